Background: an optimization exercise with open tools, aiming at small area. Do not read the settings as production practice. RTL that was checked went through simulation tests only; none was proved equivalent to the original. Runs are listed by start time; runs that overlapped did not see each other's results, and the first one shown may already differ from the original design. Not every run is shown, and edits may drop behaviour that the tests do not exercise. No functional check of the RTL was part of run 2. Power and IR drop assume default switching activity. The flow treats the clock pin as an ideal source, which a real chip does not have.

### design/flow/design.v
`timescale 1ns / 1ps
module NegEdgeBuffer32(
    input clk,
    input rst,
    input [31:0] In,
    output reg [31:0] Out
    );
	always @(posedge clk) begin
		if (rst) Out <= 0;
		else Out <= In;
	end
endmodule
`timescale 1ns / 1ps
module NegEdgeBuffer1(
    input clk,
    input rst,
    input In,
    output reg Out
    );
	always @(posedge clk) begin
		if (rst) Out <= 0;
		else Out <= In;
	end
endmodule
`timescale 1ns / 1ps
module NegEdgeBuffer2(
    input clk,
    input rst,
    input [1:0] In,
    output reg [1:0] Out
    );
	always @(posedge clk) begin
		if (rst) Out <= 0;
		else Out <= In;
	end
endmodule
`timescale 1ns / 1ps
module NegEdgeBuffer5(
    input clk,
    input rst,
    input [4:0] In,
    output reg [4:0] Out
    );
	always @(posedge clk) begin
		if (rst) Out <= 0;
		else Out <= In;
	end
endmodule
`timescale 1ns / 1ps
module MUX4(
    input [1:0] select,
    input [BITS-1:0] in1,
    input [BITS-1:0] in2,
    input [BITS-1:0] in3,
    input [BITS-1:0] in4,
    output wire [BITS-1:0] out
    );
	 parameter BITS = 32;
	 assign out = (select == 0) ? in1 :  
					  (select == 1) ? in2 :  
					  (select == 2) ? in3 :  
					  in4;
endmodule
`timescale 1ns / 1ps
module MUX2(
    input select,
    input [BITS-1:0] in1,
    input [BITS-1:0] in2,
    output wire [BITS-1:0] out
    );
	 parameter BITS = 32;
	 assign out = (select == 0) ? in1 :  
					  in2;  
endmodule
`timescale 1ns / 1ps
module Adder(
    input [31:0] A,
    input [31:0] B,
    output [31:0] C
    );
	 assign C = A+B;
endmodule
`timescale 1ns / 1ps
module BarrelShifter32(
    input [4:0] SH,
    input LR,
    input [31:0] Input,
    output wire [31:0] Output
    );
	assign Output = LR ? (Input << SH) : (Input >> SH);
endmodule
`timescale 1ns / 1ps
module ALU(
    input [4:0] Select,
    input [BITS-1:0] A,
    input [BITS-1:0] B,
    output wire [BITS-1:0] Out,
	 output wire statV,
    output wire Cout,
	 output reg shift,  
	 output reg LR
    );
	 parameter BITS = 32;
	 reg Cout_;
	 reg [BITS-1:0] Out_;
	 reg statV_;
	 assign Out = Out_;
	 assign Cout= Cout_;
	 assign statV=statV_;
	 always @(*) begin
		shift=0;
		LR=0;
		{Cout_, Out_} = 0;
		statV_ = 0;
		case(Select)
			5'b00000: 	{Cout_, Out_} = {1'b0, A};		 
			5'b00010: 	{Cout_, Out_} = A+B;			 
			5'b00101: 	{Cout_, Out_} = A+{1'b0,~B}+1;	 
			5'b00111: 	{Cout_, Out_} = A+{1'b0,~B}+1;	 
			5'b01000: 	{Cout_, Out_} = {1'b0, A&B};	 
			5'b01010: 	{Cout_, Out_} = {1'b0, A|B};	 
			5'b01100: 	{Cout_, Out_} = {1'b0, A^B};	 
			5'b01110: 	{Cout_, Out_} = {1'b0, ~A};		 
			5'b10100:	begin shift=1; LR=1; end			 
			5'b11000:	begin shift=1; LR=0; end			 
			default: ;
		endcase
		if(Select == 5'b00010)
			statV_ = (A[BITS-1] == B[BITS-1]) && (Out_[BITS-1] != A[BITS-1]);
		else if(Select == 5'b00101 || Select == 5'b00111)
			statV_ = (A[BITS-1] != B[BITS-1]) && (Out_[BITS-1] != A[BITS-1]);
	 end
endmodule
`timescale 1ns / 1ps
module FunctionUnit(
    input [BITS-1:0] A,
    input [BITS-1:0] B,
    input [4:0] FS,  
	 input [4:0] SH,  
    output wire statC,
    output wire statN,
    output wire statV,
    output wire statZ,
	 output wire [BITS-1:0] Out
    );
	parameter BITS = 32;
	assign statZ = (Out == 0);
	assign statN = Out[BITS-1];  
	wire [BITS-1:0] aluOut, ShiftOut;
	wire LR, shift;
	defparam alu1.BITS = BITS;
	ALU alu1(FS, A, B, aluOut, statV, statC, shift, LR);
	BarrelShifter32 bs1(SH, LR, A, ShiftOut);
	MUX2 muxF(shift, aluOut, ShiftOut, Out);
endmodule
`timescale 1ns / 1ps
module RegisterFile_32Bit(
	 input clk,
	 input rst,
    input Write,
    input [4:0] AddrA,
    input [4:0] AddrB,
    input [4:0] DestAddr,
    input [BITS-1:0] DestData,
    output wire [BITS-1:0] DataA,
    output wire [BITS-1:0] DataB
    );
	 parameter BITS = 32;
	 reg [BITS-1:0] Registers [31:0];
	 integer i;
	 assign DataA = (Write && DestAddr == AddrA) ? DestData : Registers[AddrA];
	 assign DataB = (Write && DestAddr == AddrB) ? DestData : Registers[AddrB];
	 always @(posedge clk) begin
		if(rst) begin
			for(i=0;i<32;i=i+1) Registers[i] <= 0;
		end else if(Write) begin
			Registers[DestAddr] <= DestData;
		end
	 end
endmodule
`timescale 1ns / 1ps
module InstructionDecoder(
    input [31:0] InputIR,
    output reg RW,	 
    output reg [1:0] MD,  
    output reg [1:0] BS,  
    output reg PS, 
    output reg MW,  
    output reg [4:0] FS,  
    output reg MA,  
    output reg MB,  
    output reg CS); 
	 wire [6:0] Select;
	 assign Select = InputIR[31:25];
	 always @(*) begin
		RW=0;
		MD=0;
		BS=0;
		PS=0;
		MW=0;
		FS=0;
		MA=0;
		MB=0;
		CS=0;
		case(InputIR[31:25])
			7'b0000000: begin		 
							RW=0;
							BS=0;
							MW=0;
						end
			7'b0000010: begin		 
							RW=1;
							MD=0;
							BS=0;
							MW=0;
							FS=2;
							MB=0;
							MA=0;
						end
			7'b0000101: begin		 
							RW=1;
							MD=0;
							BS=0;
							MW=0;
							FS=5;
							MB=0;
							MA=0;
						end
			7'b1100101: begin		 
							RW=1;
							MD=2;
							BS=0;
							MW=0;
							FS=5;
							MB=0;
							MA=0;
						end
			7'b0010000: begin		 
							RW=1;
							MD=0;
							BS=0;
							MW=0;
							FS=8;
							MB=0;
							MA=0;
						end
			7'b0001010: begin		 
							RW=1;
							MD=0;
							BS=0;
							MW=0;
							FS=10;
							MB=0;
							MA=0;
						end
			7'b0001100: begin		 
							RW=1;
							MD=0;
							BS=0;
							MW=0;
							FS=12;
							MB=0;
							MA=0;
						end
			7'b0000001: begin		 
							RW=0;
							MD=0;
							BS=0;
							MW=1;
							MB=0;
							MA=0;
						end
			7'b0100001: begin		 
							RW=1;
							MD=1;
							BS=0;
							MW=0;
							MA=0;
						end
			7'b0100010: begin		 
							RW=1;
							MD=0;
							BS=0;
							MW=0;
							FS=2;
							MB=1;
							MA=0;
							CS=1;
						end
			7'b0100101: begin		 
							RW=1;
							MD=0;
							BS=0;
							MW=0;
							FS=5;
							MB=1;
							MA=0;
							CS=1;
						end
			7'b0101110: begin		 
							RW=1;
							MD=0;
							BS=0;
							MW=0;
							FS=14;
							MB=0;
							MA=0;
						end
			7'b0101000: begin		 
							RW=1;
							MD=0;
							BS=0;
							MW=0;
							FS=8;
							MB=1;
							MA=0;
							CS=0;
						end
			7'b0101010: begin		 
							RW=1;
							MD=0;
							BS=0;
							MW=0;
							FS=10;
							MB=1;
							MA=0;
							CS=0;
						end
			7'b0101100: begin		 
							RW=1;
							MD=0;
							BS=0;
							MW=0;
							FS=12;
							MB=1;
							MA=0;
							CS=0;
						end
			7'b1100010: begin		 
							RW=1;
							MD=0;
							BS=0;
							MW=0;
							FS=2;
							MB=1;
							MA=0;
							CS=0;
						end
			7'b1000101: begin		 
							RW=1;
							MD=0;
							BS=0;
							MW=0;
							FS=5;
							MB=1;
							MA=0;
							CS=0;
						end
			7'b1000000: begin		 
							RW=1;
							MD=0;
							BS=0;
							MW=0;
							FS=0;
							MA=0;
						end
			7'b0110000: begin		 
							RW=1;
							MD=0;
							BS=0;
							MW=0;
							FS=20;
							MA=0;
						end
			7'b0110001: begin		 
							RW=1;
							MD=0;
							BS=0;
							MW=0;
							FS=24;
							MA=0;
						end
			7'b1100001: begin		 
							RW=0;
							BS=2;
							MW=0;
							FS=0;
						end
			7'b0100000: begin		 
							RW=0;
							BS=1;
							PS=0;
							MW=0;
							FS=0;
							MB=1;
							MA=0;
							CS=1;
						end
			7'b1100000: begin		 
							RW=0;
							BS=1;
							PS=1;
							MW=0;
							FS=0;
							MB=1;
							MA=0;
							CS=1;
						end
			7'b0000111: begin		 
							RW=0;
							BS=3;
							MW=0;
							MB=1;
							CS=1;
						end
			7'b1100000: begin		 
							RW=1;
							MD=0;
							BS=3;
							MW=0;
							FS=7;
							MB=1;
							MA=1;
							CS=1;
						end
		endcase
	 end
endmodule
`timescale 1ns / 1ps
module RISC(
	input clk,
	input rst,
	output [31:0] imem_addr,
	input  [31:0] imem_rdata,
	output        dmem_we,
	output [31:0] dmem_addr,
	output [31:0] dmem_wdata,
	input  [31:0] dmem_rdata
	);
	wire [31:0] PC;
	wire [1:0] PCSelect;
	wire [31:0] PC_IF, IR;
	wire [31:0] IR_DOF, PC_DOF, DecBusA, DecBusB, RAA, MBd, MbConstIM;
	wire [4:0] RegA, RegB, RegD;
	wire RW, PS, MW, MA, MB, CS;
	wire [1:0] BS, MD;
	wire [4:0] FS, SH;
	wire [31:0] PC_EX, RAA_EX, MBd_EX, BrA;
	wire [4:0] FS_EX, SH_EX, DA_EX;
	wire [1:0] MD_EX, BS_EX;
	wire RW_EX, MW_EX, PS_EX, Z, C, N, V;
	wire [31:0] MemDataOut, FuncOut;
	wire CompBA_EX, CompAA_EX, HA, HB;
	wire [31:0] MDOut2;
	wire [31:0] FO_WB, MEM_WB;
	wire [4:0] DA_WB;
	wire [1:0] MD_WB;
	wire RW_WB, NV_WB;
	wire [31:0] MDOut;
	assign PCSelect = {{BS_EX[1]}, {BS_EX[0] & (BS_EX[1] | (PS_EX^Z))}};
	MUX4 mC(PCSelect, PC_IF+32'd1, BrA, RAA_EX, BrA, PC);  
	 NegEdgeBuffer32 pcif(clk, rst, PC, PC_IF);
	 assign imem_addr = PC_IF;
	 assign IR = imem_rdata;
	 NegEdgeBuffer32 pcdof(clk, rst, PC_IF+32'd1, PC_DOF);
	 NegEdgeBuffer32 irdof(clk, rst, IR, IR_DOF);
	 assign RegA = IR_DOF[19:15];
	 assign RegB = IR_DOF[14:10];
	 assign RegD = IR_DOF[24:20];
	 assign SH = IR_DOF[4:0];
	 assign MbConstIM = CS ? {{17{IR_DOF[14]}}, IR_DOF[14:0]} : {17'b0, IR_DOF[14:0]};
	 InstructionDecoder id1(IR_DOF, RW, MD, BS, PS, MW, FS, MA, MB, CS);
	 RegisterFile_32Bit RegFile(clk, rst, RW_WB, RegA, RegB, DA_WB, MDOut, DecBusA, DecBusB);
	 MUX4 mA({{HA},{MA}}, DecBusA, PC_DOF, MDOut2, 32'd0, RAA);  
	 MUX4 mB({{HB},{MB}}, DecBusB, MbConstIM, MDOut2, 32'd0, MBd);  
	 assign CompAA_EX = (RegA == DA_EX);
	 assign CompBA_EX = (RegB == DA_EX);
	 assign HA = CompAA_EX && ~MA && RW_EX;
	 assign HB = CompBA_EX && ~MB && RW_EX;
	 MUX4 mD2(MD_EX, FuncOut, MemDataOut, {{31'b0000000000000000000000000000000},{N^V}}, 32'd0, MDOut2);  
	 NegEdgeBuffer32 pcex(clk, rst, PC_DOF, PC_EX);
	 NegEdgeBuffer1  rwex(clk, rst, RW, RW_EX);
	 NegEdgeBuffer5  daex(clk, rst, RegD, DA_EX);
	 NegEdgeBuffer2  mdex(clk, rst, MD, MD_EX);
	 NegEdgeBuffer2  bsex(clk, rst, BS, BS_EX);
	 NegEdgeBuffer1  psex(clk, rst, PS, PS_EX);
	 NegEdgeBuffer1  mwex(clk, rst, MW, MW_EX);
	 NegEdgeBuffer5  fsex(clk, rst, FS, FS_EX);
	 NegEdgeBuffer5  shex(clk, rst, SH, SH_EX);
	 NegEdgeBuffer32 busaex(clk, rst, RAA, RAA_EX);
	 NegEdgeBuffer32 busbex(clk, rst, MBd, MBd_EX);
	 assign dmem_we = MW_EX;
	 assign dmem_addr = RAA_EX;
	 assign dmem_wdata = MBd_EX;
	 assign MemDataOut = dmem_rdata;
	 FunctionUnit fu1(RAA_EX, MBd_EX, FS_EX, SH_EX, C, N, V, Z, FuncOut);
	 Adder add1(PC_EX, MBd_EX, BrA);
	 NegEdgeBuffer1  rwWB(clk, rst, RW_EX, RW_WB);
	 NegEdgeBuffer5  daWB(clk, rst, DA_EX, DA_WB);  
	 NegEdgeBuffer1  NVWB(clk, rst, (N^V), NV_WB);
	 NegEdgeBuffer32 FOWB(clk, rst, FuncOut, FO_WB);
	 NegEdgeBuffer32 memWB(clk, rst, MemDataOut, MEM_WB);
	 NegEdgeBuffer2  mdwb(clk, rst, MD_EX, MD_WB);
	 MUX4 mD(MD_WB, FO_WB, MEM_WB, {{31'b0000000000000000000000000000000},{NV_WB}}, 32'd0, MDOut);  
endmodule
### design/flow/config.mk
export PLATFORM = sky130hd
export DESIGN_NAME = RISC
export DESIGN_NICKNAME = RISC
export VERILOG_FILES = /design/flow/design.v
export SDC_FILE = /design/flow/constraint.sdc
export NUM_CORES = 4
export LEC_CHECK = 0
export CAP_MARGIN = 20
export CORE_MARGIN = 2
export CORE_UTILIZATION = 45
export PLACE_DENSITY = 0.6
export SLEW_MARGIN = 20
### design/flow/run.sh
#!/bin/bash
# synth_recipe.tcl (not shown) runs the flow's synth.tcl, then flattens the netlist and writes it again
# the make line also repeats each setting of config.mk as NAME=value (left out here)
make -C /OpenROAD-flow-scripts/flow DESIGN_CONFIG=/design/flow/config.mk WORK_HOME=/design/flow/orfs CLKGATE_MAP_FILE= SYNTH_SCRIPT=/design/flow/synth_recipe.tcl finish
### design/flow/constraint.sdc
create_clock -name core_clock -period 7.5 [get_ports {clk}]
set_input_delay 1.5000 -clock core_clock [delete_from_list [all_inputs] [get_ports {clk}]]
set_output_delay 1.5000 -clock core_clock [all_outputs]
set_load 0.01 [all_outputs]
==> run_results.csv, run 1 <==
group,metric,value,unit
placed_design,gp_congestion,1.04,
sta,layout_min_cycle_time,7.13,ns
yosys,yosysTopAreaCell,"edfxtp_1",
yosys,syn_nets,6547,
sta,period_share,0.951,
yosys,synth_top_family_by_area,"multiplexers",
yosys,ys.flop_type,"edfxtp_1",
route,drt_iter0_drc,8148,
yosys,ys_top_cells_by_count,"nor2_1 (1,402), edfxtp_1 (1,024), mux4_2 (683)",
clock_tree,h-tree-depth,4,
global_routing,grt_antenna_before_repair,9,
final_layout,fillers,14550,
final_layout,drive_gt1_frac,0.214,
setup_path,critPathSlowestCell,"a211oi_1",
sta,hold_viol,0,
floorplanning,initial_utilization,0.453,
yosys,synth_cell_type_count,100,
yosys,synth.most_common_cell,"nor2_1",
yosys,async_flop_share,0,
yosys,syn_avg_cell_area,11.9,um^2
final_layout,fin_nets,6421,
setup_path,cp_cell_sequence,"buf_4, inv_1, ha_1, or4_1, nand2b_1, a211oi_1, nor3_1, o211ai_1, o2111ai_1, o22ai_1, nor4b_2, nand4_1, nor4_4, mux2i_2, buf_4, nand2_4, mux2_4",
placed_design,placed_cell_area,79500,um^2
clock_tree,clk_pin_slew,0.06,ns
sta,max_freq,140,MHz
setup_path,r2r_start,"busaex.Out[14]",
min_path,min_from,"pcdof.Out[25]",
global_routing,grt_pass1_wl,448000,um
setup_path,reg2reg_slack,0.37,ns
final_layout,finalInstanceArea,84400,um^2
yosys,ys_ff_latch,1311,
floorplanning,die_area,172000,um^2
min_path,holdPathEnd,"pcex.Out[25]",
sta,tightest_slew,1.24,ns
clock_tree,cts_buffers,150,
floorplanning,die_h,414,um
global_routing,gr-usage-all-layers,0.372,
sta,skew,0.0277,ns
yosys,synth_xor_area_frac,0.0101,
yosys,synthesis.area,75800,um^2
yosys,post_synth_mux_area_share,0.234,
global_routing,grt-ovfl-total,0,
yosys,synth_compound_area_frac,0.0801,
final_layout,ff_latch_area,36500,um^2
placed_design,portBuffers,162,
route,antenna_left,0,
setup_path,r2r_cells,17,
min_path,worstHoldPathCells,1,
route,drcViolationCount,0,
yosys,synthAdderAreaFrac,0.0233,
status,status,"timing/DRC/antenna clean",
floorplanning,die_w,414,um
min_path,worstHoldPathType,"register to register",
clock_tree,clk_latency,0.84,ns
global_routing,grt_pass1_vias,57259,
setup_path,startpoint_type,"register",
setup_path,cp_data_required_time,8.21,ns
job,cap_violations,0,
setup_path,cp_max_fo,17,
sta,rsz0062_at_grt,"no",
clock_tree,cts_root_buffer,"clkbuf_16",
power,power_density,229,nW/um^2
clock_tree,cts.sinks,1311,
yosys,synth_warnings,7,
setup_path,cp_num_buf_inv,3,
yosys,synth_top_area_frac,0.406,
setup_path,reg2reg_to,"pcif.Out[21]",
power,p_leak,28.3,nW
setup_path,worst_path_most_repeated_cell,"buf_4",
route,dr_total_vias,58395,
placed_design,place_hpwl,208000,um
setup_path,worstSetupEndpointType,"register",
clock_tree,clock_path_buffers,3,
clock_tree,cts_resized,0,
sta,setup_violations,0,
setup_path,path_delay_family,"simple AND/OR/NAND/NOR gates",
sta,drv_slew,0,
setup_path,critPathKind,"register to register",
clock_tree,cts_setup_buffers,0,
route,routed_wl,323000,um
clock_tree,ctsHoldBuffers,0,
sta,slew_headroom,0.169,
power,ir_drop,285,uV
yosys,synth_cells,6342,
yosys,yosysSeqAreaShare,0.482,
final_layout,multi_input_area,36500,um^2
yosys,yosys.area_share.simple,0.131,
final_layout,area_growth_syn_to_layout,11.5,%
sta,fin_setup_tns,0,ns
setup_path,cpPeakStageDelay,0.80,ns
floorplanning,io_pins,163,
clock_tree,cts_tree,"done",
yosys,synth_area_leaders,"edfxtp_1 (41%), mux4_2 (20%), dfxtp_1 (7.6%)",
floorplanning,row_count,150,
floorplanning,core,167000,um^2
setup_path,crit_arrival,7.85,ns
yosys,synth_edf_count,1024,
global_routing,grt_max_degree,133,
route,via_per_inst,6.83,
route,first_pass_iters,6,
route,wl_per_cell,37.7,um
## registers in the layout, summed over array words and instances, names as in the netlist, 2 cells and up
signal and count:
RegFile.Registers 1024, FOWB.Out 32, busaex.Out 32, busbex.Out 32
irdof.Out 32, memWB.Out 32, pcdof.Out 32, pcex.Out 32
pcif.Out 32, daWB.Out 5, daex.Out 5, fsex.Out 5
shex.Out 5, bsex.Out 2, mdex.Out 2, mdwb.Out 2
## layout make-up
cell class	count	share of cell area
Inverter	123	0.00547
Clock buffer	190	0.0471
Timing Repair Buffer	357	0.0388
Sequential cell	1311	0.433
Tap cell	2204	0.0327
Antenna cell	9	0.000267
Multi-Input combinational cell	4273	0.432
Clock inverter	83	0.0107
## power by group
part / internal (mW) / total [mW] / switching, mW / leakage [nW]
logic: 1.26 / 3.52 / 2.25 / 13.0
clock network: 4.27 / 7.46 / 3.20 / 2.37
registers: 8.09 / 8.39 / 0.297 / 12.9
total: 13.6 / 19.4 / 5.75 / 28.3
## layout by cell type (no fill, tap or decap), types with 29 or more instances in the layout
master,n
nor2_1,1398
edfxtp_1,1024
mux4_2,683
dfxtp_1,271
a21oi_1,250
nand2_1,192
buf_4,179
nor2b_1,167
clkdlybuf4s50_1,161
clkbuf_16,152
mux2i_1,138
ha_1,136
inv_1,119
a211oi_1,113
o21ai_0,103
nor3_1,83
mux2_2,76
nand3_1,66
nand2_2,64
xor2_1,51
or2_2,48
o211ai_1,47
nand2b_1,36
xnor2_1,35
clkbuf_1,35
a31oi_1,33
o22ai_1,32
a221oi_1,32
nand4_1,29
## worst reg2reg max path, cell delays in order, from the launching register on
cell and delay, ns:
dfxtp_1 0.30, buf_4 0.29, inv_1 0.29, ha_1 0.58
or4_1 0.62, nand2b_1 0.18, a211oi_1 0.80, nor3_1 0.26
o211ai_1 0.27, o2111ai_1 0.14, o22ai_1 0.69, nor4b_2 0.78
nand4_1 0.27, nor4_4 0.55, mux2i_2 0.26, buf_4 0.20
nand2_4 0.19, mux2_4 0.37
## per-stage QoR
stage / power, mW / setup WS [ns] / hold WS, ns / std cells / utilization
final: 19.4 / 0.367 / 0.434 / 8550 / 0.505
after global routing: 19.8 / 0.428 / 0.452 / 8545 / 0.505
after CTS: 19.3 / 0.680 / 0.432 / 8540 / 0.505
after detailed placement: 11.9 / 0.677 / 0.423 / 8267 / 0.475
after global placement: 11.9 / 0.667 / 0.416 / 8267 / 0.475
after floorplan: 10.5 / 2.58 / 0.414 / 6342 / -
## worst max-delay path by stage
stage | from | to | slack (ns) | cells after the start
3_3_place_gp | busaex.Out[14] | pcif.Out[23] | 0.67 | 17
4_1_cts | busaex.Out[14] | pcif.Out[21] | 0.68 | 17
3_5_place_dp | busaex.Out[14] | pcif.Out[21] | 0.68 | 17
2_1_floorplan | busaex.Out[0] | pcif.Out[21] | 2.58 | 19
5_1_grt | busaex.Out[11] | pcif.Out[21] | 0.43 | 16
6_report | busaex.Out[14] | pcif.Out[21] | 0.37 | 17
## per-layer routing
metal  share of wire  routed length, um  GRT usage  vias up
met5         0.00012                 38          0        -
met4           0.082              26300      0.256        6
met3            0.11              34500     0.0822     1061
met2            0.47             151000      0.593     4050
met1            0.34             111000      0.451    29665
li1                -                  -          -    23613
## kinds of logic (layout without fill, tap and decap cells)
| kind of cell | Yosys count | after routing |
|---|---|---|
| buffers and inverters | 758 | 753 |
| XOR/XNOR | 87 | 87 |
| AND/OR/NAND/NOR | 2255 | 2255 |
| other | 0 | 9 |
| flip-flops | 1311 | 1311 |
| multiplexers | 902 | 902 |
| adder cells (fa/ha/maj) | 139 | 139 |
| AO/OA/AOI/OAI | 890 | 890 |
==> run 2, diff against run 1 <==
==> design/flow/design.v (replaced) <==
`timescale 1ns / 1ps
module RF_AOI222(input a0, input b0, input a1, input b1, input a2, input b2, output y);
	assign y = ~((a0 & b0) | (a1 & b1) | (a2 & b2));
endmodule
module RF_AOI22(input a0, input b0, input a1, input b1, output y);
	assign y = ~((a0 & b0) | (a1 & b1));
endmodule
module RF_Nand11(input [10:0] x, output y);
	assign y = ~&x;
endmodule
module RF_ReadBit(input [31:0] q, input [31:0] sel, output y);
	wire [10:0] t;
	genvar i;
	generate for (i = 0; i < 10; i = i + 1) begin : g
		RF_AOI222 u(q[3*i], sel[3*i], q[3*i+1], sel[3*i+1], q[3*i+2], sel[3*i+2], t[i]);
	end endgenerate
	RF_AOI22 u10(q[30], sel[30], q[31], sel[31], t[10]);
	RF_Nand11 n(t, y);
endmodule
module RegisterFile_32Bit(
	input         clk,
	input         rst,
	input         Write,
	input  [4:0]  AddrA,
	input  [4:0]  AddrB,
	input  [4:0]  DestAddr,
	input  [31:0] DestData,
	output [31:0] DataA,
	output [31:0] DataB
	);
	wire [31:0] wsel = 32'd1 << DestAddr;
	wire [31:0] asel = 32'd1 << AddrA;
	wire [31:0] bsel = 32'd1 << AddrB;
	wire [31:0] wdata = DestData & {32{~rst}};
	genvar g, j;
	generate
		for (g = 0; g < 32; g = g + 1) begin : r
			wire wen = rst | (Write & wsel[g]);
			reg [31:0] q;
			always @(posedge clk)
				if (wen) q <= wdata;
		end
		for (j = 0; j < 32; j = j + 1) begin : c
			wire [31:0] col;
			for (g = 0; g < 32; g = g + 1) begin : e
				assign col[g] = r[g].q[j];
			end
			RF_ReadBit ra(col, asel, DataA[j]);
			RF_ReadBit rb(col, bsel, DataB[j]);
		end
	endgenerate
endmodule
`timescale 1ns / 1ps
module RISC(
	input clk,
	input rst,
	output [31:0] imem_addr,
	input  [31:0] imem_rdata,
	output        dmem_we,
	output [31:0] dmem_addr,
	output [31:0] dmem_wdata,
	input  [31:0] dmem_rdata
	);
	localparam [6:0] OP_ADD = 7'b0000010, OP_SUB = 7'b0000101, OP_SLT = 7'b1100101,
	                 OP_AND = 7'b0010000, OP_OR  = 7'b0001010, OP_XOR = 7'b0001100,
	                 OP_ST  = 7'b0000001, OP_LD  = 7'b0100001, OP_ADI = 7'b0100010,
	                 OP_SBI = 7'b0100101, OP_NOT = 7'b0101110, OP_ANI = 7'b0101000,
	                 OP_ORI = 7'b0101010, OP_XRI = 7'b0101100, OP_AIU = 7'b1100010,
	                 OP_SIU = 7'b1000101, OP_MOV = 7'b1000000, OP_LSL = 7'b0110000,
	                 OP_LSR = 7'b0110001, OP_JMR = 7'b1100001, OP_BZ  = 7'b0100000,
	                 OP_BNZ = 7'b1100000, OP_JMP = 7'b0000111;
	reg  [31:0] PC_IF;
	wire [31:0] PC_inc = PC_IF + 32'd1;
	wire [6:0]  op_IF = imem_rdata[31:25];
	wire        br_IF = (op_IF == OP_BZ) | (op_IF == OP_BNZ) | (op_IF == OP_JMP);
	wire [31:0] target_IF = PC_inc + {{17{imem_rdata[14]}}, imem_rdata[14:0]};
	wire [31:0] X_IF = br_IF ? target_IF : {target_IF[31:20], imem_rdata[24:20], imem_rdata[14:0]};
	assign imem_addr = PC_IF;
	reg [6:0]  op_DOF, op_EX;
	reg [4:0]  SA_DOF, SA_EX;
	reg [31:0] X_DOF, X_EX;
	wire [4:0]  SA = SA_EX;
	wire [4:0]  DA = X_EX[19:15];
	wire [4:0]  SB = X_EX[14:10];
	wire [14:0] K  = X_EX[14:0];
	wire [4:0]  SH = X_EX[4:0];
	reg rw, isld, isslt, mb, cs, sub, arith, shl, shr;
	reg [3:0] ltt;         
	reg isbz, isbnz, isjmp, isjmr, mw;
	always @(*) begin
		rw = 1'b0; isld = 1'b0; isslt = 1'b0; mb = 1'b0; cs = 1'b0; sub = 1'b0;
		arith = 1'b0; shl = 1'b0; shr = 1'b0; ltt = 4'b1100;
		isbz = 1'b0; isbnz = 1'b0; isjmp = 1'b0; isjmr = 1'b0; mw = 1'b0;
		case (op_EX)
			OP_ADD: begin rw = 1; arith = 1; end
			OP_SUB: begin rw = 1; arith = 1; sub = 1; end
			OP_SLT: begin rw = 1; isslt = 1; sub = 1; end
			OP_AND: begin rw = 1; ltt = 4'b1000; end
			OP_OR:  begin rw = 1; ltt = 4'b1110; end
			OP_XOR: begin rw = 1; ltt = 4'b0110; end
			OP_ST:  begin mw = 1; end
			OP_LD:  begin rw = 1; isld = 1; end
			OP_ADI: begin rw = 1; arith = 1; mb = 1; cs = 1; end
			OP_SBI: begin rw = 1; arith = 1; sub = 1; mb = 1; cs = 1; end
			OP_NOT: begin rw = 1; ltt = 4'b0011; end
			OP_ANI: begin rw = 1; ltt = 4'b1000; mb = 1; end
			OP_ORI: begin rw = 1; ltt = 4'b1110; mb = 1; end
			OP_XRI: begin rw = 1; ltt = 4'b0110; mb = 1; end
			OP_AIU: begin rw = 1; arith = 1; mb = 1; end
			OP_SIU: begin rw = 1; arith = 1; sub = 1; mb = 1; end
			OP_MOV: begin rw = 1; ltt = 4'b1100; end
			OP_LSL: begin rw = 1; shl = 1; end
			OP_LSR: begin rw = 1; shr = 1; end
			OP_JMR: begin isjmr = 1; end
			OP_BZ:  begin isbz = 1; end
			OP_BNZ: begin isbnz = 1; end
			OP_JMP: begin isjmp = 1; end
			default: ;
		endcase
	end
	wire [31:0] A, B;
	wire [31:0] result;
	RegisterFile_32Bit RegFile(clk, rst, rw, SA, SB, DA, result, A, B);
	wire [31:0] bop = mb ? {{17{cs & K[14]}}, K} : B;
	wire [31:0] bx  = sub ? ~bop : bop;
	wire [31:0] sum = A + bx + {31'd0, sub};
	wire lt = (A[31] ^ B[31]) ? A[31] : sum[31];    
	reg [31:0] lout;
	integer i;
	always @(*)
		for (i = 0; i < 32; i = i + 1)
			lout[i] = ltt[{A[i], bop[i]}];
	reg [31:0] ain, srt, sout;
	always @(*) begin
		for (i = 0; i < 32; i = i + 1) ain[i] = shl ? A[31-i] : A[i];
		srt = ain >> SH;
		for (i = 0; i < 32; i = i + 1) sout[i] = shl ? srt[31-i] : srt[i];
	end
	assign result = isld  ? dmem_rdata :
	                isslt ? {31'd0, lt} :
	                (shl | shr) ? sout :
	                arith ? sum : lout;
	wire Z = (A == 32'd0);
	wire taken = isjmp | (isbz & Z) | (isbnz & ~Z);
	assign dmem_we    = mw;
	assign dmem_addr  = A;
	assign dmem_wdata = B;
	always @(posedge clk) begin
		if (rst) begin
			PC_IF <= 32'd0;
			op_DOF[4] <= 1'b1; op_DOF[1] <= 1'b1;
			op_EX[4]  <= 1'b1; op_EX[1]  <= 1'b1;
		end else begin
			PC_IF <= isjmr ? A : taken ? X_EX : PC_inc;
			op_DOF[4] <= op_IF[4];  op_DOF[1] <= op_IF[1];
			op_EX[4]  <= op_DOF[4]; op_EX[1]  <= op_DOF[1];
		end
		{op_DOF[6:5], op_DOF[3:2], op_DOF[0]} <= {op_IF[6:5], op_IF[3:2], op_IF[0]};
		{op_EX[6:5],  op_EX[3:2],  op_EX[0]}  <= {op_DOF[6:5], op_DOF[3:2], op_DOF[0]};
		SA_DOF <= imem_rdata[19:15];
		SA_EX  <= SA_DOF;
		X_DOF  <= X_IF;
		X_EX   <= X_DOF;
	end
endmodule
--- a/design/flow/config.mk
+++ b/design/flow/config.mk
@@ -11,2 +11,3 @@
 export PLACE_DENSITY = 0.6
 export SLEW_MARGIN = 20
+export SYNTH_HIERARCHICAL = 1
==> run 2 against run 1 <==
Against the previous run: largest cell class unchanged; critical endpoint is now RegFile.r[22].q[30]; clock skew rose by 0.078 ns; routed wire length fell by 32%; highest routed layer unchanged; setup slack got worse by 0.12 ns; synthesized cell count fell by 42%.
==> run_results.csv, run 2 <==
group,metric,value,unit
status,status,"timing/DRC/antenna clean",
clock_tree,cts_resized,0,
power,p_sw,4.91,mW
final_layout,mostFrequentLayoutCell,"edfxtp_1",
clock_tree,clk_latency,0.80,ns
power,p_int,12.0,mW
sta,setup_violations,0,
sta,tightest_slew,1.16,ns
yosys,synth_warnings,8,
power,power_frac_clock,0.349,
route,antenna_left,0,
setup_path,cp_max_fo,32,
floorplanning,die_h,345,um
yosys,yosysSeqAreaShare,0.632,
global_routing,grt_pass1_wl,303000,um
floorplanning,io_pins,163,
setup_path,cp_data_required_time,8.00,ns
placed_design,gp_congestion,0.988,
yosys,synth_cells,3660,
route,drt_iter0_drc,10229,
power,p_sw_frac,0.291,
global_routing,gr-usage-all-layers,0.355,
clock_tree,cts_setup_buffers,0,
setup_path,startpoint_type,"register",
yosys,yosysTopAreaCell,"edfxtp_1",
sta,fin_hold_ws,0.326,ns
clock_tree,cts_buffers,115,
setup_path,crit_arrival,7.76,ns
yosys,synth.most_common_cell,"edfxtp_1",
global_routing,grt_max_degree,61,
clock_tree,cts_root_buffer,"clkbuf_16",
yosys,syn_avg_cell_area,14.3,um^2
setup_path,cpPeakStageDelay,0.61,ns
yosys,ys.flop_type,"edfxtp_1",
clock_tree,clk_pin_slew,0.06,ns
power,ir_drop,223,uV
route,first_pass_iters,15,
global_routing,grt-ovfl-total,0,
floorplanning,core,116000,um^2
sta,period_share,0.968,
route,routed_wl,219000,um
setup_path,cp_cell_sequence,"nand3b_1, nor2_4, a222oi_1, nand4_1, or3_1, o221a_1, a2111oi_4, buf_4, mux2i_1, fa_1, o21ai_1, a31oi_1, o21ai_1, a221o_1, a41oi_1, buf_4, o21ai_1, o41ai_1, o21ai_0, xnor2_1, a21oi_1, nor2b_2, buf_4",
setup_path,critPathSlowestCell,"or3_1",
global_routing,grt_antenna_before_repair,20,
power,total_power,16.9,mW
final_layout,largest_reg_flops,1024,
route,via_per_inst,7.48,
floorplanning,initial_utilization,0.453,
final_layout,mostFrequentLayoutCells,"edfxtp_1 (1,024), a222oi_1 (640), buf_4 (253)",
sta,layout_min_cycle_time,7.26,ns
clock_tree,cts.sinks,1144,
sta,skew,0.106,ns
yosys,async_flop_share,0,
power,combPwrFrac,0.173,
floorplanning,die_area,119000,um^2
power,power_density,272,nW/um^2
clock_tree,clock_path_buffers,3,
route,dr_total_vias,42846,
yosys,syn_nets,3798,
setup_path,worstSetupEndpointType,"register",
power,p_leak,22.1,nW
sta,slew_headroom,0.216,
sta,hold_viol,0,
yosys,synth_edf_count,1024,
placed_design,place_hpwl,150000,um
power,power_frac_seq,0.478,
sta,drv_slew,0,
clock_tree,h-tree-depth,3,
final_layout,area_growth_syn_to_layout,18.6,%
yosys,synth_cell_type_count,92,
clock_tree,ctsHoldBuffers,0,
global_routing,grt_pass1_vias,40019,
min_path,worstHoldPathType,"register to register",
clock_tree,cts_tree,"done",
sta,rsz0062_at_grt,"no",
floorplanning,die_w,345,um
job,cap_violations,0,
yosys,synth_area_leaders,"edfxtp_1 (59%), a222oi_1 (12%), dfxtp_1 (4.6%)",
route,wl_per_cell,38.3,um
placed_design,portBuffers,162,
floorplanning,row_count,125,
yosys,synth_top_area_frac,0.586,
final_layout,regMostFlops,"RegFile.r.q",
sta,max_freq,138,MHz
yosys,ys_ff_latch,1144,
yosys,synthesis.area,52500,um^2
yosys,ys_top_cells_by_count,"edfxtp_1 (1,024), a222oi_1 (640), nor2_1 (224)",
route,drcViolationCount,0,
sta,fin_setup_tns,0,ns
setup_path,critPathKind,"register to register",
final_layout,drive_gt1_frac,0.168,
final_layout,fin_nets,4236,
==> run 2: changes by cell type after synthesis, sizes merged, moves of 134 or more <==
cell,before,now
nand2,257,123
a222oi,1,640
clkbuf,490,73
mux4,683,29
dfxtp,287,120
nor2,1405,224
==> run 2: area by class of cell <==
type / count / area (um^2)
Timing Repair Buffer: 423 / 3690
Tap cell: 1524 / 1910
Antenna cell: 9 / 22.5
Clock inverter: 73 / 848
Clock buffer: 140 / 2980
Multi-Input combinational cell: 2382 / 19500
Inverter: 32 / 120
Fill cell: 9546 / 53700
Sequential cell: 1144 / 33200
==> run 2: modules after synthesis, one instance, submodules excluded, a selection <==
module	flops+latches	cells	cell area [um^2]	copies in the design
RF_AOI22	0	1	12.5	64
RF_AOI222	0	1	10.0	640
RF_Nand11	0	4	23.8	64
RISC	120	1487	11900	1
RegisterFile_32Bit	1024	1213	31800	1
==> run 2: through the flow <==
stage / setup WS, ns / instances / cell area (um^2) / util
2_1_floorplan: 0.469 / 3660 / 52500 / -
3_3_place_gp: 0.640 / 5505 / 58400 / 0.504
3_5_place_dp: 0.551 / 5505 / 58400 / 0.504
4_1_cts: 0.543 / 5718 / 62200 / 0.537
5_1_grt: 0.0928 / 5720 / 62200 / 0.537
6_report: 0.243 / 5727 / 62200 / 0.537
==> run 2: metal layers <==
metal / wire length, um / global-route usage / vias up
met5: 89 / 0.00200 / -
met4: 16800 / 0.234 / 14
met3: 30100 / 0.0958 / 675
met2: 93900 / 0.519 / 3729
met1: 78200 / 0.465 / 21212
li1: - / - / 17216
==> run 2: cells by family (layout without fill, tap and decap cells) <==
family                   Yosys count  in the layout  share of synthesized area
XOR/XNOR                         118            118                     0.0197
AND/OR/NAND/NOR                  832            832                     0.0820
flip-flops                      1144           1144                      0.632
AO/OA/AOI/OAI                   1163           1163                      0.194
adder cells (fa/ha/maj)           72             72                     0.0175
multiplexers                     197            197                     0.0447
buffers and inverters            134            668                     0.0104
other                              0              9                          0
==> run 2: worst paths after layout <==
check / from / endpoint / slack, ns / cells after the start
max: X_EX[13] / RegFile.r[22].q[30] / 0.24 / 23
min: X_DOF[26] / X_EX[26] / 0.33 / 0
max reg2reg: X_EX[13] / RegFile.r[22].q[30] / 0.24 / 23
min reg2reg: X_DOF[26] / X_EX[26] / 0.33 / 0
==> run 2: power groups by stage <==
stage | Clock (mW) | Combinational, mW | Sequential [mW]
2_1_floorplan | 0 | 1.43 | 8.09
3_3_place_gp | 0 | 2.81 | 8.17
3_5_place_dp | 0 | 2.81 | 8.19
4_1_cts | 5.92 | 2.82 | 8.06
5_1_grt | 6.16 | 3.00 | 8.13
6_report | 5.90 | 2.93 | 8.08
==> run 2: worst max-delay path, delay by kind of cell, from the launching register on <==
| kind | cells | cell delay [ns] |
|---|---|---|
| flops | 1 | 0.53 |
| xor+xnor | 1 | 0.16 |
| buf+inv | 3 | 0.79 |
| fa+ha+maj | 1 | 0.23 |
| compound gates | 12 | 3.28 |
| mux | 1 | 0.23 |
| simple gates | 5 | 1.79 |
==> run 3, diff against run 2 <==
==> design/flow/design.v (replaced) <==
`timescale 1ns / 1ps
module G_MUX2I(input s, input a, input b, output y);    
	assign y = ~(s ? b : a);
endmodule
module G_NOR2(input a, input b, output y);
	assign y = ~(a | b);
endmodule
module G_NAND2(input a, input b, output y);
	assign y = ~(a & b);
endmodule
module G_NAND3(input a, input b, input c, output y);
	assign y = ~(a & b & c);
endmodule
module G_XNOR2(input a, input b, output y);
	assign y = ~(a ^ b);
endmodule
module G_XOR2(input a, input b, output y);
	assign y = a ^ b;
endmodule
module G_HA(input a, input b, output s, output c);
	assign s = a ^ b;
	assign c = a & b;
endmodule
module G_AOI22(input a0, input b0, input a1, input b1, output y);
	assign y = ~((a0 & b0) | (a1 & b1));
endmodule
module G_AOI222(input a0, input b0, input a1, input b1, input a2, input b2, output y);
	assign y = ~((a0 & b0) | (a1 & b1) | (a2 & b2));
endmodule
module G_AO22(input a0, input b0, input a1, input b1, output y);
	assign y = (a0 & b0) | (a1 & b1);
endmodule
module G_AO21(input a0, input a1, input b, output y);
	assign y = (a0 & a1) | b;
endmodule
`timescale 1ns / 1ps
module Adder(
	input  [30:0] g,
	input  [30:0] p,
	input         cin,
	output [31:0] c
	);
	reg [30:0] G, P;
	integer i, d;
	always @(*) begin
		G = g; P = p;
		G[0] = g[0] | (p[0] & cin);
		for (d = 1; d < 31; d = d * 2)
			for (i = 2*d-1; i < 31; i = i + 2*d) begin
				G[i] = G[i] | (P[i] & G[i-d]);
				P[i] = P[i] & P[i-d];
			end
		for (d = 8; d >= 1; d = d / 2)
			for (i = 3*d-1; i < 31; i = i + 2*d) begin
				G[i] = G[i] | (P[i] & G[i-d]);
				P[i] = P[i] & P[i-d];
			end
	end
	assign c = {G, cin};
endmodule
`timescale 1ns / 1ps
module BarrelShifter32(
	input  [4:0]  SH,
	input         rev,
	input  [31:0] A,
	output [31:0] Out
	);
	wire [31:0] n0, l0, n1, l2, n3;
	wire ns1, ns3;
	assign ns1 = ~SH[1];
	assign ns3 = ~SH[3];
	genvar i;
	generate
		for (i = 0; i < 32; i = i + 1) begin : lv
			G_MUX2I ui(rev, A[i], A[31-i], n0[i]);
			if (i + 1 < 32) begin : a
				G_MUX2I m(SH[0], n0[i], n0[i+1], l0[i]);
			end else begin : b
				G_NOR2 m(SH[0], n0[i], l0[i]);
			end
			if (i + 2 < 32) begin : c
				G_MUX2I m(SH[1], l0[i], l0[i+2], n1[i]);
			end else begin : d
				G_NAND2 m(ns1, l0[i], n1[i]);
			end
			if (i + 4 < 32) begin : e
				G_MUX2I m(SH[2], n1[i], n1[i+4], l2[i]);
			end else begin : f
				G_NOR2 m(SH[2], n1[i], l2[i]);
			end
			if (i + 8 < 32) begin : g
				G_MUX2I m(SH[3], l2[i], l2[i+8], n3[i]);
			end else begin : h
				G_NAND2 m(ns3, l2[i], n3[i]);
			end
			if (i + 16 < 32) begin : k
				G_MUX2I m(SH[4], n3[i], n3[i+16], Out[i]);
			end else begin : l
				G_NOR2 m(SH[4], n3[i], Out[i]);
			end
		end
	endgenerate
endmodule
`timescale 1ns / 1ps
module FunctionUnit(
	input  [31:0] A,
	input  [31:0] B,
	input  [31:0] Kx,         
	input  [31:0] MemIn,
	input  [4:0]  SH,
	input  useb, mb, inv, arith,
	input  selx, selg, selld, selshr, selshl, selslt,
	output [31:0] Out,
	output        lt
	);
	wire [31:0] bop, bx, p, g, nt, s, sr, ra, rb, rc;
	wire [31:0] c;
	genvar i;
	generate
		for (i = 0; i < 32; i = i + 1) begin : b
			G_AO22  ub(useb, B[i], mb, Kx[i], bop[i]);
			G_XOR2  ux(bop[i], inv, bx[i]);
			G_HA    uh(A[i], bx[i], p[i], g[i]);
			G_NAND2 un(c[i], arith, nt[i]);
			G_XNOR2 us(p[i], nt[i], s[i]);
			G_AOI222 ua(selx, s[i], selg, g[i], selld, MemIn[i], ra[i]);
			if (i == 0) begin : z
				G_AOI222 ub2(selshr, sr[i], selshl, sr[31-i], selslt, lt, rb[i]);
				G_NAND2 uo(ra[i], rb[i], Out[i]);
			end else begin : nz
				G_NAND2  ub2(selshr, sr[i], rb[i]);
				G_NAND2  uc2(selshl, sr[31-i], rc[i]);
				G_NAND3  uo(ra[i], rb[i], rc[i], Out[i]);
			end
		end
	endgenerate
	Adder cn(g[30:0], p[30:0], inv, c);
	assign lt = (A[31] ^ B[31]) ? A[31] : (p[31] ^ c[31]);
	BarrelShifter32 sh(SH, selshl, A, sr);
endmodule
`timescale 1ns / 1ps
module RF_AOI222(input a0, input b0, input a1, input b1, input a2, input b2, output y);
	assign y = ~((a0 & b0) | (a1 & b1) | (a2 & b2));
endmodule
module RF_NAND2(input a, input b, output y);
	assign y = ~(a & b);
endmodule
module RF_Nand12(input [11:0] x, output y);
	assign y = ~&x;
endmodule
module RF_ReadBit(input [31:0] q, input [31:0] sel, output y);
	wire [11:0] t;
	genvar i;
	generate for (i = 0; i < 10; i = i + 1) begin : g
		RF_AOI222 u(q[3*i], sel[3*i], q[3*i+1], sel[3*i+1], q[3*i+2], sel[3*i+2], t[i]);
	end endgenerate
	RF_NAND2 u10(q[30], sel[30], t[10]);
	RF_NAND2 u11(q[31], sel[31], t[11]);
	RF_Nand12 n(t, y);
endmodule
module RegisterFile_32Bit(
	input         clk,
	input         rst,
	input         Write,
	input  [4:0]  AddrA,
	input  [4:0]  AddrB,
	input  [4:0]  DestAddr,
	input  [31:0] DestData,
	output [31:0] DataA,
	output [31:0] DataB
	);
	wire [31:0] wsel = 32'd1 << DestAddr;
	wire [31:0] asel = 32'd1 << AddrA;
	wire [31:0] bsel = 32'd1 << AddrB;
	genvar g, j;
	generate
		for (g = 0; g < 32; g = g + 1) begin : r
			wire wen = rst | (Write & wsel[g]);
			reg [31:0] q;
			always @(posedge clk)
				if (wen) q <= DestData;
		end
		for (j = 0; j < 32; j = j + 1) begin : c
			wire [31:0] col;
			for (g = 0; g < 32; g = g + 1) begin : e
				assign col[g] = r[g].q[j];
			end
			RF_ReadBit ra(col, asel, DataA[j]);
			RF_ReadBit rb(col, bsel, DataB[j]);
		end
	endgenerate
endmodule
`timescale 1ns / 1ps
module RISC(
	input clk,
	input rst,
	output [31:0] imem_addr,
	input  [31:0] imem_rdata,
	output        dmem_we,
	output [31:0] dmem_addr,
	output [31:0] dmem_wdata,
	input  [31:0] dmem_rdata
	);
	localparam [6:0] OP_ADD = 7'b0000010, OP_SUB = 7'b0000101, OP_SLT = 7'b1100101,
	                 OP_AND = 7'b0010000, OP_OR  = 7'b0001010, OP_XOR = 7'b0001100,
	                 OP_ST  = 7'b0000001, OP_LD  = 7'b0100001, OP_ADI = 7'b0100010,
	                 OP_SBI = 7'b0100101, OP_NOT = 7'b0101110, OP_ANI = 7'b0101000,
	                 OP_ORI = 7'b0101010, OP_XRI = 7'b0101100, OP_AIU = 7'b1100010,
	                 OP_SIU = 7'b1000101, OP_MOV = 7'b1000000, OP_LSL = 7'b0110000,
	                 OP_LSR = 7'b0110001, OP_JMR = 7'b1100001, OP_BZ  = 7'b0100000,
	                 OP_BNZ = 7'b1100000, OP_JMP = 7'b0000111;
	reg  [31:0] PC_IF;
	wire [31:0] PC_inc = PC_IF + 32'd1;
	wire [6:0]  op_IF = imem_rdata[31:25];
	wire        br_IF = (op_IF == OP_BZ) | (op_IF == OP_BNZ) | (op_IF == OP_JMP);
	assign imem_addr = PC_IF;
	wire [8:0] lo_c;
	wire [7:0] lo;
	assign lo_c[0] = 1'b0;
	genvar gi;
	generate for (gi = 0; gi < 8; gi = gi + 1) begin : tlo
		assign lo[gi] = PC_inc[gi] ^ imem_rdata[gi] ^ lo_c[gi];
		assign lo_c[gi+1] = (PC_inc[gi] & imem_rdata[gi]) | (lo_c[gi] & (PC_inc[gi] ^ imem_rdata[gi]));
	end endgenerate
	wire [39:0] X_IF;
	assign X_IF[39:20] = PC_inc[31:12];
	assign X_IF[19:15] = br_IF ? {PC_inc[11:8], lo_c[8]} : imem_rdata[24:20];
	assign X_IF[14:8]  = imem_rdata[14:8];
	assign X_IF[7:0]   = br_IF ? lo : imem_rdata[7:0];
	reg [6:0]  op_DOF, op_EX;
	reg [4:0]  SA_DOF, SA_EX;
	reg [39:0] X_DOF;
	reg [31:0] X_EX;
	wire br_DOF = (op_DOF == OP_BZ) | (op_DOF == OP_BNZ) | (op_DOF == OP_JMP);
	wire [7:0] hi_c;
	wire [6:0] hi;
	assign hi_c[0] = X_DOF[15];
	generate for (gi = 0; gi < 7; gi = gi + 1) begin : thi
		assign hi[gi] = X_DOF[16+gi] ^ X_DOF[8+gi] ^ hi_c[gi];
		assign hi_c[gi+1] = (X_DOF[16+gi] & X_DOF[8+gi]) | (hi_c[gi] & (X_DOF[16+gi] ^ X_DOF[8+gi]));
	end endgenerate
	wire [16:0] pcu = X_DOF[39:23];
	wire        ks  = X_DOF[14];
	wire [16:0] e   = pcu ^ {17{ks}};
	reg  [16:0] run;
	integer ri;
	always @(*) begin
		run[0] = hi_c[7] ^ ks;
		for (ri = 1; ri < 17; ri = ri + 1) run[ri] = run[ri-1] & e[ri-1];
	end
	wire [16:0] up = pcu ^ run;
	wire [31:0] T_DOF = {up, hi, X_DOF[7:0]};
	wire [31:0] X_DOF_EX = br_DOF ? T_DOF : {T_DOF[31:20], X_DOF[19:0]};
	wire [4:0]  SA = SA_EX;
	wire [4:0]  DA = X_EX[19:15];
	wire [4:0]  SB = X_EX[14:10];
	wire [14:0] K  = X_EX[14:0];
	wire [4:0]  SH = X_EX[4:0];
	reg rw, useb, mb, cs, inv, arith, selx, selg, selld, selshr, selshl, selslt;
	reg isbz, isbnz, isjmp, isjmr, mw;
	always @(*) begin
		rw = 1'b0; useb = 1'b0; mb = 1'b0; cs = 1'b0; inv = 1'b0; arith = 1'b0;
		selx = 1'b0; selg = 1'b0; selld = 1'b0; selshr = 1'b0; selshl = 1'b0; selslt = 1'b0;
		isbz = 1'b0; isbnz = 1'b0; isjmp = 1'b0; isjmr = 1'b0; mw = 1'b0;
		case (op_EX)
			OP_ADD: begin rw = 1; useb = 1; arith = 1; selx = 1; end
			OP_SUB: begin rw = 1; useb = 1; arith = 1; inv = 1; selx = 1; end
			OP_SLT: begin rw = 1; useb = 1; inv = 1; selslt = 1; end
			OP_AND: begin rw = 1; useb = 1; selg = 1; end
			OP_OR:  begin rw = 1; useb = 1; selx = 1; selg = 1; end
			OP_XOR: begin rw = 1; useb = 1; selx = 1; end
			OP_ST:  begin mw = 1; end
			OP_LD:  begin rw = 1; selld = 1; end
			OP_ADI: begin rw = 1; mb = 1; cs = 1; arith = 1; selx = 1; end
			OP_SBI: begin rw = 1; mb = 1; cs = 1; arith = 1; inv = 1; selx = 1; end
			OP_NOT: begin rw = 1; inv = 1; selx = 1; end
			OP_ANI: begin rw = 1; mb = 1; selg = 1; end
			OP_ORI: begin rw = 1; mb = 1; selx = 1; selg = 1; end
			OP_XRI: begin rw = 1; mb = 1; selx = 1; end
			OP_AIU: begin rw = 1; mb = 1; arith = 1; selx = 1; end
			OP_SIU: begin rw = 1; mb = 1; arith = 1; inv = 1; selx = 1; end
			OP_MOV: begin rw = 1; selx = 1; end
			OP_LSL: begin rw = 1; selshl = 1; end
			OP_LSR: begin rw = 1; selshr = 1; end
			OP_JMR: begin isjmr = 1; end
			OP_BZ:  begin isbz = 1; end
			OP_BNZ: begin isbnz = 1; end
			OP_JMP: begin isjmp = 1; end
			default: ;
		endcase
	end
	wire [31:0] A, B;
	wire [31:0] result;
	wire lt;
	RegisterFile_32Bit RegFile(clk, rst, rw, SA, SB, DA, result, A, B);
	wire [31:0] Kx = {{17{cs & K[14]}}, K};
	FunctionUnit fu(A, B, Kx, dmem_rdata, SH, useb, mb, inv, arith,
	                selx & ~rst, selg & ~rst, selld & ~rst, selshr & ~rst, selshl & ~rst, selslt & ~rst,
	                result, lt);
	wire Z = (A == 32'd0);
	wire taken = isjmp | (isbz & Z) | (isbnz & ~Z);
	assign dmem_we    = mw;
	assign dmem_addr  = A;
	assign dmem_wdata = B;
	always @(posedge clk) begin
		if (rst) begin
			PC_IF <= 32'd0;
			op_DOF[4] <= 1'b1; op_DOF[1] <= 1'b1;
			op_EX[4]  <= 1'b1; op_EX[1]  <= 1'b1;
		end else begin
			PC_IF <= isjmr ? A : taken ? X_EX : PC_inc;
			op_DOF[4] <= op_IF[4];  op_DOF[1] <= op_IF[1];
			op_EX[4]  <= op_DOF[4]; op_EX[1]  <= op_DOF[1];
		end
		{op_DOF[6:5], op_DOF[3:2], op_DOF[0]} <= {op_IF[6:5], op_IF[3:2], op_IF[0]};
		{op_EX[6:5],  op_EX[3:2],  op_EX[0]}  <= {op_DOF[6:5], op_DOF[3:2], op_DOF[0]};
		SA_DOF <= imem_rdata[19:15];
		SA_EX  <= SA_DOF;
		X_DOF  <= X_IF;
		X_EX   <= X_DOF_EX;
	end
endmodule
--- a/design/flow/config.mk
+++ b/design/flow/config.mk
@@ -9,4 +9,5 @@
 export CORE_MARGIN = 2
 export CORE_UTILIZATION = 45
+export CTS_BUF_LIST = sky130_fd_sc_hd__clkbuf_4 sky130_fd_sc_hd__clkbuf_8
 export PLACE_DENSITY = 0.6
 export SLEW_MARGIN = 20
==> run 3 against run 2 <==
Against the previous run: count of clock-buffer cells in the layout is 114 higher; flip-flop and latch count rose by 8; maximum frequency is 2.8% higher; via count fell by 6.7%; die area down 4.3%; design area fell by 4.4%; sequential share of layout area rose by 2.7 points; hold slack lost 0.012 ns; sequential power fell by 8.8%; clock skew is 0.038 ns lower; register-to-register slack better by 0.20 ns; total power is 14% lower.
==> run_results.csv, run 3 <==
group,metric,value,unit
route,routed_wl,201000,um
job,cap_violations,0,
route,drt_iter0_drc,9964,
global_routing,grt_antenna_before_repair,7,
final_layout,regMostFlops,"RegFile.r.q",
yosys,synth.most_common_cell,"edfxtp_1",
placed_design,portBuffers,162,
yosys,synth_top_area_frac,0.613,
placed_design,placed_cell_area,55600,um^2
setup_path,worstSetupEndpointType,"register",
min_path,worstHoldPathCells,0,
sta,slew_headroom,0.233,
yosys,ys.flop_type,"edfxtp_1",
clock_tree,cts_resized,0,
clock_tree,clk_pin_slew,0.07,ns
floorplanning,core,111000,um^2
yosys,synth_cell_type_count,78,
setup_path,r2r_cells,13,
sta,max_freq,142,MHz
final_layout,fillers,9110,
clock_tree,clock_path_buffers,3,
sta,hold_viol,0,
floorplanning,die_h,338,um
yosys,syn_avg_cell_area,14.9,um^2
yosys,synthesis.area,50200,um^2
route,first_pass_iters,15,
clock_tree,ctsHoldBuffers,0,
sta,fin_hold_ws,0.314,ns
power,ir_drop,149,uV
global_routing,gr-usage-all-layers,0.345,
final_layout,largest_reg_flops,1024,
yosys,synth_warnings,9,
global_routing,grt_pass1_wl,279000,um
power,power_density,243,nW/um^2
final_layout,finalInstanceArea,59500,um^2
route,via_per_inst,7.26,
yosys,syn_nets,3482,
setup_path,startpoint_type,"register",
sta,tightest_slew,1.15,ns
sta,period_share,0.941,
min_path,worstHoldPathType,"register to register",
yosys,synth_cells,3368,
route,dr_total_vias,39972,
sta,skew,0.0681,ns
floorplanning,die_area,114000,um^2
route,drcViolationCount,0,
setup_path,crit_arrival,7.82,ns
clock_tree,cts_root_buffer,"clkbuf_8",
sta,rsz0062_at_grt,"no",
floorplanning,die_w,338,um
clock_tree,cts.sinks,1152,
clock_tree,h-tree-depth,4,
clock_tree,cts_setup_buffers,0,
clock_tree,clk_latency,0.92,ns
yosys,yosysTopAreaCell,"edfxtp_1",
final_layout,reg_top3,"RegFile.r.q (1024), X_DOF (40)",
global_routing,grt_pass1_vias,37671,
clock_tree,cts_tree,"done",
yosys,synth_edf_count,1024,
final_layout,drive_gt1_frac,0.164,
final_layout,fin_util,0.538,
final_layout,area_growth_syn_to_layout,18.5,%
yosys,yosysSeqAreaShare,0.664,
yosys,synth_area_leaders,"edfxtp_1 (61%), a222oi_1 (13%), dfxtp_1 (5.1%)",
setup_path,cp_max_fo,22,
yosys,ys_top_cells_by_count,"edfxtp_1 (1,024), a222oi_1 (673), nand2_1 (308)",
clock_tree,cts_buffers,184,
status,status,"timing/DRC/antenna clean",
global_routing,grt_max_degree,72,
setup_path,cp_data_required_time,8.26,ns
placed_design,gp_congestion,1.03,
sta,fin_setup_tns,0,ns
yosys,ys_ff_latch,1152,
floorplanning,initial_utilization,0.454,
global_routing,grt-ovfl-total,0,
sta,layout_min_cycle_time,7.06,ns
yosys,async_flop_share,0,
route,antenna_left,0,
floorplanning,io_pins,163,
setup_path,critPathKind,"register to register",
power,p_leak,21.0,nW
placed_design,place_hpwl,131000,um
final_layout,fin_nets,3975,
route,wl_per_cell,36.5,um
floorplanning,row_count,122,
final_layout,mostFrequentLayoutCells,"edfxtp_1 (1,024), a222oi_1 (673), nand2_1 (308)",
sta,drv_slew,0,
sta,setup_violations,0,
final_layout,mostFrequentLayoutCell,"edfxtp_1",
[run 3: cell types whose count changed in the layout (fill, tap and decap cells not counted), sizes merged, moves of 30 or more]
cell,before,now
nor2b,47,6
a22oi,69,0
buf,262,190
o21ai,104,41
ha,70,34
a222oi,640,673
nand2,123,311
a22o,3,33
nor2,224,123
nand3,95,57
a21oi,148,29
clkbuf,140,254
nand4,140,213
[run 3: worst max-delay path, stage by stage, from the launching register on]
cell	delay (ns)
dfxtp_1	0.35
nand2b_1	0.81
nor2_4	0.33
buf_4	0.32
a222oi_1	0.28
nand4_1	0.44
or3_1	0.80
nor4_2	0.99
nand4_1	0.39
o2111ai_1	0.62
buf_4	0.22
nand3_2	0.52
and4_1	0.49
a311o_1	0.32
[run 3: stage by stage]
step                      total power, mW  setup slack, ns  instances
after floorplan                      8.09            0.434       3368
after global placement               8.88            0.399       5159
after detailed placement             8.88            0.716       5162
after CTS                            14.5            0.633       5499
after global routing                 14.9            0.277       5502
final                                14.5            0.441       5509
[run 3: power breakdown]
part	leakage (nW)	internal, mW	switching [mW]
Sequential	11.6	7.22	0.155
Clock	2.02	3.01	2.63
Combinational	7.37	0.441	1.01
[run 3: path summary, 6_finish.rpt]
path	start	to	slack [ns]
worst max-delay path	SA_EX[3]	PC_IF[18]	0.44
worst min-delay path	X_DOF[5]	X_EX[5]	0.31
worst max register to register	SA_EX[3]	PC_IF[18]	0.44
worst min register to register	X_DOF[5]	X_EX[5]	0.31
[run 3: final cells by class]
class	instances	area [um^2]	area share
multi-input combinational	2145	17300	0.290
timing repair buffer	351	3100	0.0521
tap	1488	1860	0.0313
sequential	1152	33300	0.560
clock inverter	83	691	0.0116
inverter	27	101	0.00170
clock buffer	254	3130	0.0525
antenna	9	22.5	0.000379
[run 3: layer usage]
metal	part of all wire	up-vias	track usage	routed length [um]
li1	-	16242	-	-
met1	0.37	19860	0.464	74300
met2	0.42	3349	0.496	84800
met3	0.15	519	0.105	29300
met4	0.063	2	0.197	12700
met5	0.000085	-	0	17
[run 3: Yosys stat by module (local to each module, per instance), excerpt]
module	copies in the design	cell area (um^2)
G_HA	32	12.5
G_XNOR2	32	8.76
G_AO22	32	8.76
RegisterFile_32Bit	1	31600
RF_AOI222	640	10.0
RF_Nand12	64	25.0
G_NAND3	31	5.00
G_NOR2	21	3.75
Adder	1	608
G_AOI222	33	10.0
G_MUX2I	161	10.0
RF_NAND2	128	3.75
G_XOR2	32	8.76
[run 3: cells by family after synthesis]
logic type,count (synthesis),share of synthesized area
muxes,180,0.0363
and+or+nand+nor,898,0.0918
adders and majority gates,49,0.0143
xor gates and xnor gates,119,0.0208
DFF,1152,0.664
buffers and inverters,71,0.00601
AOI/OAI and AO/OA,899,0.167
==> run 4, diff against run 3 <==
==> design/flow/flow/run.sh (new file) <==
#!/bin/bash
set -o pipefail
cp standard.sh standard_sh.txt
export BUFFER_PORTS_ARGS="-buffer_cell sky130_fd_sc_hd__buf_1"
export CTS_ARGS="-sink_clustering_enable -repair_clock_nets -dont_use_dummy_load -buf_list {sky130_fd_sc_hd__clkbuf_8 sky130_fd_sc_hd__clkbuf_16} -sink_clustering_size 30 -sink_clustering_max_diameter 120"
bash standard.sh finish > standard.log 2>&1
==> design/flow/standard.sh (new file) <==
#!/bin/bash
# synth_recipe.tcl (not shown) runs the flow's synth.tcl, then flattens the netlist and writes it again
# the make line also repeats each setting of config.mk as NAME=value (left out here)
make -C /OpenROAD-flow-scripts/flow DESIGN_CONFIG=/design/flow/config.mk WORK_HOME=/design/flow/orfs CLKGATE_MAP_FILE= SYNTH_SCRIPT=/design/flow/synth_recipe.tcl "${@:-finish}"
--- a/design/flow/config.mk
+++ b/design/flow/config.mk
@@ -9,5 +9,4 @@
 export CORE_MARGIN = 2
 export CORE_UTILIZATION = 45
-export CTS_BUF_LIST = sky130_fd_sc_hd__clkbuf_4 sky130_fd_sc_hd__clkbuf_8
 export PLACE_DENSITY = 0.6
 export SLEW_MARGIN = 20
removed: design/flow/run.sh
==> run 4 against run 3 <==
Against the previous run: total power decreased by 19%; setup slack got worse by 0.0013 ns; combinational power decreased by 7%; flip-flop and latch count unchanged; design area decreased by 5.6%; first-iteration DRC count decreased by 3.2%; count of clock-buffer cells in the layout decreased by 208; sequential power about the same; highest routed layer unchanged; hold slack got worse by 0.039 ns.
==> run_results.csv, run 4 <==
group,metric,value,unit
final_layout,fin_nets,3864,
floorplanning,die_h,338,um
global_routing,grt_pass1_vias,36813,
yosys,syn_nets,3482,
global_routing,grt_max_degree,72,
global_routing,grtUsageMet3,0.101,
clock_tree,clk_latency,0.73,ns
floorplanning,row_count,122,
final_layout,largest_reg_flops,1024,
final_layout,mostFrequentLayoutCells,"edfxtp_1 (1,024), a222oi_1 (673), nand2_1 (308)",
placed_design,place_hpwl,132000,um
power,power_density,209,nW/um^2
floorplanning,die_area,114000,um^2
sta,setup_slack,0.440,ns
global_routing,busiest_layer,"met2",
yosys,synth_area_leaders,"edfxtp_1 (61%), a222oi_1 (13%), dfxtp_1 (5.1%)",
final_layout,drive_gt1_frac,0.115,
global_routing,grt_use_met2,0.502,
setup_path,crit_path_start,"X_EX[11]",
setup_path,cp_cell_sequence,"or3b_1, nor2_4, a222oi_1, nand4_1, or3_1, a22o_1, xor2_1, ha_1, a21oi_1, o21ai_0, a221oi_2, o41ai_4, a21oi_1, inv_2, a21o_1, nand2_1, xnor2_1, a222oi_1, nand3_1, buf_4",
clock_tree,clk_pin_slew,0.12,ns
clock_tree,cts.sinks,1152,
floorplanning,die_w,338,um
global_routing,grt_pass1_wl,280000,um
final_layout,area_growth_syn_to_layout,11.9,%
route,drt_iter0_drc,9650,
final_layout,regMostFlops,"RegFile.r.q",
power,power_frac_clock,0.258,
setup_path,cp_max_fo,32,
route,dr_total_vias,39175,
clock_tree,cts_setup_buffers,0,
power,p_int,8.66,mW
yosys,ys_top_cells_by_count,"edfxtp_1 (1,024), a222oi_1 (673), nand2_1 (308)",
global_routing,grt-ovfl-total,0,
sta,slew_headroom,0.197,
yosys,synth_cell_type_count,78,
power,p_sw,3.07,mW
global_routing,grt_antenna_before_repair,13,
yosys,yosysSeqAreaShare,0.664,
setup_path,crit_arrival,7.47,ns
yosys,synth_top_area_frac,0.613,
job,cap_violations,0,
floorplanning,io_pins,163,
power,p_leak,19.3,nW
global_routing,use_met1,0.474,
clock_tree,cts_tree,"done",
sta,setup_violations,0,
setup_path,r2r_start,"X_EX[11]",
min_path,worstHoldPathType,"register to register",
clock_tree,cts_resized,0,
yosys,synth.most_common_cell,"edfxtp_1",
sta,fin_setup_tns,0,ns
floorplanning,core,111000,um^2
sta,period_share,0.941,
yosys,synth_cells,3368,
final_layout,mostFrequentLayoutCell,"edfxtp_1",
floorplanning,initial_utilization,0.454,
route,via_per_inst,7.47,
clock_tree,clock_path_buffers,3,
yosys,ys_ff_latch,1152,
yosys,syn_avg_cell_area,14.9,um^2
sta,drv_slew,0,
power,power_frac_seq,0.627,
clock_tree,cts_root_buffer,"clkbuf_16",
power,combPwrFrac,0.115,
final_layout,reg_top3,"RegFile.r.q (1024), X_DOF (40)",
setup_path,cpPeakStageDelay,0.96,ns
power,ir_drop,214,uV
yosys,async_flop_share,0,
clock_tree,ctsHoldBuffers,0,
sta,layout_min_cycle_time,7.06,ns
min_path,min_from,"X_DOF[5]",
placed_design,portBuffers,162,
setup_path,critPathKind,"register to register",
route,first_pass_iters,13,
sta,skew,0.136,ns
setup_path,worstSetupEndpointType,"register",
route,routed_wl,202000,um
sta,hold_viol,0,
setup_path,critPathSlowestCell,"nor2_4",
sta,max_freq,142,MHz
clock_tree,h-tree-depth,2,
status,status,"timing/DRC/antenna clean",
power,p_sw_frac,0.262,
yosys,ys.flop_type,"edfxtp_1",
sta,tightest_slew,1.20,ns
power,total_power,11.7,mW
yosys,synthesis.area,50200,um^2
setup_path,cp_data_required_time,7.91,ns
global_routing,gr-usage-all-layers,0.346,
placed_design,gp_congestion,1.03,
placed_design,preCtsSetupSlack,0.788,ns
sta,rsz0062_at_grt,"no",
yosys,yosysTopAreaCell,"edfxtp_1",
sta,fin_hold_ws,0.274,ns
yosys,synth_edf_count,1024,
route,drcViolationCount,0,
route,antenna_left,0,
yosys,synth_warnings,9,
setup_path,startpoint_type,"register",
route,wl_per_cell,38.6,um
clock_tree,cts_buffers,46,
## run 4: cell counts after synthesis
Identical to the previous run, type by type.
## run 4: final cells by class
type / instances / area (um^2)
Fill cell: 9351 / 54500
Sequential cell: 1152 / 33300
Multi-Input combinational cell: 2145 / 17300
Timing Repair Buffer: 378 / 2440
Tap cell: 1488 / 1860
Clock buffer: 46 / 1150
Inverter: 27 / 101
Antenna cell: 5 / 12.5
## run 4: critical path: cells and delay by family (launching register included)
| kind | cells | cell delay [ns] |
|---|---|---|
| AOI/OAI and AO/OA | 9 | 2.66 |
| and+or+nand+nor | 6 | 2.56 |
| DFF | 1 | 0.52 |
| buffers and inverters | 2 | 0.38 |
| adders and majority gates | 1 | 0.35 |
| xor gates and xnor gates | 2 | 0.30 |
## run 4: worst paths after layout
check	depth (start not counted)	end	slack (ns)
worst max-delay path	20	RegFile.r[26].q[21]	0.44
worst min-delay path	0	X_EX[5]	0.27
worst max register to register	20	RegFile.r[26].q[21]	0.44
worst min register to register	0	X_EX[5]	0.27
## run 4: power by group through the flow
| stage | Combinational (mW) | Sequential (mW) | Clock [mW] |
|---|---|---|---|
| floorplan | 0.617 | 7.47 | 0 |
| global placement | 1.28 | 7.48 | 0 |
| detailed placement | 1.28 | 7.49 | 0 |
| CTS | 1.29 | 7.35 | 3.03 |
| global route | 1.37 | 7.38 | 3.23 |
| finish | 1.35 | 7.35 | 3.02 |
## run 4: cell families after synthesis
group                    share of synthesized area
AO/OA/AOI/OAI                                0.167
AND/OR/NAND/NOR                             0.0918
XOR/XNOR                                    0.0208
adder cells (fa/ha/maj)                     0.0143
multiplexers                                0.0363
flip-flops                                   0.664
buffers and inverters                      0.00601
## run 4: modules after synthesis, one instance, submodules excluded, a selection
module | flops+latches | cell area (um^2) | copies in the design | cells inside
Adder | 0 | 608 | 1 | 98
G_AO22 | 0 | 8.76 | 32 | 1
G_XNOR2 | 0 | 8.76 | 32 | 1
G_MUX2I | 0 | 10.0 | 161 | 1
BarrelShifter32 | 0 | 7.51 | 1 | 2
RF_AOI222 | 0 | 10.0 | 640 | 1
G_NAND2 | 0 | 3.75 | 105 | 1
G_XOR2 | 0 | 8.76 | 32 | 1
FunctionUnit | 0 | 23.8 | 1 | 3
G_NOR2 | 0 | 3.75 | 21 | 1
G_AOI222 | 0 | 10.0 | 33 | 1
RegisterFile_32Bit | 1024 | 31600 | 1 | 1170
RF_NAND2 | 0 | 3.75 | 128 | 1
RISC | 128 | 5690 | 1 | 592
G_HA | 0 | 12.5 | 32 | 1
RF_Nand12 | 0 | 25.0 | 64 | 4
## run 4: per-layer routing
metal  wire (um)  part of all wire
met1       75200              0.37
met3       29700              0.15
met4       12400             0.061
met5          46           0.00023
met2       85100              0.42
## run 4: through the flow
| step | cell area (um^2) | cells | util |
|---|---|---|---|
| 6_report | 56200 | 5241 | 0.508 |
| 5_1_grt | 56200 | 5236 | 0.507 |
| 4_1_cts | 56100 | 5236 | 0.507 |
| 3_5_place_dp | 55000 | 5190 | 0.497 |
| 3_3_place_gp | 55000 | 5189 | 0.497 |
| 2_1_floorplan | 50200 | 3368 | - |
==> run 5, diff against run 4 <==
==> design/flow/flow/run.sh (replaced) <==
#!/bin/bash
set -o pipefail
cp standard.sh standard_sh.txt
export BUFFER_PORTS_ARGS="-buffer_cell sky130_fd_sc_hd__buf_1"
export CTS_ARGS="-sink_clustering_enable -repair_clock_nets -dont_use_dummy_load -buf_list {sky130_fd_sc_hd__clkbuf_8 sky130_fd_sc_hd__clkbuf_16} -sink_clustering_size 20 -sink_clustering_max_diameter 100"
bash standard.sh finish > standard.log 2>&1
==> run 5 against run 4 <==
Against the previous run: final cell count is 0.48% higher; flip-flop and latch count stayed put; critical path depth stayed put; core utilization is 0.54 points higher; hold slack better by 0.021 ns; largest power group unchanged.
==> run_results.csv, run 5 <==
group,metric,value,unit
yosys,synthesis.area,50200,um^2
clock_tree,cts_buffers,70,
floorplanning,core,111000,um^2
yosys,synth_top_area_frac,0.613,
final_layout,fillers,9293,
power,combPwrFrac,0.109,
setup_path,worstSetupEndpointType,"register",
global_routing,grt_pass1_wl,281000,um
clock_tree,clock_path_buffers,3,
yosys,syn_nets,3482,
route,routed_wl,203000,um
clock_tree,cts_root_buffer,"clkbuf_16",
placed_design,portBuffers,162,
clock_tree,cts_resized,0,
sta,skew,0.107,ns
power,power_frac_clock,0.298,
yosys,synth_warnings,9,
route,drcViolationCount,0,
clock_tree,cts_tree,"done",
clock_tree,h-tree-depth,3,
final_layout,drive_gt1_frac,0.121,
global_routing,gr-usage-all-layers,0.348,
status,status,"timing/DRC/antenna clean",
route,top_layer,"met5",
power,power_frac_seq,0.593,
floorplanning,io_pins,163,
placed_design,placed_cell_area,55000,um^2
sta,slew_headroom,0.173,
yosys,ys_top_cells_by_count,"edfxtp_1 (1,024), a222oi_1 (673), nand2_1 (308)",
floorplanning,die_h,338,um
sta,fin_setup_tns,0,ns
setup_path,critPathKind,"register to register",
setup_path,crit_arrival,7.47,ns
clock_tree,cts_setup_buffers,0,
sta,hold_viol,0,
power,p_sw_frac,0.256,
final_layout,mostFrequentLayoutCells,"edfxtp_1 (1,024), a222oi_1 (673), nand2_1 (308)",
global_routing,grt_pass1_vias,37099,
clock_tree,ctsHoldBuffers,0,
sta,tightest_slew,1.24,ns
floorplanning,row_count,122,
route,antenna_left,0,
sta,rsz0062_at_grt,"no",
setup_path,startpoint_type,"register",
route,wl_met2,85300,um
setup_path,crit_path_start,"X_EX[11]",
final_layout,largest_reg_flops,1024,
route,via_per_inst,7.47,
final_layout,fin_nets,3888,
placed_design,place_hpwl,132000,um
yosys,yosysTopAreaCell,"edfxtp_1",
power,ir_drop,162,uV
clock_tree,clk_latency,0.69,ns
global_routing,grt-ovfl-total,0,
power,p_sw,3.18,mW
yosys,yosysSeqAreaShare,0.664,
route,first_pass_iters,14,
route,drt_iter0_drc,9477,
setup_path,cp_max_fo,32,
yosys,ys_ff_latch,1152,
clock_tree,clk_pin_slew,0.10,ns
yosys,synth_cells,3368,
yosys,synth_area_leaders,"edfxtp_1 (61%), a222oi_1 (13%), dfxtp_1 (5.1%)",
setup_path,reg2reg_slack,0.40,ns
job,cap_violations,0,
sta,layout_min_cycle_time,7.10,ns
clock_tree,cts.sinks,1152,
final_layout,area_growth_syn_to_layout,13.1,%
floorplanning,initial_utilization,0.454,
global_routing,grt_max_degree,72,
setup_path,cp_data_required_time,7.86,ns
final_layout,reg_top3,"RegFile.r.q (1024), X_DOF (40)",
route,m1WireLength,75100,um
route,dr_total_vias,39354,
final_layout,regMostFlops,"RegFile.r.q",
route,wl_met3,30000,um
final_layout,multi_input_area,17300,um^2
yosys,synth_cell_type_count,78,
yosys,async_flop_share,0,
route,wl_per_cell,38.5,um
sta,drv_slew,0,
final_layout,mostFrequentLayoutCell,"edfxtp_1",
yosys,syn_avg_cell_area,14.9,um^2
min_path,min_from,"X_DOF[5]",
yosys,synth.most_common_cell,"edfxtp_1",
final_layout,ff_latch_area,33300,um^2
yosys,ys.flop_type,"edfxtp_1",
floorplanning,die_area,114000,um^2
global_routing,grt_antenna_before_repair,10,
min_path,worstHoldPathType,"register to register",
sta,setup_violations,0,
sta,max_freq,141,MHz
setup_path,r2r_start,"X_EX[11]",
yosys,synth_edf_count,1024,
power,power_density,218,nW/um^2
sta,period_share,0.947,
placed_design,gp_congestion,1.03,
final_layout,finalInstanceArea,56800,um^2
power,p_int,9.21,mW
power,p_leak,19.6,nW
floorplanning,die_w,338,um
-- run 5: metal layers --
layer / global-route usage / up-vias
li1: - / 15933
met1: 0.477 / 19597
met2: 0.501 / 3340
met3: 0.0990 / 478
met4: 0.187 / 6
met5: 0 / -
-- run 5: path summary, 6_finish.rpt --
path                         end  cells after the start
max reg2reg  RegFile.r[23].q[21]                     20
min reg2reg              X_EX[5]                      0
min                      X_EX[5]                      0
max          RegFile.r[23].q[21]                     20
-- run 5: through the flow --
stage	power, mW	worst slack (ns)	util	hold WS (ns)	instances
5_1_grt	12.7	0.339	0.513	0.293	5260
2_1_floorplan	8.09	0.434	-	0.310	3368
4_1_cts	12.4	0.790	0.513	0.299	5260
3_3_place_gp	8.76	0.823	0.497	0.311	5189
6_report	12.4	0.397	0.513	0.295	5266
3_5_place_dp	8.78	0.788	0.497	0.313	5190
-- run 5: cell type report --
| type | count | share of cell area |
|---|---|---|
| well taps | 1488 | 0.0328 |
| multi-input cells | 2145 | 0.304 |
| clock buffers | 70 | 0.0309 |
| repair buffers | 378 | 0.0430 |
| flip-flops and latches | 1152 | 0.587 |
| inverters | 27 | 0.00179 |
| diodes | 6 | 0.000264 |
-- run 5: power groups by stage --
stage          registers, mW  clock network, mW  logic [mW]
4_1_cts                 7.35               3.72        1.29
5_1_grt                 7.38               3.94        1.37
6_report                7.35               3.69        1.35
2_1_floorplan           7.47                  0       0.617
3_5_place_dp            7.49                  0        1.28
3_3_place_gp            7.48                  0        1.28
-- run 5: Yosys stat by module (local to each module, per instance), a selection --
| module | cell area, um^2 | times used |
|---|---|---|
| Adder | 608 | 1 |
| BarrelShifter32 | 7.51 | 1 |
| FunctionUnit | 23.8 | 1 |
| G_AOI222 | 10.0 | 33 |
| G_HA | 12.5 | 32 |
| G_NAND2 | 3.75 | 105 |
| G_NAND3 | 5.00 | 31 |
| G_NOR2 | 3.75 | 21 |
| RF_Nand12 | 25.0 | 64 |
| RISC | 5690 | 1 |
| RegisterFile_32Bit | 31600 | 1 |
-- run 5: kinds of logic (layout without fill, tap and decap cells) --
group | count (synthesis) | count (layout) | share of synthesized area
AOI/OAI and AO/OA | 899 | 899 | 0.167
xor gates and xnor gates | 119 | 119 | 0.0208
other | 0 | 6 | 0
and+or+nand+nor | 898 | 898 | 0.0918
buffers and inverters | 71 | 475 | 0.00601
adders and majority gates | 49 | 49 | 0.0143
muxes | 180 | 180 | 0.0363
DFF | 1152 | 1152 | 0.664
-- run 5: critical path: stages (launching register included) --
cell	delay [ns]
dfxtp_1	0.52
or3b_1	0.61
nor2_4	0.97
a222oi_1	0.26
nand4_1	0.38
or3_1	0.28
a22o_1	0.19
xor2_1	0.21
ha_1	0.34
a21oi_1	0.22
o21ai_0	0.16
a221oi_2	0.33
o41ai_4	0.23
a21oi_1	0.39
inv_2	0.07
a21o_1	0.18
nand2_1	0.08
xnor2_1	0.08
a222oi_1	0.67
nand3_1	0.27
buf_4	0.32
==> run 6, diff against run 5 <==
==> design/flow/config.mk (replaced) <==
export PLATFORM = sky130hd
export DESIGN_NAME = RISC
export DESIGN_NICKNAME = RISC
export VERILOG_FILES = /design/flow/design.v
export SDC_FILE = /design/flow/constraint.sdc
export NUM_CORES = 4
export LEC_CHECK = 0
export CAP_MARGIN = 0
export CORE_MARGIN = 2
export CORE_UTILIZATION = 55
export PLACE_DENSITY = 0.7
export SLEW_MARGIN = 0
export SYNTH_HIERARCHICAL = 1
==> run 6 against run 5 <==
Against the previous run: core utilization increased by 11 points; critical path type unchanged; sequential power about the same; synthesized area unchanged; count of clock-buffer cells in the layout decreased by 2; global-route usage increased by 5.5 points.
==> run_results.csv, run 6 <==
group,metric,value,unit
yosys,ys_top_cells_by_count,"edfxtp_1 (1,024), a222oi_1 (673), nand2_1 (308)",
final_layout,drive_gt1_frac,0.117,
global_routing,grt-ovfl-total,0,
clock_tree,cts_root_buffer,"clkbuf_16",
yosys,yosysTopAreaCell,"edfxtp_1",
setup_path,worstSetupEndpointType,"register",
final_layout,ff_latch_area,33300,um^2
floorplanning,initial_utilization,0.556,
clock_tree,cts_buffers,68,
route,via_per_inst,8.17,
placed_design,gp_congestion,1.08,
yosys,async_flop_share,0,
final_layout,area_growth_syn_to_layout,11.7,%
setup_path,r2r_start,"X_EX[14]",
floorplanning,die_w,306,um
power,combPwrFrac,0.111,
setup_path,critPathKind,"register to register",
min_path,worstHoldPathCells,0,
sta,tightest_slew,1.31,ns
final_layout,multi_input_area,17200,um^2
sta,skew,0.0953,ns
min_path,min_from,"X_DOF[2]",
final_layout,fin_nets,3875,
yosys,yosysSeqAreaShare,0.664,
setup_path,cp_data_required_time,7.88,ns
sta,setup_violations,0,
route,first_pass_iters,17,
final_layout,finalInstanceArea,56100,um^2
yosys,synth_top_area_frac,0.613,
floorplanning,die_area,93700,um^2
sta,layout_min_cycle_time,7.27,ns
power,p_int,9.17,mW
yosys,synth_cell_type_count,78,
placed_design,portBuffers,162,
min_path,worstHoldPathType,"register to register",
sta,drv_slew,0,
yosys,ys.flop_type,"edfxtp_1",
global_routing,grt_pass1_wl,269000,um
route,wl_per_cell,39.3,um
final_layout,fillers,6797,
route,routed_wl,194000,um
global_routing,busiest_layer,"met2",
global_routing,gr-usage-all-layers,0.403,
final_layout,mostFrequentLayoutCell,"edfxtp_1",
global_routing,grt_pass1_vias,37067,
power,p_sw_frac,0.257,
final_layout,fin_util,0.621,
placed_design,preCtsSetupSlack,0.639,ns
final_layout,stdcell_count,4941,
yosys,synth_warnings,9,
sta,hold_viol,0,
yosys,syn_avg_cell_area,14.9,um^2
clock_tree,clock_path_buffers,3,
power,p_leak,19.5,nW
yosys,synth_area_leaders,"edfxtp_1 (61%), a222oi_1 (13%), dfxtp_1 (5.1%)",
sta,rsz0062_at_grt,"no",
clock_tree,cts.sinks,1152,
yosys,ys_ff_latch,1152,
clock_tree,cts_resized,0,
clock_tree,ctsHoldBuffers,0,
floorplanning,die_h,306,um
global_routing,grtUsageMet3,0.147,
floorplanning,row_count,110,
job,cap_violations,0,
sta,max_freq,138,MHz
route,antenna_left,0,
clock_tree,clk_pin_slew,0.09,ns
global_routing,grt_antenna_before_repair,8,
power,power_density,220,nW/um^2
route,drt_iter0_drc,10790,
sta,slew_headroom,0.130,
floorplanning,core,90300,um^2
sta,fin_setup_tns,0,ns
final_layout,reg_top3,"RegFile.r.q (1024), X_DOF (40)",
final_layout,regMostFlops,"RegFile.r.q",
global_routing,grt_max_degree,67,
setup_path,crit_path_start,"X_EX[14]",
final_layout,largest_reg_flops,1024,
yosys,synth.most_common_cell,"edfxtp_1",
sta,period_share,0.970,
clock_tree,h-tree-depth,3,
setup_path,crit_arrival,7.66,ns
global_routing,grt_use_met2,0.576,
clock_tree,cts_setup_buffers,0,
yosys,synth_edf_count,1024,
placed_design,place_hpwl,125000,um
final_layout,mostFrequentLayoutCells,"edfxtp_1 (1,024), a222oi_1 (673), nand2_1 (308)",
setup_path,startpoint_type,"register",
sta,setup_slack,0.227,ns
power,ir_drop,201,uV
route,dr_total_vias,40366,
power,p_sw,3.17,mW
setup_path,reg2reg_slack,0.23,ns
status,status,"timing/DRC/antenna clean",
placed_design,placed_cell_area,54400,um^2
yosys,synthesis.area,50200,um^2
setup_path,r2r_cells,19,
yosys,syn_nets,3482,
route,drcViolationCount,0,
setup_path,cp_max_fo,32,
power,power_frac_clock,0.293,
clock_tree,cts_tree,"done",
floorplanning,io_pins,163,
yosys,synth_cells,3368,
global_routing,use_met1,0.526,
clock_tree,clk_latency,0.69,ns
placed_design,dp_cells,4867,
setup_path,reg2reg_to,"RegFile.r[25].q[27]",
min_path,holdPathEnd,"X_EX[2]",
power,power_frac_seq,0.596,
run 6: changes by cell type in the layout (fill, tap and decap cells not counted), sizes merged:
cell    previous run  this run
clkbuf            71        69
buf              377       366
run 6: kinds of logic (layout without fill, tap and decap cells):
logic type               Yosys count  after routing  share of synthesized area
XOR/XNOR                         119            119                     0.0208
flip-flops                      1152           1152                      0.664
other                              0              6                          0
AO/OA/AOI/OAI                    899            899                      0.167
multiplexers                     180            180                     0.0363
AND/OR/NAND/NOR                  898            898                     0.0918
buffers and inverters             71            462                    0.00601
adder cells (fa/ha/maj)           49             49                     0.0143
run 6: per-stage QoR:
| stage | total power [mW] | hold WS [ns] |
|---|---|---|
| global placement | 8.76 | 0.311 |
| detailed placement | 8.77 | 0.314 |
| CTS | 12.2 | 0.327 |
| finish | 12.3 | 0.323 |
| global route | 12.6 | 0.335 |
| floorplan | 8.09 | 0.310 |
run 6: how the worst max path moves through the flow:
stage,cells past startpoint,to
finish,19,RegFile.r[25].q[27]
global route,20,RegFile.r[12].q[0]
CTS,20,RegFile.r[12].q[0]
detailed placement,20,RegFile.r[0].q[0]
global placement,20,RegFile.r[2].q[0]
floorplan,11,RegFile.r[0].q[0]
run 6: per-module statistics from Yosys (local to each module, per instance), a selection:
module | cells | copies in the design
G_XNOR2 | 1 | 32
Adder | 98 | 1
RISC | 592 | 1
G_MUX2I | 1 | 161
RegisterFile_32Bit | 1170 | 1
BarrelShifter32 | 2 | 1
G_AO22 | 1 | 32
FunctionUnit | 3 | 1
G_HA | 1 | 32
run 6: final cells by class:
cell class | instances | area share
Inverter | 27 | 0.00181
Multi-Input combinational cell | 2145 | 0.307
Antenna cell | 6 | 0.000268
Timing Repair Buffer | 367 | 0.0403
Tap cell | 1176 | 0.0262
Clock buffer | 68 | 0.0303
Sequential cell | 1152 | 0.594
run 6: power by group through the flow:
stage               Clock (mW)  Combinational, mW  Sequential (mW)
global placement             0               1.27             7.49
detailed placement           0               1.27             7.50
global route              3.81               1.36             7.39
CTS                       3.60               1.28             7.35
floorplan                    0              0.617             7.47
finish                    3.62               1.36             7.36
run 6: layer usage:
metal / up-vias / wire length, um
met5: - / 81
met3: 757 / 34000
met4: 6 / 15700
met1: 19448 / 64500
met2: 4250 / 79800
li1: 15905 / -
run 6: worst max-delay path, stage by stage, from the launching register on:
cell      delay [ns]
dfxtp_1         0.48
nand2b_1        0.44
buf_4           0.29
nor2_4          0.05
buf_4           0.34
a222oi_1        0.44
nand4_1         0.31
or3_1           0.53
a22o_1          0.25
xor2_1          0.15
ha_1            0.41
nand4_1         0.36
o41ai_4         0.71
a31oi_1         0.27
a31oi_1         0.24
nand2_1         0.08
xnor2_1         0.15
a222oi_1        0.58
nand3_1         0.54
buf_4           0.39
==> run 7, diff against run 6 <==
--- a/design/flow/design.v
+++ b/design/flow/design.v
@@ -9,4 +9,7 @@
 	assign y = ~(a & b);
 endmodule
+module G_AND2(input a, input b, output y);
+	assign y = a & b;
+endmodule
 module G_NAND3(input a, input b, input c, output y);
 	assign y = ~(a & b & c);
@@ -116,8 +119,13 @@
 	wire [31:0] bop, bx, p, g, nt, s, sr, ra, rb, rc;
 	wire [31:0] c;
+	wire kh = mb & Kx[31];    
 	genvar i;
 	generate
 		for (i = 0; i < 32; i = i + 1) begin : b
-			G_AO22  ub(useb, B[i], mb, Kx[i], bop[i]);
+			if (i < 15) begin : lo
+				G_AO22  ub(useb, B[i], mb, Kx[i], bop[i]);
+			end else begin : hi
+				G_AO21  ub(useb, B[i], kh, bop[i]);
+			end
 			G_XOR2  ux(bop[i], inv, bx[i]);
 			G_HA    uh(A[i], bx[i], p[i], g[i]);
@@ -211,5 +219,13 @@
 	                 OP_BNZ = 7'b1100000, OP_JMP = 7'b0000111;
 	reg  [31:0] PC_IF;
-	wire [31:0] PC_inc = PC_IF + 32'd1;
+	wire [31:0] PC_inc;
+	wire [31:0] inc_c;
+	assign PC_inc[0] = ~PC_IF[0];
+	assign inc_c[1]  = PC_IF[0];
+	genvar gi;
+	generate for (gi = 1; gi < 31; gi = gi + 1) begin : inc
+		G_HA h(PC_IF[gi], inc_c[gi], PC_inc[gi], inc_c[gi+1]);
+	end endgenerate
+	assign PC_inc[31] = PC_IF[31] ^ inc_c[31];
 	wire [6:0]  op_IF = imem_rdata[31:25];
 	wire        br_IF = (op_IF == OP_BZ) | (op_IF == OP_BNZ) | (op_IF == OP_JMP);
@@ -218,5 +234,4 @@
 	wire [7:0] lo;
 	assign lo_c[0] = 1'b0;
-	genvar gi;
 	generate for (gi = 0; gi < 8; gi = gi + 1) begin : tlo
 		assign lo[gi] = PC_inc[gi] ^ imem_rdata[gi] ^ lo_c[gi];
@@ -242,12 +257,13 @@
 	wire [16:0] pcu = X_DOF[39:23];
 	wire        ks  = X_DOF[14];
-	wire [16:0] e   = pcu ^ {17{ks}};
-	reg  [16:0] run;
-	integer ri;
-	always @(*) begin
-		run[0] = hi_c[7] ^ ks;
-		for (ri = 1; ri < 17; ri = ri + 1) run[ri] = run[ri-1] & e[ri-1];
-	end
-	wire [16:0] up = pcu ^ run;
+	wire [16:0] e, run, up;
+	assign run[0] = hi_c[7] ^ ks;
+	generate for (gi = 0; gi < 17; gi = gi + 1) begin : tup
+		G_XOR2 ue(pcu[gi], ks, e[gi]);
+		if (gi < 16) begin : a
+			G_AND2 ua(run[gi], e[gi], run[gi+1]);
+		end
+		G_XOR2 uu(pcu[gi], run[gi], up[gi]);
+	end endgenerate
 	wire [31:0] T_DOF = {up, hi, X_DOF[7:0]};
 	wire [31:0] X_DOF_EX = br_DOF ? T_DOF : {T_DOF[31:20], X_DOF[19:0]};
@@ -300,14 +316,22 @@
 	wire Z = (A == 32'd0);
 	wire taken = isjmp | (isbz & Z) | (isbnz & ~Z);
+	wire s_jmr = isjmr & ~rst;
+	wire s_tk  = taken & ~rst;
+	wire s_seq = ~(isjmr | taken) & ~rst;
+	wire [31:0] npc_n, PC_next;
+	genvar gp;
+	generate for (gp = 0; gp < 32; gp = gp + 1) begin : npc
+		G_AOI222 m(s_jmr, A[gp], s_tk, X_EX[gp], s_seq, PC_inc[gp], npc_n[gp]);
+		assign PC_next[gp] = ~npc_n[gp];
+	end endgenerate
 	assign dmem_we    = mw;
 	assign dmem_addr  = A;
 	assign dmem_wdata = B;
 	always @(posedge clk) begin
+		PC_IF <= PC_next;
 		if (rst) begin
-			PC_IF <= 32'd0;
 			op_DOF[4] <= 1'b1; op_DOF[1] <= 1'b1;
 			op_EX[4]  <= 1'b1; op_EX[1]  <= 1'b1;
 		end else begin
-			PC_IF <= isjmr ? A : taken ? X_EX : PC_inc;
 			op_DOF[4] <= op_IF[4];  op_DOF[1] <= op_IF[1];
 			op_EX[4]  <= op_DOF[4]; op_EX[1]  <= op_DOF[1];
--- a/design/flow/config.mk
+++ b/design/flow/config.mk
@@ -8,6 +8,6 @@
 export CAP_MARGIN = 0
 export CORE_MARGIN = 2
-export CORE_UTILIZATION = 55
-export PLACE_DENSITY = 0.7
+export CORE_UTILIZATION = 50
+export PLACE_DENSITY = 0.65
 export SLEW_MARGIN = 0
 export SYNTH_HIERARCHICAL = 1
==> run 7 against run 6 <==
Against the previous run: largest power group unchanged; critical endpoint is now RegFile.r[31].q[28]; maximum frequency rose by 4.5%; clock skew fell by 0.030 ns; sequential power barely moved; largest cell class unchanged.
==> run_results.csv, run 7 <==
group,metric,value,unit
clock_tree,clock_path_buffers,3,
route,dr_total_vias,38464,
setup_path,cp_max_fo,32,
setup_path,worstSetupEndpointType,"register",
sta,tightest_slew,1.30,ns
final_layout,mostFrequentLayoutCells,"edfxtp_1 (1,024), a222oi_1 (705), nand2_1 (259)",
global_routing,grt-ovfl-total,0,
final_layout,largest_reg_flops,1024,
setup_path,cpPeakStageDelay,1.00,ns
yosys,yosysTopAreaCell,"edfxtp_1",
power,p_leak,20.1,nW
placed_design,preCtsSetupSlack,0.844,ns
min_path,holdPathEnd,"X_EX[1]",
yosys,synth_warnings,9,
yosys,async_flop_share,0,
route,via_per_inst,7.84,
clock_tree,cts_root_buffer,"clkbuf_16",
clock_tree,cts_tree,"done",
global_routing,grt_max_degree,65,
clock_tree,cts_buffers,69,
yosys,synth_area_leaders,"edfxtp_1 (62%), a222oi_1 (14%), dfxtp_1 (5.2%)",
global_routing,grt_antenna_before_repair,11,
setup_path,r2r_cells,21,
route,wl_met2,83900,um
power,ir_drop,147,uV
final_layout,multi_input_area,16400,um^2
power,combPwrFrac,0.107,
setup_path,crit_arrival,7.30,ns
setup_path,critPathKind,"register to register",
sta,fin_setup_tns,0,ns
sta,hold_viol,0,
route,routed_wl,197000,um
clock_tree,cts_setup_buffers,0,
final_layout,drive_gt1_frac,0.110,
route,drt_iter0_drc,9969,
sta,rsz0062_at_grt,"no",
clock_tree,h-tree-depth,3,
setup_path,cp_cell_sequence,"nand3b_1, nor2_2, buf_4, a222oi_1, nand4_1, or3_1, a22o_1, xor2_1, ha_1, nand2_1, o21ai_2, a21oi_2, o41ai_4, a21oi_1, o21ai_0, nand2_1, xnor2_1, a222oi_1, buf_4, nand3_1, buf_4",
power,p_sw,3.12,mW
yosys,syn_avg_cell_area,15.4,um^2
setup_path,critPathSlowestCell,"nor2_2",
global_routing,gr-usage-all-layers,0.377,
yosys,synth_top_area_frac,0.620,
sta,drv_slew,0,
final_layout,fillers,7817,
yosys,ys_top_cells_by_count,"edfxtp_1 (1,024), a222oi_1 (705), nand2_1 (259)",
route,wl_met3,29800,um
global_routing,grt_pass1_wl,274000,um
clock_tree,cts_resized,0,
final_layout,regMostFlops,"RegFile.r.q",
setup_path,reg2reg_slack,0.54,ns
route,wl_per_cell,40.2,um
clock_tree,cts.sinks,1152,
setup_path,r2r_start,"X_EX[13]",
power,p_sw_frac,0.254,
route,first_pass_iters,17,
yosys,synth_cells,3219,
job,cap_violations,0,
placed_design,portBuffers,162,
min_path,worstHoldPathCells,0,
placed_design,place_hpwl,125000,um
floorplanning,die_w,319,um
floorplanning,io_pins,163,
floorplanning,initial_utilization,0.505,
sta,layout_min_cycle_time,6.96,ns
sta,setup_slack,0.539,ns
floorplanning,die_h,319,um
clock_tree,clk_latency,0.69,ns
setup_path,startpoint_type,"register",
setup_path,crit_path_start,"X_EX[13]",
floorplanning,row_count,115,
power,power_frac_seq,0.597,
route,drcViolationCount,0,
route,top_layer,"met5",
sta,slew_headroom,0.132,
sta,period_share,0.928,
min_path,worstHoldPathType,"register to register",
sta,setup_violations,0,
power,power_frac_clock,0.296,
yosys,synth_cell_type_count,71,
global_routing,grt_pass1_vias,36359,
yosys,yosysSeqAreaShare,0.672,
final_layout,fin_nets,3760,
placed_design,gp_congestion,1.06,
sta,skew,0.0655,ns
final_layout,area_growth_syn_to_layout,11.5,%
final_layout,reg_top3,"RegFile.r.q (1024), X_DOF (40)",
setup_path,reg2reg_to,"RegFile.r[31].q[28]",
power,p_int,9.17,mW
yosys,synth_edf_count,1024,
clock_tree,ctsHoldBuffers,0,
power,power_density,223,nW/um^2
yosys,synthesis.area,49600,um^2
setup_path,cp_data_required_time,7.84,ns
yosys,syn_nets,3362,
clock_tree,clk_pin_slew,0.09,ns
route,m1WireLength,68900,um
setup_path,worst_path_most_repeated_cell,"buf_4",
status,status,"timing/DRC/antenna clean",
yosys,ys.flop_type,"edfxtp_1",
sta,max_freq,144,MHz
yosys,synth.most_common_cell,"edfxtp_1",
floorplanning,core,98300,um^2
floorplanning,die_area,102000,um^2
yosys,ys_ff_latch,1152,
final_layout,mostFrequentLayoutCell,"edfxtp_1",
route,antenna_left,0,
final_layout,ff_latch_area,33300,um^2
min_path,min_from,"X_DOF[1]",
## run 7: layer usage
layer  global-route usage  up-vias
met2                0.551     3586
met1                0.502    18947
met3                0.100      571
met4                0.239       10
met5                    0        -
li1                     -    15350
## run 7: final cells by class
class / count / share of cell area
antenna: 3 / 0.000136
clock buffer: 69 / 0.0312
inverter: 61 / 0.00414
multi-input combinational: 1983 / 0.296
sequential: 1152 / 0.603
tap: 1287 / 0.0291
timing repair buffer: 350 / 0.0366
## run 7: per-stage QoR
step                utilization  area, um^2  total power, mW  instances  hold slack [ns]
finish                    0.562       55300             12.3       4905            0.333
global route              0.562       55300             12.6       4902            0.335
CTS                       0.562       55300             12.3       4902            0.333
detailed placement        0.545       53500             8.74       4833            0.313
global placement          0.545       53500             8.71       4833            0.315
floorplan                     -       49600             8.06       3219            0.310
## run 7: kinds of logic (layout without fill, tap and decap cells)
logic type | count (synthesis) | count (layout) | synth area share
AO/OA/AOI/OAI | 860 | 860 | 0.165
XOR/XNOR | 101 | 101 | 0.0178
buffers and inverters | 84 | 480 | 0.00676
AND/OR/NAND/NOR | 762 | 762 | 0.0795
adder cells (fa/ha/maj) | 78 | 78 | 0.0218
other | 0 | 3 | 0
flip-flops | 1152 | 1152 | 0.672
multiplexers | 182 | 182 | 0.0372
## run 7: power groups by stage
stage / logic, mW / registers, mW / clock network (mW)
5_1_grt: 1.34 / 7.37 / 3.88
6_report: 1.32 / 7.34 / 3.64
3_3_place_gp: 1.25 / 7.46 / 0
3_5_place_dp: 1.26 / 7.48 / 0
4_1_cts: 1.26 / 7.34 / 3.67
2_1_floorplan: 0.606 / 7.46 / 0
## run 7: worst max-delay path by stage
| stage | to | slack [ns] |
|---|---|---|
| 2_1_floorplan | RegFile.r[0].q[31] | 0.54 |
| 3_3_place_gp | PC_IF[31] | 0.74 |
| 3_5_place_dp | PC_IF[31] | 0.84 |
| 4_1_cts | RegFile.r[23].q[0] | 0.84 |
| 5_1_grt | RegFile.r[23].q[0] | 0.42 |
| 6_report | RegFile.r[31].q[28] | 0.54 |
## run 7: Yosys stat by module (local to each module, per instance), excerpt
module,flops+latches,times used,cells
Adder,0,1,98
FunctionUnit,0,1,4
G_AO21,0,17,1
G_AOI222,0,65,1
G_HA,0,62,1
G_XOR2,0,65,1
RF_AOI222,0,640,1
RF_Nand12,0,64,4
RISC,128,1,331
RegisterFile_32Bit,1024,1,1170
## run 7: worst max-delay path, delay by kind of cell (launching register included)
family / cells / cell delay [ns]
AOI/OAI and AO/OA: 8 / 2.30
xor gates and xnor gates: 2 / 0.23
adders and majority gates: 1 / 0.38
buffers and inverters: 3 / 0.88
DFF: 1 / 0.58
and+or+nand+nor: 7 / 2.19
==> run 8, diff against run 7 <==
==> design/flow/flow/run.sh (replaced) <==
#!/bin/bash
set -o pipefail
cp standard.sh standard_sh.txt
export BUFFER_PORTS_ARGS="-buffer_cell sky130_fd_sc_hd__buf_1"
export CTS_ARGS="-sink_clustering_enable -repair_clock_nets -dont_use_dummy_load -buf_list {sky130_fd_sc_hd__clkbuf_8} -sink_clustering_size 12 -sink_clustering_max_diameter 100"
bash standard.sh finish > standard.log 2>&1
==> run 8 against run 7 <==
Against the previous run: setup slack got worse by 0.056 ns; routed wire length increased by 0.38%; synthesized cell count unchanged; sequential power about the same; register-to-register slack got worse by 0.06 ns; clock skew increased by 0.053 ns; synthesized area unchanged; critical path depth decreased by 1; critical path type unchanged; critical endpoint is now RegFile.r[8].q[0]; largest cell class unchanged; highest routed layer unchanged.
==> run_results.csv, run 8 <==
group,metric,value,unit
sta,layout_min_cycle_time,7.02,ns
yosys,synth_cells,3219,
final_layout,fin_nets,3797,
clock_tree,ctsHoldBuffers,0,
global_routing,grt_pass1_wl,275000,um
route,antenna_left,0,
route,wl_per_cell,40.0,um
placed_design,gp_congestion,1.06,
sta,rsz0062_at_grt,"no",
placed_design,placed_cell_area,53500,um^2
clock_tree,clock_path_buffers,3,
clock_tree,cts_resized,0,
final_layout,stdcell_count,4944,
yosys,synth_top_area_frac,0.620,
setup_path,critPathKind,"register to register",
yosys,yosysTopAreaCell,"edfxtp_1",
yosys,ys_ff_latch,1152,
clock_tree,cts_setup_buffers,0,
floorplanning,initial_utilization,0.505,
floorplanning,die_w,319,um
power,p_leak,20.0,nW
route,dr_total_vias,38594,
final_layout,regMostFlops,"RegFile.r.q",
clock_tree,cts.sinks,1152,
clock_tree,cts_tree,"done",
sta,skew,0.119,ns
yosys,yosysSeqAreaShare,0.672,
final_layout,multi_input_area,16400,um^2
sta,fin_setup_tns,0,ns
setup_path,crit_arrival,7.48,ns
final_layout,drive_gt1_frac,0.119,
route,via_per_inst,7.81,
power,ir_drop,153,uV
floorplanning,row_count,115,
yosys,syn_nets,3362,
power,total_power,11.9,mW
clock_tree,clk_latency,0.86,ns
yosys,syn_avg_cell_area,15.4,um^2
sta,hold_viol,0,
yosys,synth_warnings,9,
yosys,synth_cell_type_count,71,
yosys,async_flop_share,0,
sta,setup_violations,0,
yosys,synth_edf_count,1024,
sta,period_share,0.936,
final_layout,fillers,7866,
clock_tree,clk_pin_slew,0.08,ns
power,power_density,217,nW/um^2
final_layout,mostFrequentLayoutCells,"edfxtp_1 (1,024), a222oi_1 (705), nand2_1 (259)",
job,cap_violations,0,
status,status,"timing/DRC/antenna clean",
placed_design,preCtsSetupSlack,0.844,ns
yosys,synthesis.area,49600,um^2
yosys,synth.most_common_cell,"edfxtp_1",
global_routing,grt_max_degree,65,
clock_tree,h-tree-depth,3,
floorplanning,die_h,319,um
min_path,worstHoldPathType,"register to register",
placed_design,dp_cells,4833,
setup_path,critPathSlowestCell,"nor2_2",
floorplanning,core,98300,um^2
yosys,synth_area_leaders,"edfxtp_1 (62%), a222oi_1 (14%), dfxtp_1 (5.2%)",
clock_tree,cts_buffers,106,
final_layout,ff_latch_area,33300,um^2
setup_path,cpPeakStageDelay,1.16,ns
final_layout,area_growth_syn_to_layout,10.9,%
setup_path,startpoint_type,"register",
global_routing,grt_pass1_vias,36659,
clock_tree,cts_root_buffer,"clkbuf_8",
global_routing,grt-ovfl-total,0,
setup_path,worstSetupEndpointType,"register",
sta,slew_headroom,0.108,
yosys,ys_top_cells_by_count,"edfxtp_1 (1,024), a222oi_1 (705), nand2_1 (259)",
sta,max_freq,143,MHz
route,drt_iter0_drc,10129,
yosys,ys.flop_type,"edfxtp_1",
floorplanning,io_pins,163,
floorplanning,die_area,102000,um^2
sta,tightest_slew,1.34,ns
final_layout,largest_reg_flops,1024,
route,routed_wl,198000,um
sta,setup_slack,0.483,ns
global_routing,gr-usage-all-layers,0.378,
route,first_pass_iters,14,
setup_path,cp_max_fo,32,
global_routing,grt_antenna_before_repair,8,
final_layout,mostFrequentLayoutCell,"edfxtp_1",
placed_design,portBuffers,162,
setup_path,cp_data_required_time,7.96,ns
final_layout,reg_top3,"RegFile.r.q (1024), X_DOF (40)",
sta,drv_slew,0,
route,drcViolationCount,0,
placed_design,place_hpwl,125000,um
final_layout,finalInstanceArea,55000,um^2
setup_path,cp_cell_sequence,"nand3b_1, nor2_2, buf_4, a222oi_1, nand4_1, or3_1, a21o_1, xor2_1, ha_1, a21oi_1, o21ai_0, a221oi_1, o21ai_0, a41o_1, a31o_1, xor2_1, maj3_2, a222oi_1, nand2_1, buf_4",
==> run 8: through the flow <==
step,hold WS [ns],utilization
floorplan,0.310,-
global placement,0.315,0.545
detailed placement,0.313,0.545
CTS,0.332,0.560
global route,0.335,0.560
finish,0.331,0.560
==> run 8: metal layers <==
metal,global-route usage,share of wire
met3,0.103,0.16
met5,0,0.000066
met2,0.553,0.43
met4,0.232,0.069
met1,0.504,0.35
==> run 8: power breakdown <==
part	total [mW]	internal [mW]	switching, mW
clock network	3.28	1.25	2.03
registers	7.34	7.20	0.146
logic	1.32	0.337	0.980
==> run 8: cell families after synthesis <==
family / synth area share
multiplexers: 0.0372
AND/OR/NAND/NOR: 0.0795
XOR/XNOR: 0.0178
buffers and inverters: 0.00676
adder cells (fa/ha/maj): 0.0218
flip-flops: 0.672
AO/OA/AOI/OAI: 0.165
==> run 8: worst paths after layout <==
| check | to | start | slack [ns] | cells past startpoint |
|---|---|---|---|---|
| worst min register to register | X_EX[0] | X_DOF[0] | 0.33 | 0 |
| worst min-delay path | X_EX[0] | X_DOF[0] | 0.33 | 0 |
| worst max register to register | RegFile.r[8].q[0] | X_EX[14] | 0.48 | 20 |
| worst max-delay path | RegFile.r[8].q[0] | X_EX[14] | 0.48 | 20 |
==> run 8: cell type report <==
| cell class | instances | share of cell area |
|---|---|---|
| antenna | 5 | 0.000227 |
| clock buffer | 106 | 0.0265 |
| inverter | 61 | 0.00416 |
| multi-input combinational | 1983 | 0.297 |
| sequential | 1152 | 0.606 |
| tap | 1287 | 0.0293 |
| timing repair buffer | 350 | 0.0367 |
==> run 8: Yosys stat by module, one instance, submodules excluded, a selection <==
| module | cell area, um^2 | flops+latches |
|---|---|---|
| FunctionUnit | 30.0 | 0 |
| G_NOR2 | 3.75 | 0 |
| RF_AOI222 | 10.0 | 0 |
| G_XOR2 | 8.76 | 0 |
| G_AO22 | 8.76 | 0 |
| RISC | 3990 | 128 |
| G_MUX2I | 10.0 | 0 |
| BarrelShifter32 | 7.51 | 0 |
==> run 8: worst max-delay path: cells and delay by family (launching register included) <==
kind            cells  cell delay [ns]
simple gates        5             2.35
buf+inv             2             0.64
flops               1             0.57
fa+ha+maj           2             0.61
xor+xnor            2             0.35
compound gates      9             2.08
==> run 9, diff against run 8 <==
--- a/design/flow/design.v
+++ b/design/flow/design.v
@@ -112,10 +112,10 @@
 	input  [31:0] MemIn,
 	input  [4:0]  SH,
-	input  useb, mb, inv, arith,
-	input  selx, selg, selld, selshr, selshl, selslt,
+	input  useb, mb, inv,
+	input  sels, selp, selg, selld, selshr, selshl, selslt,
 	output [31:0] Out,
 	output        lt
 	);
-	wire [31:0] bop, bx, p, g, nt, s, sr, ra, rb, rc;
+	wire [31:0] bop, bx, p, g, s, sr, ra, rb;
 	wire [31:0] c;
 	wire kh = mb & Kx[31];    
@@ -130,19 +130,18 @@
 			G_XOR2  ux(bop[i], inv, bx[i]);
 			G_HA    uh(A[i], bx[i], p[i], g[i]);
-			G_NAND2 un(c[i], arith, nt[i]);
-			G_XNOR2 us(p[i], nt[i], s[i]);
-			G_AOI222 ua(selx, s[i], selg, g[i], selld, MemIn[i], ra[i]);
+			G_XOR2  us(p[i], c[i], s[i]);
+			G_AOI222 ua(sels, s[i], selg, g[i], selld, MemIn[i], ra[i]);
+			G_AOI222 ub2(selp, p[i], selshr, sr[i], selshl, sr[31-i], rb[i]);
 			if (i == 0) begin : z
-				G_AOI222 ub2(selshr, sr[i], selshl, sr[31-i], selslt, lt, rb[i]);
-				G_NAND2 uo(ra[i], rb[i], Out[i]);
+				wire rc;
+				G_NAND2 uc2(selslt, lt, rc);
+				G_NAND3 uo(ra[i], rb[i], rc, Out[i]);
 			end else begin : nz
-				G_NAND2  ub2(selshr, sr[i], rb[i]);
-				G_NAND2  uc2(selshl, sr[31-i], rc[i]);
-				G_NAND3  uo(ra[i], rb[i], rc[i], Out[i]);
+				G_NAND2 uo(ra[i], rb[i], Out[i]);
 			end
 		end
 	endgenerate
 	Adder cn(g[30:0], p[30:0], inv, c);
-	assign lt = (A[31] ^ B[31]) ? A[31] : (p[31] ^ c[31]);
+	assign lt = (A[31] ^ B[31]) ? A[31] : s[31];
 	BarrelShifter32 sh(SH, selshl, A, sr);
 endmodule
@@ -273,28 +272,28 @@
 	wire [14:0] K  = X_EX[14:0];
 	wire [4:0]  SH = X_EX[4:0];
-	reg rw, useb, mb, cs, inv, arith, selx, selg, selld, selshr, selshl, selslt;
+	reg rw, useb, mb, cs, inv, sels, selp, selg, selld, selshr, selshl, selslt;
 	reg isbz, isbnz, isjmp, isjmr, mw;
 	always @(*) begin
-		rw = 1'b0; useb = 1'b0; mb = 1'b0; cs = 1'b0; inv = 1'b0; arith = 1'b0;
-		selx = 1'b0; selg = 1'b0; selld = 1'b0; selshr = 1'b0; selshl = 1'b0; selslt = 1'b0;
+		rw = 1'b0; useb = 1'b0; mb = 1'b0; cs = 1'b0; inv = 1'b0;
+		sels = 1'b0; selp = 1'b0; selg = 1'b0; selld = 1'b0; selshr = 1'b0; selshl = 1'b0; selslt = 1'b0;
 		isbz = 1'b0; isbnz = 1'b0; isjmp = 1'b0; isjmr = 1'b0; mw = 1'b0;
 		case (op_EX)
-			OP_ADD: begin rw = 1; useb = 1; arith = 1; selx = 1; end
-			OP_SUB: begin rw = 1; useb = 1; arith = 1; inv = 1; selx = 1; end
+			OP_ADD: begin rw = 1; useb = 1; sels = 1; end
+			OP_SUB: begin rw = 1; useb = 1; inv = 1; sels = 1; end
 			OP_SLT: begin rw = 1; useb = 1; inv = 1; selslt = 1; end
 			OP_AND: begin rw = 1; useb = 1; selg = 1; end
-			OP_OR:  begin rw = 1; useb = 1; selx = 1; selg = 1; end
-			OP_XOR: begin rw = 1; useb = 1; selx = 1; end
+			OP_OR:  begin rw = 1; useb = 1; selp = 1; selg = 1; end
+			OP_XOR: begin rw = 1; useb = 1; selp = 1; end
 			OP_ST:  begin mw = 1; end
 			OP_LD:  begin rw = 1; selld = 1; end
-			OP_ADI: begin rw = 1; mb = 1; cs = 1; arith = 1; selx = 1; end
-			OP_SBI: begin rw = 1; mb = 1; cs = 1; arith = 1; inv = 1; selx = 1; end
-			OP_NOT: begin rw = 1; inv = 1; selx = 1; end
+			OP_ADI: begin rw = 1; mb = 1; cs = 1; sels = 1; end
+			OP_SBI: begin rw = 1; mb = 1; cs = 1; inv = 1; sels = 1; end
+			OP_NOT: begin rw = 1; inv = 1; selp = 1; end
 			OP_ANI: begin rw = 1; mb = 1; selg = 1; end
-			OP_ORI: begin rw = 1; mb = 1; selx = 1; selg = 1; end
-			OP_XRI: begin rw = 1; mb = 1; selx = 1; end
-			OP_AIU: begin rw = 1; mb = 1; arith = 1; selx = 1; end
-			OP_SIU: begin rw = 1; mb = 1; arith = 1; inv = 1; selx = 1; end
-			OP_MOV: begin rw = 1; selx = 1; end
+			OP_ORI: begin rw = 1; mb = 1; selp = 1; selg = 1; end
+			OP_XRI: begin rw = 1; mb = 1; selp = 1; end
+			OP_AIU: begin rw = 1; mb = 1; sels = 1; end
+			OP_SIU: begin rw = 1; mb = 1; inv = 1; sels = 1; end
+			OP_MOV: begin rw = 1; selp = 1; end
 			OP_LSL: begin rw = 1; selshl = 1; end
 			OP_LSR: begin rw = 1; selshr = 1; end
@@ -311,6 +310,6 @@
 	RegisterFile_32Bit RegFile(clk, rst, rw, SA, SB, DA, result, A, B);
 	wire [31:0] Kx = {{17{cs & K[14]}}, K};
-	FunctionUnit fu(A, B, Kx, dmem_rdata, SH, useb, mb, inv, arith,
-	                selx & ~rst, selg & ~rst, selld & ~rst, selshr & ~rst, selshl & ~rst, selslt & ~rst,
+	FunctionUnit fu(A, B, Kx, dmem_rdata, SH, useb, mb, inv,
+	                sels & ~rst, selp & ~rst, selg & ~rst, selld & ~rst, selshr & ~rst, selshl & ~rst, selslt & ~rst,
 	                result, lt);
 	wire Z = (A == 32'd0);
==> run 9 against run 8 <==
Against the previous run: largest power group unchanged; flip-flop and latch count unchanged; critical path depth shrank 2; maximum frequency shrank 0.69%; first-iteration DRC count up 4.7%.
==> run_results.csv, run 9 <==
group,metric,value,unit
job,cap_violations,0,
floorplanning,die_w,318,um
route,dr_total_vias,38612,
power,power_density,219,nW/um^2
final_layout,mostFrequentLayoutCells,"edfxtp_1 (1,024), a222oi_1 (736), nand4_1 (199)",
floorplanning,core,98100,um^2
sta,fin_setup_tns,0,ns
power,p_sw,3.21,mW
yosys,synth_top_area_frac,0.622,
sta,setup_slack,0.434,ns
setup_path,crit_arrival,7.34,ns
yosys,synthesis.area,49400,um^2
floorplanning,initial_utilization,0.504,
floorplanning,die_area,101000,um^2
global_routing,grt-ovfl-total,0,
final_layout,ff_latch_area,33300,um^2
clock_tree,cts_tree,"done",
final_layout,fin_nets,3688,
route,antenna_left,0,
final_layout,multi_input_area,16200,um^2
power,p_sw_frac,0.268,
yosys,ys_ff_latch,1152,
final_layout,fin_util,0.557,
power,p_leak,20.0,nW
route,drt_iter0_drc,10607,
yosys,syn_avg_cell_area,15.7,um^2
floorplanning,row_count,115,
final_layout,area_growth_syn_to_layout,10.5,%
clock_tree,clk_latency,0.86,ns
placed_design,place_hpwl,125000,um
clock_tree,cts_buffers,106,
power,ir_drop,149,uV
power,total_power,12.0,mW
yosys,synth_edf_count,1024,
clock_tree,cts_resized,0,
clock_tree,clk_pin_slew,0.09,ns
power,combPwrFrac,0.112,
sta,drv_slew,0,
global_routing,gr-usage-all-layers,0.390,
yosys,synth_cells,3143,
final_layout,drive_gt1_frac,0.111,
clock_tree,h-tree-depth,3,
placed_design,gp_congestion,1.03,
yosys,yosysTopAreaCell,"edfxtp_1",
yosys,yosysSeqAreaShare,0.674,
route,first_pass_iters,13,
yosys,synth_warnings,9,
final_layout,fillers,7762,
route,drcViolationCount,0,
power,power_frac_clock,0.273,
status,status,"timing/DRC/antenna clean",
setup_path,cp_data_required_time,7.77,ns
sta,setup_violations,0,
sta,max_freq,142,MHz
sta,rsz0062_at_grt,"no",
setup_path,cp_max_fo,32,
clock_tree,cts_setup_buffers,0,
placed_design,portBuffers,162,
sta,skew,0.120,ns
route,routed_wl,203000,um
yosys,synth_cell_type_count,70,
yosys,ys.flop_type,"edfxtp_1",
yosys,ys_top_cells_by_count,"edfxtp_1 (1,024), a222oi_1 (736), nand4_1 (199)",
clock_tree,clock_path_buffers,3,
floorplanning,io_pins,163,
placed_design,preCtsSetupSlack,0.682,ns
final_layout,reg_top3,"RegFile.r.q (1024), X_DOF (40)",
min_path,worstHoldPathType,"register to register",
power,p_int,8.77,mW
sta,hold_viol,0,
route,wl_per_cell,41.9,um
sta,fin_hold_ws,0.326,ns
sta,layout_min_cycle_time,7.07,ns
setup_path,startpoint_type,"register",
global_routing,grt_pass1_vias,37334,
global_routing,grt_pass1_wl,280000,um
sta,slew_headroom,0.0726,
setup_path,worstSetupEndpointType,"register",
clock_tree,cts_root_buffer,"clkbuf_8",
global_routing,grt_max_degree,44,
final_layout,regMostFlops,"RegFile.r.q",
yosys,synth.most_common_cell,"edfxtp_1",
final_layout,largest_reg_flops,1024,
yosys,syn_nets,3286,
floorplanning,die_h,318,um
global_routing,grt_antenna_before_repair,19,
yosys,synth_area_leaders,"edfxtp_1 (62%), a222oi_1 (15%), dfxtp_1 (5.2%)",
sta,tightest_slew,1.39,ns
final_layout,mostFrequentLayoutCell,"edfxtp_1",
power,power_frac_seq,0.614,
clock_tree,cts.sinks,1152,
sta,period_share,0.942,
setup_path,critPathKind,"register to register",
yosys,async_flop_share,0,
clock_tree,ctsHoldBuffers,0,
route,via_per_inst,7.99,
==> run 9: cell types whose count changed after synthesis, sizes merged, moves of 4 or more <==
| cell | previous run | this run |
|---|---|---|
| xor2 | 68 | 99 |
| nand3 | 39 | 12 |
| nand2 | 259 | 190 |
| a222oi | 705 | 736 |
| nor3 | 11 | 6 |
| mux2i | 162 | 166 |
| a21oi | 22 | 17 |
| xnor2 | 33 | 1 |
==> run 9: area by class of cell <==
class | count | share of cell area
Sequential cell | 1152 | 0.610
Multi-Input combinational cell | 1905 | 0.297
Timing Repair Buffer | 317 | 0.0327
Tap cell | 1287 | 0.0295
Clock buffer | 106 | 0.0267
Inverter | 63 | 0.00433
Antenna cell | 5 | 0.000229
==> run 9: power by group through the flow <==
stage	Sequential (mW)	Combinational, mW	Clock (mW)
global route	7.38	1.35	3.52
floorplan	7.46	0.599	0
detailed placement	7.50	1.27	0
global placement	7.48	1.26	0
CTS	7.35	1.27	3.30
finish	7.36	1.34	3.27
==> run 9: metrics by stage <==
step / cell area [um^2] / instances
finish: 54600 / 4835
global route: 54600 / 4832
CTS: 54600 / 4830
detailed placement: 53100 / 4724
global placement: 53100 / 4724
floorplan: 49400 / 3143
==> run 9: per-module statistics from Yosys, one instance, submodules excluded, excerpt <==
| module | flip-flops and latches | times used | area [um^2] | cells inside |
|---|---|---|---|---|
| RegisterFile_32Bit | 1024 | 1 | 31600 | 1170 |
| RISC | 128 | 1 | 3940 | 318 |
| RF_Nand12 | 0 | 64 | 25.0 | 4 |
| FunctionUnit | 0 | 1 | 21.3 | 3 |
| G_HA | 0 | 62 | 12.5 | 1 |
| G_MUX2I | 0 | 161 | 10.0 | 1 |
| RF_AOI222 | 0 | 640 | 10.0 | 1 |
| G_AOI222 | 0 | 96 | 10.0 | 1 |
| G_XOR2 | 0 | 97 | 8.76 | 1 |
| G_AO21 | 0 | 17 | 7.51 | 1 |
| BarrelShifter32 | 0 | 1 | 7.51 | 2 |
| G_AND2 | 0 | 16 | 6.26 | 1 |
| G_NAND3 | 0 | 1 | 5.00 | 1 |
| G_NAND2 | 0 | 42 | 3.75 | 1 |
| G_NOR2 | 0 | 21 | 3.75 | 1 |
| RF_NAND2 | 0 | 128 | 3.75 | 1 |
==> run 9: layer usage <==
metal,up-vias,track usage,share of wire
met3,691,0.127,0.16
met4,16,0.246,0.075
met2,3788,0.566,0.42
met1,18931,0.505,0.34
met5,-,0,0.00054
li1,15186,-,-
==> run 9: kinds of logic (layout without fill, tap and decap cells) <==
| logic type | after synthesis | in the layout | share of synthesized area |
|---|---|---|---|
| flip-flops | 1152 | 1152 | 0.674 |
| XOR/XNOR | 100 | 100 | 0.0177 |
| other | 0 | 5 | 0 |
| AND/OR/NAND/NOR | 660 | 660 | 0.0710 |
| buffers and inverters | 86 | 486 | 0.00688 |
| adder cells (fa/ha/maj) | 78 | 78 | 0.0218 |
| multiplexers | 186 | 186 | 0.0382 |
| AO/OA/AOI/OAI | 881 | 881 | 0.171 |
==> run 9: worst paths after layout <==
path / endpoint / depth (start not counted) / slack, ns / start
max: RegFile.r[20].q[11] / 18 / 0.43 / X_EX[14]
min: X_EX[5] / 0 / 0.33 / X_DOF[5]
max reg2reg: RegFile.r[20].q[11] / 18 / 0.43 / X_EX[14]
min reg2reg: X_EX[5] / 0 / 0.33 / X_DOF[5]
==> run 9: worst max-delay path, cell delays in order, from the launching register on <==
cell,delay [ns]
dfxtp_1,0.74
or3b_4,0.51
nor2_2,0.81
buf_4,0.40
a222oi_1,0.11
nand4_1,0.35
or3_1,0.24
a22o_1,0.17
xor2_1,0.18
ha_1,0.33
a21oi_1,0.26
o21ai_2,0.11
a21oi_2,0.31
o21ai_0,0.22
a21o_1,0.26
a31o_2,0.26
xor2_1,0.15
a222oi_1,0.35
nand2_1,0.73

separate check: timing with driven ports:
No port has a modelled driver above. Below, the same layouts with a new extraction and two added sets of constraints. Step 1: set_driving_cell puts a clkbuf_16 on clk and a buf_2 on each other input, an assumption about the parent block. Step 2 moves the port delays by t, midway between the first and last clock arrival at a register: inputs arrive t later, outputs are due t later. That takes back most of the time a late clock gives input paths. Three values: ideal ports, drivers, drivers and shift; two values: the first two.
run	t, ns	setup WS [ns]	latest minus earliest clock arrival (ns)
run 1	0.915	0.367 / 0.367 / 0.367	0.030 / 0.030
run 2	0.830	0.243 / 0.243 / 0.243	0.106 / 0.106
run 3	0.970	0.441 / 0.441 / 0.441	0.069 / 0.068
run 4	0.732	0.440 / 0.440 / 0.440	0.135 / 0.136
run 5	0.707	0.397 / 0.397 / 0.397	0.107 / 0.107
run 6	0.702	0.227 / 0.227 / 0.227	0.096 / 0.096
run 7	0.738	0.539 / 0.539 / 0.539	0.066 / 0.066
run 8	0.862	0.483 / 0.483 / 0.483	0.118 / 0.118
run 9	0.886	0.434 / 0.434 / 0.434	0.119 / 0.120
After both steps setup and hold are still met in every run listed.
